This design comes from an exercise in tuning for small area on the open sky130 flow, not from production work. Function was checked by simulation only, so behaviour that the tests miss may differ from the original. Order is by start time. A run may have started before the one above it ended, and the first run may already hold edits. Some runs may be left out. An edit can pass the tests and still lose a function that they never use. In runs 6 to 8 the design's own scripts or RTL, not TritonCTS, make the clock network. The flow treats the clock pin as an ideal source. Dropping or thinning the clock tree relies on that and would not hold on a real chip. Power and IR drop assume default switching activity.

==> design.v <==
module spt(
input clk_100m,
input rst_spt_n,
output reg spt_cpuif_head_err,
output reg spt_cpuif_tail_err,
output reg spt_cpuif_short_pkt,
output reg spt_cpuif_long_pkt,
output reg spt_cpuif_ok_pkt,
input vid_in,
input [15:0]data_in,
output SRAM_WE_A_N,
output [9:0]SRAM_ADDR_A,
output [16:0]SRAM_WDATA_A,
output [9:0]LAST_ADDR);
wire [15:0]payload_data_sum1;
reg vid_in_d0,vid_in_d1,vid_in_d2,vid_in_d3,vid_in_d4;
reg [9:0]data_cnt;
reg [16:0]payload_data_sum;
always@(posedge clk_100m)
if (!rst_spt_n)begin
vid_in_d0<=1'b0;
vid_in_d1<=1'b0;
vid_in_d2<=1'b0;
vid_in_d3<=1'b0;
vid_in_d4<=1'b0;
end
else begin
vid_in_d0<=vid_in;
vid_in_d1<=vid_in_d0;
vid_in_d2<=vid_in_d1;
vid_in_d3<=vid_in_d2;
vid_in_d4<=vid_in_d3;
end
wire vid_in_posedge=vid_in_d2&~vid_in_d3;
wire vid_in_negedge=~vid_in_d0&vid_in_d1;
wire payload_flag=vid_in_d2&vid_in_d3;
reg [15:0]data_1,data_2,data_3,data_reg;
always@(posedge clk_100m)
if(!rst_spt_n)begin
data_1<=16'h0000;
data_2<=16'h0000;
data_3<=16'h0000;
data_reg<=16'h0000;
end
else if(vid_in|vid_in_d0|vid_in_d1|vid_in_d2)begin
data_1<=data_in;
data_2<=data_1;
data_3<=data_2;
data_reg<=data_3;
end
reg[1:0]cs,nxst;
parameter [1:0]
INIT=2'b00,
HEAD=2'b01,
LOAD=2'b11,
TAIL=2'b10;
wire init_st=cs==INIT;
wire head_st=cs==HEAD;
wire load_st=cs==LOAD;
wire tail_st=cs==TAIL;
always @(posedge clk_100m)
if(!rst_spt_n)
cs<=INIT;
else
cs<=nxst;
always @(*)
case(cs)
INIT:
if(vid_in_posedge)
nxst=HEAD;
else
nxst=cs;
HEAD:
if(vid_in_d1)
nxst=LOAD;
else
nxst=INIT;
LOAD:
if(vid_in_d1)
nxst=LOAD;
else
nxst=TAIL;
TAIL:
nxst=INIT;
endcase
always@(posedge clk_100m)
if(!rst_spt_n)
data_cnt<=10'h000;
else if(head_st)
data_cnt<=10'h000;
else if(load_st)
data_cnt<=data_cnt+1;
always @(posedge clk_100m)
if(!rst_spt_n)
payload_data_sum<=17'h0_0000;
else if(head_st)
payload_data_sum<=17'h0_0000;
else if(payload_flag)
payload_data_sum<=data_reg+payload_data_sum1;
wire[15:0]tail_expect=(payload_data_sum1==16'hffff) ? payload_data_sum1:~payload_data_sum1;
assign payload_data_sum1=payload_data_sum[16]+payload_data_sum[15:0];
always@(posedge clk_100m)
if(!rst_spt_n)
spt_cpuif_head_err<=1'b0;
else if(tail_st)
spt_cpuif_head_err<=1'b0;
else if(head_st)
spt_cpuif_head_err<=data_reg!=16'h55d5;
always@(posedge clk_100m)
if(!rst_spt_n)
spt_cpuif_tail_err<=1'b0;
else if(head_st)
spt_cpuif_tail_err<=1'b0;
else if(tail_st)
spt_cpuif_tail_err<=data_reg!=tail_expect & data_cnt>=20 & data_cnt<=600;
always@(posedge clk_100m)
if(!rst_spt_n)
spt_cpuif_short_pkt<=1'b0;
else if(head_st)
spt_cpuif_short_pkt<=1'b0;
else if (tail_st)
spt_cpuif_short_pkt<=data_cnt<=20&data_cnt>3;
always@(posedge clk_100m)
if(!rst_spt_n)
spt_cpuif_long_pkt<=1'b0;
else if(head_st)
spt_cpuif_long_pkt<=1'b0;
else if(tail_st)
spt_cpuif_long_pkt<=data_cnt>601;
always@(posedge clk_100m)
if(!rst_spt_n)
spt_cpuif_ok_pkt<=1'b0;
else if(head_st)
spt_cpuif_ok_pkt<=1'b0;
else if(tail_st)
spt_cpuif_ok_pkt<=data_cnt>20 & data_cnt<=601 & data_reg==tail_expect &~spt_cpuif_head_err;
reg [9:0]last_addr;
reg spt_cs_a_n;
always@(posedge clk_100m)
if(!rst_spt_n)
spt_cs_a_n<=1'b1;
else if(!vid_in_d3&vid_in_d4)
spt_cs_a_n<=1'b1;
else if(vid_in_d3&!vid_in_d4)
spt_cs_a_n<=data_reg!=16'h55d5;
reg [9:0]spt_addr_a;
assign SRAM_WE_A_N=spt_cs_a_n;
assign SRAM_WDATA_A={vid_in_negedge,data_reg[7:0],data_reg[15:8]};
always@(posedge clk_100m)
if(!rst_spt_n)
spt_addr_a<=10'h000;
else if (head_st)
spt_addr_a<=spt_cpuif_ok_pkt? spt_addr_a : last_addr;
else if(vid_in_d2&vid_in_d3)
spt_addr_a<=spt_addr_a+1;
assign SRAM_ADDR_A=spt_addr_a;
always@(posedge clk_100m)
if(!rst_spt_n)
last_addr<=10'h000;
else if(spt_cpuif_ok_pkt)
last_addr<=spt_addr_a;
assign LAST_ADDR=last_addr;
endmodule
module pkt_stats(
input clk_100m,
input rst_core_n,
input spt_cpuif_head_err,
input spt_cpuif_tail_err,
input spt_cpuif_short_pkt,
input spt_cpuif_long_pkt,
input spt_cpuif_ok_pkt,
input CPU_RD,
input [15:0]CPU_ADDR,
output reg [31:0]CPU_RDATA
);
wire [15:0]cpuif_addr=CPU_ADDR;
wire reb_posedge=CPU_RD;
reg spt_cpuif_head_err_reg1,spt_cpuif_head_err_reg2;
always @(posedge clk_100m)
if(!rst_core_n)begin
spt_cpuif_head_err_reg1<=1'b0;
spt_cpuif_head_err_reg2<=1'b0;
end
else begin
spt_cpuif_head_err_reg1<=spt_cpuif_head_err;
spt_cpuif_head_err_reg2<=spt_cpuif_head_err_reg1;
end
wire spt_cpuif_head_err_posedge=spt_cpuif_head_err_reg1&~spt_cpuif_head_err_reg2;
reg spt_cpuif_tail_err_reg1,spt_cpuif_tail_err_reg2;
always @(posedge clk_100m)
if(!rst_core_n)begin
spt_cpuif_tail_err_reg1<=1'b0;
spt_cpuif_tail_err_reg2<=1'b0;
end
else begin
spt_cpuif_tail_err_reg1<=spt_cpuif_tail_err;
spt_cpuif_tail_err_reg2<=spt_cpuif_tail_err_reg1;
end
wire spt_cpuif_tail_err_posedge=spt_cpuif_tail_err_reg1&~spt_cpuif_tail_err_reg2;
reg spt_cpuif_short_pkt_reg1,spt_cpuif_short_pkt_reg2;
always @(posedge clk_100m)
if(!rst_core_n)begin
spt_cpuif_short_pkt_reg1<=1'b0;
spt_cpuif_short_pkt_reg2<=1'b0;
end
else begin
spt_cpuif_short_pkt_reg1<=spt_cpuif_short_pkt;
spt_cpuif_short_pkt_reg2<=spt_cpuif_short_pkt_reg1;
end
wire spt_cpuif_short_pkt_posedge=spt_cpuif_short_pkt_reg1&~spt_cpuif_short_pkt_reg2;
reg spt_cpuif_long_pkt_reg1,spt_cpuif_long_pkt_reg2;
always @(posedge clk_100m)
if(!rst_core_n)begin
spt_cpuif_long_pkt_reg1<=1'b0;
spt_cpuif_long_pkt_reg2<=1'b0;
end
else begin
spt_cpuif_long_pkt_reg1<=spt_cpuif_long_pkt;
spt_cpuif_long_pkt_reg2<=spt_cpuif_long_pkt_reg1;
end
wire spt_cpuif_long_pkt_posedge=spt_cpuif_long_pkt_reg1&~spt_cpuif_long_pkt_reg2;
reg spt_cpuif_ok_pkt_reg1,spt_cpuif_ok_pkt_reg2;
always @(posedge clk_100m)
if(!rst_core_n)begin
spt_cpuif_ok_pkt_reg1<=1'b0;
spt_cpuif_ok_pkt_reg2<=1'b0;
end
else begin
spt_cpuif_ok_pkt_reg1<=spt_cpuif_ok_pkt;
spt_cpuif_ok_pkt_reg2<=spt_cpuif_ok_pkt_reg1;
end
wire spt_cpuif_ok_pkt_posedge=spt_cpuif_ok_pkt_reg1&~spt_cpuif_ok_pkt_reg2;
reg [15:0]head_err_cnt;
always@(posedge clk_100m)
if(!rst_core_n)
head_err_cnt<=16'h0000;
else if(~reb_posedge&head_err_cnt==2**16-1)
head_err_cnt<=head_err_cnt;
else if(reb_posedge&~spt_cpuif_head_err_posedge)
head_err_cnt<=16'h0000;
else if(reb_posedge&spt_cpuif_head_err_posedge)
head_err_cnt<=16'h0001;
else if(spt_cpuif_head_err_posedge)
head_err_cnt<=head_err_cnt+1;
reg [15:0]tail_err_cnt;
always@(posedge clk_100m)
if(!rst_core_n)
tail_err_cnt<=16'h0000;
else if(~reb_posedge&tail_err_cnt==2**16-1)
tail_err_cnt<=tail_err_cnt;
else if(reb_posedge&~spt_cpuif_tail_err_posedge)
tail_err_cnt<=16'h0000;
else if(reb_posedge&spt_cpuif_tail_err_posedge)
tail_err_cnt<=16'h0001;
else if(spt_cpuif_tail_err_posedge)
tail_err_cnt<=tail_err_cnt+1;
reg [15:0]short_pkt_cnt;
always@(posedge clk_100m)
if(!rst_core_n)
short_pkt_cnt<=16'h0000;
else if( ~reb_posedge& short_pkt_cnt==2**16-1)
short_pkt_cnt<=short_pkt_cnt;
else if(reb_posedge&~spt_cpuif_short_pkt_posedge)
short_pkt_cnt<=16'h0000;
else if(reb_posedge&spt_cpuif_short_pkt_posedge)
short_pkt_cnt<=16'h0001;
else if(spt_cpuif_short_pkt_posedge)
short_pkt_cnt<=short_pkt_cnt+1;
reg [15:0]long_pkt_cnt;
always@(posedge clk_100m)
if(!rst_core_n)
long_pkt_cnt<=16'h0000;
else if(~reb_posedge& long_pkt_cnt==2**16-1)
long_pkt_cnt<=long_pkt_cnt;
else if(reb_posedge&~spt_cpuif_long_pkt_posedge)
long_pkt_cnt<=16'h0000;
else if(reb_posedge&spt_cpuif_long_pkt_posedge)
long_pkt_cnt<=16'h0001;
else if(spt_cpuif_long_pkt_posedge)
long_pkt_cnt<=long_pkt_cnt+1;
reg [15:0]ok_pkt_cnt;
always@(posedge clk_100m)
if(!rst_core_n)
ok_pkt_cnt<=16'h0000;
else if(~reb_posedge& ok_pkt_cnt==2**16-1)
ok_pkt_cnt<=ok_pkt_cnt;
else if(reb_posedge&~spt_cpuif_ok_pkt_posedge)
ok_pkt_cnt<=16'h0000;
else if(reb_posedge&spt_cpuif_ok_pkt_posedge)
ok_pkt_cnt<=16'h0001;
else if(spt_cpuif_ok_pkt_posedge)
ok_pkt_cnt<=ok_pkt_cnt+1;
reg[31:0]register_out;
always@(*)
case(cpuif_addr)
16'h4100:register_out={16'h0000,head_err_cnt};
16'h4104:register_out={16'h0000,tail_err_cnt};
16'h4108:register_out={16'h0000,short_pkt_cnt};
16'h410C:register_out={16'h0000,long_pkt_cnt};
16'h4110:register_out={16'h0000,ok_pkt_cnt};
default:register_out=32'h0000_0000;
endcase
always @(posedge clk_100m)
if(!rst_core_n)
CPU_RDATA<=32'h0000_0000;
else if(reb_posedge)
CPU_RDATA<=register_out;
endmodule
module pkt_checker(
input clk,
input rst_n,
input vid_in,
input [15:0]data_in,
input cpu_rd,
input [15:0]cpu_addr,
output [31:0]cpu_rdata,
output head_err,
output tail_err,
output short_pkt,
output long_pkt,
output ok_pkt,
output buf_we,
output [9:0]buf_waddr,
output [16:0]buf_wdata,
output [9:0]buf_commit
);
wire sram_we_a_n;
spt spt_0(
.clk_100m(clk),
.rst_spt_n(rst_n),
.spt_cpuif_head_err(head_err),
.spt_cpuif_tail_err(tail_err),
.spt_cpuif_short_pkt(short_pkt),
.spt_cpuif_long_pkt(long_pkt),
.spt_cpuif_ok_pkt(ok_pkt),
.vid_in(vid_in),
.data_in(data_in),
.SRAM_WE_A_N(sram_we_a_n),
.SRAM_ADDR_A(buf_waddr),
.SRAM_WDATA_A(buf_wdata),
.LAST_ADDR(buf_commit));
assign buf_we=~sram_we_a_n;
pkt_stats pkt_stats_0(
.clk_100m(clk),
.rst_core_n(rst_n),
.spt_cpuif_head_err(head_err),
.spt_cpuif_tail_err(tail_err),
.spt_cpuif_short_pkt(short_pkt),
.spt_cpuif_long_pkt(long_pkt),
.spt_cpuif_ok_pkt(ok_pkt),
.CPU_RD(cpu_rd),
.CPU_ADDR(cpu_addr),
.CPU_RDATA(cpu_rdata));
endmodule
==> run.sh <==
#!/bin/bash
# synth_recipe.tcl (not shown) runs the flow's synth.tcl, then flattens the netlist and writes it again
# the make line also repeats each setting of config.mk as NAME=value (left out here)
make -C /OpenROAD-flow-scripts/flow DESIGN_CONFIG=/design/flow/config.mk WORK_HOME=/design/flow/orfs CLKGATE_MAP_FILE= SYNTH_SCRIPT=/design/flow/synth_recipe.tcl finish
==> config.mk <==
export PLATFORM = sky130hd
export DESIGN_NAME = pkt_checker
export DESIGN_NICKNAME = pkt_checker
export VERILOG_FILES = /design/flow/design.v
export SDC_FILE = /design/flow/constraint.sdc
export NUM_CORES = 4
export LEC_CHECK = 0
export CAP_MARGIN = 20
export CORE_MARGIN = 2
export CORE_UTILIZATION = 40
export SLEW_MARGIN = 20
==> constraint.sdc <==
create_clock -name core_clock -period 4.5 [get_ports {clk}]
set_input_delay 0.9000 -clock core_clock [delete_from_list [all_inputs] [get_ports {clk}]]
set_output_delay 0.9000 -clock core_clock [all_outputs]
set_load 0.01 [all_outputs]
==> results.ini, run 1 <==
[clock_network]
cts_buffers = 27
clock_sinks = 230
htree_levels = 1
cts-resized-gates = 0
cts_setup_buffers = 0
cts_root_buf = clkbuf_16
clk_path_buf_depth = 3
clock_latency_ps = 540
clkSlewWorstSetupHoldPaths_ps = 50
cts-hold-fix-buffers = 0
cts_tree = yes

[sta]
fmax_mhz = 256
slew_headroom_pct = 40.8
hold_viol = 0
period_needed_ps = 3910
worst_slew_pin_slew_ps = 887
finClkSkew_ps = 14.3
fin_crit_sh_pct = 86.9
rsz0062_at_grt = no
drv_slew = 0
setup_violations = 0
setup_slack_ps = 588
hold-worst-slack_ps = 449
fin_tns_setup_ps = 0

[critical_path]
cp-startpoint = spt_0.payload_data_sum[0]
end_kind = flip-flop
rr_worst_depth = 14
worstSetupPathType = reg -> reg
cp_max_fo = 6
cp-endpoint = spt_0.payload_data_sum[15]
reg2reg_from = spt_0.payload_data_sum[0]
r2r_setup_slack_ps = 590
start_kind = flip-flop
required_ps = 4950
arrival_ps = 4370
r2r-end = spt_0.payload_data_sum[15]

[worst_hold_path]
hold_class = reg -> reg
hp-start = pkt_stats_0.spt_cpuif_long_pkt_reg1

[floorplanning]
core_area_um2 = 27800
die_area_um2 = 29600
ioPinCount = 111
die_h_um = 172
die_w_um = 172
num_rows = 61
start_util_pct = 40.6

[layout]
area_delta_synth_final_pct = 18.7
antenna_cells = 0
drive_above_1_share_pct = 4.93
largest_reg_flops = 17
top_register = spt_0.payload_data_sum
nets = 1487

[synthesis]
yosysSeqAreaShare_pct = 40.8
ys_top_cells_by_count = dfxtp_1, nand2_1, nor2_1, a21boi_0, xor2_1
synth_top_area_share_pct = 40.8
synth_edf_count = 0
syn_inst = 1353
ys_ff_latch = 230
syn_avg_cell_area_um2 = 8.34
synth.cell_area_um2 = 11300
yosys.area.top_type = dfxtp_1
synth_cell_types = 67
ys_top_cells_by_area = dfxtp_1, nand2_1, xor2_1
ys.flop_type = dfxtp_1
yosysMostFrequentCell = dfxtp_1
yosysWarnings = 2
async_reset_ff_share_pct = 0

[place]
portBuffers = 94
routabilityCongestion = 0.916
dpl.hpwl_mm = 19.7
pre_cts_ws_ps = 620

[global_route]
grt_util_all_layers_pct = 19.0
grt_overflow = 0
grt_pass1_vias = 8851
antenna_found_initial = 0
grt_max_degree = 95
grt_pass1_wl_mm = 45.7

[job]
cap_violations = 0

[power]
max-vdd-ir-drop_mv = 0.249
power.density_nw_per_um2 = 337
p_leak_nw = 4.69

[routing]
drc_errors = 0
viasPerCell = 5.34
firstDrtPassIters = 8
drt-total-wl_mm = 28.4
num_vias = 9709
wl_per_cell_um = 15.6
drtIter0Drc = 798
ant_nets = 0

[run_status]
status = timing/DRC/antenna clean

==> worst min-delay path by stage <==
stage                                                      to  slack [ps]  cells past startpoint
after floorplan           pkt_stats_0.spt_cpuif_long_pkt_reg2         420                      1
after global placement    pkt_stats_0.spt_cpuif_long_pkt_reg2         430                      1
after detailed placement  pkt_stats_0.spt_cpuif_long_pkt_reg2         440                      1
after CTS                 pkt_stats_0.spt_cpuif_long_pkt_reg2         450                      1
after global routing      pkt_stats_0.spt_cpuif_long_pkt_reg2         460                      1
final                     pkt_stats_0.spt_cpuif_long_pkt_reg2         450                      1
==> power breakdown <==
part	total (W)	leakage (nW)	internal [W]	switching, W
Combinational	0.000196	2.38	0.0000849	0.000111
Sequential	0.00209	1.86	0.00207	0.0000228
Clock	0.00222	0.449	0.00134	0.000879
Total	0.00451	4.69	0.00350	0.00101
==> routing by layer <==
metal | routed length [µm] | vias up | GRT usage [%]
met3 | 1390 | 51 | 2.40
met1 | 13200 | 4576 | 25.7
met5 | 0 | - | 0
met4 | 759 | 0 | 5.66
met2 | 13000 | 236 | 31.6
li1 | - | 4846 | -
==> worst max-delay path: stages (launching register included) <==
cell and delay, ps:
dfxtp_1 360, ha_1 310, ha_1 270, nand3_1 260
xor2_1 350, inv_1 80, ha_1 330, and3_1 200
a221o_1 340, o41a_1 390, a221oi_1 390, o21ai_0 180
xor2_1 150, nand2_1 60, a21oi_1 160
==> metrics by stage <==
stage          util [%]  cells  area (µm²)  power (W)
5_1_grt            48.2   1819       13400    0.00469
3_3_place_gp       44.9   1770       12500    0.00233
4_1_cts            48.2   1819       13400    0.00457
6_report           48.2   1819       13400    0.00451
3_5_place_dp       44.9   1770       12500    0.00234
2_1_floorplan         -   1368       11300    0.00226
==> layout make-up <==
cell class                      instances  area (µm²)
Fill cell                            2802       14400
Clock inverter                         15         173
Multi-Input combinational cell       1031        6270
Sequential cell                       230        4600
Timing Repair Buffer                  108        1040
Tap cell                              378         473
Clock buffer                           34         742
Inverter                               23        86.3
==> layout by cell type, fill, tap and decap left out, types with 21 or more instances in the layout <==
master             n
a21boi_0          69
a21oi_1           47
a31oi_1           21
and2_1            28
clkbuf_16         27
clkdlybuf4s50_1   93
dfxtp_1          230
ha_1              29
inv_1             23
nand2_1          217
nand3_1           43
nand4_1           28
nor2_1           124
nor2b_1           24
nor3_1            29
o21ai_0           52
xnor2_1           42
xor2_1            68
==> cells by family (layout without fill, tap and decap cells) <==
group,Yosys count,count (layout),share of synthesized area (%)
XOR/XNOR,112,112,8.94
adder cells (fa/ha/maj),30,30,3.39
other,1,16,0.0332
flip-flops,230,230,40.8
AND/OR/NAND/NOR,588,588,25.0
AO/OA/AOI/OAI,267,267,16.1
multiplexers,18,18,1.60
buffers and inverters,107,180,4.17
==> inputs of run 2 (changes only) <==
==> design.v (replaced) <==
module spt(
input clk_100m,
input rst_spt_n,
output reg spt_cpuif_head_err,
output reg spt_cpuif_tail_err,
output reg spt_cpuif_short_pkt,
output reg spt_cpuif_long_pkt,
output reg spt_cpuif_ok_pkt,
output head_rise,
output tail_rise,
input vid_in,
input [15:0]data_in,
output SRAM_WE_A_N,
output [9:0]SRAM_ADDR_A,
output [16:0]SRAM_WDATA_A,
output [9:0]LAST_ADDR);
reg vid_in_d0,vid_in_d1,vid_in_d2,vid_in_d3,vid_in_d4;
always@(posedge clk_100m)
if (!rst_spt_n)begin
vid_in_d0<=1'b0;
vid_in_d1<=1'b0;
vid_in_d2<=1'b0;
vid_in_d3<=1'b0;
vid_in_d4<=1'b0;
end
else begin
vid_in_d0<=vid_in;
vid_in_d1<=vid_in_d0;
vid_in_d2<=vid_in_d1;
vid_in_d3<=vid_in_d2;
vid_in_d4<=vid_in_d3;
end
wire vid_in_posedge=vid_in_d2&~vid_in_d3;
wire vid_in_negedge=~vid_in_d0&vid_in_d1;
wire payload_flag=vid_in_d2&vid_in_d3;
reg [15:0]data_1,data_2,data_3,data_reg;
always@(posedge clk_100m)begin
data_1<=data_in;
data_2<=data_1;
data_3<=data_2;
if(vid_in|vid_in_d0|vid_in_d1|vid_in_d2)
  data_reg<=data_3;
end
reg[1:0]cs,nxst;
parameter [1:0]
INIT=2'b00,
HEAD=2'b01,
LOAD=2'b11,
TAIL=2'b10;
wire init_st=cs==INIT;
wire head_st=cs==HEAD;
wire load_st=cs==LOAD;
wire tail_st=cs==TAIL;
always @(posedge clk_100m)
if(!rst_spt_n)
cs<=INIT;
else
cs<=nxst;
always @(*)
case(cs)
INIT: nxst=vid_in_posedge?HEAD:INIT;
HEAD: nxst=vid_in_d1?LOAD:INIT;
LOAD: nxst=vid_in_d1?LOAD:TAIL;
default: nxst=INIT;
endcase
reg [9:0]data_cnt;
always@(posedge clk_100m)
if(head_st)
data_cnt<=10'h000;
else if(load_st)
data_cnt<=data_cnt+1'b1;
reg [16:0]sum;
wire [15:0]sum_a=data_3&{16{vid_in_d2}};
wire [16:0]sum_b=head_st?17'h0:sum;
always@(posedge clk_100m)
sum<=sum_a+sum_b[15:0]+sum_b[16];
wire tail_ok=(&sum[15:1])&(sum[16]?~sum[0]:(sum[0]&(|data_reg)));
always@(posedge clk_100m)
if(!rst_spt_n)
spt_cpuif_head_err<=1'b0;
else if(tail_st)
spt_cpuif_head_err<=1'b0;
else if(head_st)
spt_cpuif_head_err<=data_reg!=16'h55d5;
always@(posedge clk_100m)
if(!rst_spt_n|head_st)begin
spt_cpuif_tail_err<=1'b0;
spt_cpuif_short_pkt<=1'b0;
spt_cpuif_long_pkt<=1'b0;
spt_cpuif_ok_pkt<=1'b0;
end
else if(tail_st)begin
spt_cpuif_tail_err<=~tail_ok & data_cnt>=20 & data_cnt<=600;
spt_cpuif_short_pkt<=data_cnt<=20&data_cnt>3;
spt_cpuif_long_pkt<=data_cnt>601;
spt_cpuif_ok_pkt<=data_cnt>20 & data_cnt<=601 & tail_ok &~spt_cpuif_head_err;
end
reg head_d1,head_d2,tail_d1,tail_d2;
always@(posedge clk_100m)begin
head_d1<=head_st&~spt_cpuif_head_err;
head_d2<=head_d1;
tail_d1<=tail_st;
tail_d2<=tail_d1;
end
assign head_rise=head_d2;
assign tail_rise=tail_d2;
reg [9:0]last_addr;
reg spt_cs_a_n;
always@(posedge clk_100m)
if(!rst_spt_n)
spt_cs_a_n<=1'b1;
else if(!vid_in_d3&vid_in_d4)
spt_cs_a_n<=1'b1;
else if(vid_in_d3&!vid_in_d4)
spt_cs_a_n<=data_reg!=16'h55d5;
reg [9:0]spt_addr_a;
assign SRAM_WE_A_N=spt_cs_a_n;
assign SRAM_WDATA_A={vid_in_negedge,data_reg[7:0],data_reg[15:8]};
always@(posedge clk_100m)
if (head_st)
spt_addr_a<=spt_cpuif_ok_pkt? spt_addr_a : last_addr;
else if(payload_flag)
spt_addr_a<=spt_addr_a+1'b1;
assign SRAM_ADDR_A=spt_addr_a;
always@(posedge clk_100m)
if(!rst_spt_n)
last_addr<=10'h000;
else if(spt_cpuif_ok_pkt)
last_addr<=spt_addr_a;
assign LAST_ADDR=last_addr;
endmodule
module pkt_stats(
input clk_100m,
input rst_core_n,
input spt_cpuif_head_err,
input spt_cpuif_tail_err,
input spt_cpuif_short_pkt,
input spt_cpuif_long_pkt,
input spt_cpuif_ok_pkt,
input head_rise,
input tail_rise,
input CPU_RD,
input [15:0]CPU_ADDR,
output reg [31:0]CPU_RDATA
);
wire [4:0]pe={spt_cpuif_ok_pkt&tail_rise,
              spt_cpuif_long_pkt&tail_rise,
              spt_cpuif_short_pkt&tail_rise,
              spt_cpuif_tail_err&tail_rise,
              spt_cpuif_head_err&head_rise};
reg [15:0]cnt[0:4];
integer i;
always@(posedge clk_100m)
for(i=0;i<5;i=i+1)
if(!rst_core_n)
cnt[i]<=16'h0000;
else if(CPU_RD)
cnt[i]<={15'h0000,pe[i]};
else if(pe[i]&~&cnt[i])
cnt[i]<=cnt[i]+1'b1;
reg[15:0]register_out;
always@(*)
case(CPU_ADDR)
16'h4100:register_out=cnt[0];
16'h4104:register_out=cnt[1];
16'h4108:register_out=cnt[2];
16'h410C:register_out=cnt[3];
16'h4110:register_out=cnt[4];
default:register_out=16'h0000;
endcase
always @(posedge clk_100m)
if(!rst_core_n)
CPU_RDATA<=32'h0000_0000;
else if(CPU_RD)
CPU_RDATA<={16'h0000,register_out};
endmodule
module pkt_checker(
input clk,
input rst_n,
input vid_in,
input [15:0]data_in,
input cpu_rd,
input [15:0]cpu_addr,
output [31:0]cpu_rdata,
output head_err,
output tail_err,
output short_pkt,
output long_pkt,
output ok_pkt,
output buf_we,
output [9:0]buf_waddr,
output [16:0]buf_wdata,
output [9:0]buf_commit
);
wire sram_we_a_n;
wire head_rise,tail_rise;
spt spt_0(
.clk_100m(clk),
.rst_spt_n(rst_n),
.spt_cpuif_head_err(head_err),
.spt_cpuif_tail_err(tail_err),
.spt_cpuif_short_pkt(short_pkt),
.spt_cpuif_long_pkt(long_pkt),
.spt_cpuif_ok_pkt(ok_pkt),
.head_rise(head_rise),
.tail_rise(tail_rise),
.vid_in(vid_in),
.data_in(data_in),
.SRAM_WE_A_N(sram_we_a_n),
.SRAM_ADDR_A(buf_waddr),
.SRAM_WDATA_A(buf_wdata),
.LAST_ADDR(buf_commit));
assign buf_we=~sram_we_a_n;
pkt_stats pkt_stats_0(
.clk_100m(clk),
.rst_core_n(rst_n),
.spt_cpuif_head_err(head_err),
.spt_cpuif_tail_err(tail_err),
.spt_cpuif_short_pkt(short_pkt),
.spt_cpuif_long_pkt(long_pkt),
.spt_cpuif_ok_pkt(ok_pkt),
.head_rise(head_rise),
.tail_rise(tail_rise),
.CPU_RD(cpu_rd),
.CPU_ADDR(cpu_addr),
.CPU_RDATA(cpu_rdata));
endmodule
==> run 2 against run 1 <==
Worst setup slack better by 580 ps. Core utilization increased by 0.55 points. Worst hold slack worse by 120 ps. Maximum frequency is 17% higher. Clock power is essentially flat. Critical path type unchanged.
==> results.ini, run 2 <==
[clock_network]
cts_buffers = 26  ; was 27
cts-hold-fix-buffers = 0  ; unchanged
clock_latency_ps = 530  ; was 540 ps
clock_sinks = 224  ; was 230
clk_path_buf_depth = 3  ; unchanged
htree_levels = 1  ; unchanged
cts_setup_buffers = 0  ; unchanged
cts_root_buf = clkbuf_16  ; unchanged
clkSlewWorstSetupHoldPaths_ps = 60  ; was 50 ps
cts_tree = yes  ; unchanged
cts-resized-gates = 0  ; unchanged

[critical_path]
arrival_ps = 3790  ; was 4370 ps
cp_cell_sequence = nand2b_1 > nand2_1 > fa_1 > inv_1 > fa_1 > a21o_1 > a221oi_1 > nor3_1 > o41ai_1 > xnor2_1  ; was ha_1 > ha_1 > nand3_1 > xor2_1 > inv_1 > ha_1 > and3_1 > a221o_1 > o41a_1 > a221oi_1 > o21ai_0 > xor2_1 > nand2_1 > a21oi_1
worstSetupPathType = reg -> reg  ; unchanged
start_kind = flip-flop  ; unchanged
slowest_stage = dfxtp_1  ; was o41a_1
cp_max_fo = 17  ; was 6
required_ps = 4960  ; was 4950 ps
crit_buf_inv = 1  ; unchanged
cpLargestDelayFamily = compound AO/OA/AOI/OAI gates  ; unchanged
end_kind = flip-flop  ; unchanged
crit_top_cell = fa_1  ; was ha_1
critPathMaxStageDelay_ps = 580  ; was 390 ps

[synthesis]
ys.flop_type = dfxtp_1  ; unchanged
synth_cell_types = 71  ; was 67
yosys.area.top_type = dfxtp_1  ; unchanged
ys_top_cells_by_count = dfxtp_1, nor2_1, nand2_1, mux2i_1, xnor2_1  ; was dfxtp_1, nand2_1, nor2_1, a21boi_0, xor2_1
syn_avg_cell_area_um2 = 9.37  ; was 8.34 µm²
async_reset_ff_share_pct = 0  ; unchanged
synth_edf_count = 26  ; was 0
yosysWarnings = 3  ; was 2
yosysSeqAreaShare_pct = 46.6  ; was 40.8%
ys_ff_latch = 224  ; was 230
synth.cell_area_um2 = 10200  ; was 11300 µm²
yosysMostFrequentCell = dfxtp_1  ; unchanged
synth_top_area_share_pct = 39.0  ; was 40.8%
syn_inst = 1085  ; was 1353
ys_top_cells_by_area = dfxtp_1, edfxtp_1, mux2i_1  ; was dfxtp_1, nand2_1, xor2_1

[floorplanning]
start_util_pct = 40.5  ; was 40.6%
num_rows = 58  ; was 61
die_w_um = 163  ; was 172 µm
die_area_um2 = 26700  ; was 29600 µm²
core_area_um2 = 25100  ; was 27800 µm²
ioPinCount = 111  ; unchanged
die_h_um = 163  ; was 172 µm

[global_route]
grt_pass1_vias = 7417  ; was 8851
grt_overflow = 0  ; unchanged
grt_util_all_layers_pct = 17.6  ; was 19.0%
antenna_found_initial = 0  ; unchanged
grt_pass1_wl_mm = 38.3  ; was 45.7 mm
grt_max_degree = 48  ; was 95

[worst_hold_path]
hold_class = reg -> reg  ; unchanged

[sta]
slew_headroom_pct = 32.4  ; was 40.8%
hold_viol = 0  ; unchanged
setup_slack_ps = 1170  ; was 588 ps
setup_violations = 0  ; unchanged
worst_slew_pin_slew_ps = 1010  ; was 887 ps
fin_tns_setup_ps = 0  ; unchanged
drv_slew = 0  ; unchanged
rsz0062_at_grt = no  ; unchanged
fin_crit_sh_pct = 74.0  ; was 86.9%
fmax_mhz = 300  ; was 256 MHz
period_needed_ps = 3330  ; was 3910 ps
finClkSkew_ps = 16.8  ; was 14.3 ps

[place]
pre_cts_ws_ps = 1170  ; was 620 ps
portBuffers = 94  ; unchanged
dpl.hpwl_mm = 16.6  ; was 19.7 mm
routabilityCongestion = 0.821  ; was 0.916

[layout]
antenna_cells = 0  ; unchanged
largestRegisters = pkt_stats_0.cnt (80), spt_0.sum (17)
layout_commonest_cell = dfxtp_1  ; unchanged
final_cell_mix = dfxtp_1, nor2_1, clkdlybuf4s50_1  ; was dfxtp_1, nand2_1, nor2_1
nets = 1226  ; was 1487
drive_above_1_share_pct = 5.41  ; was 4.93%
area_delta_synth_final_pct = 20.4  ; was 18.7%
largest_reg_flops = 80  ; was 17
top_register = pkt_stats_0.cnt  ; was spt_0.payload_data_sum

[power]
power.density_nw_per_um2 = 401  ; was 337 nW/µm²
p_leak_nw = 4.36  ; was 4.69 nW
max-vdd-ir-drop_mv = 0.344  ; was 0.249 mV

[routing]
wl_per_cell_um = 15.6  ; about the same
drc_errors = 0  ; unchanged
num_vias = 7895  ; was 9709
firstDrtPassIters = 5  ; was 8
drt-total-wl_mm = 23.6  ; was 28.4 mm
drtIter0Drc = 551  ; was 798
viasPerCell = 5.22  ; was 5.34
ant_nets = 0  ; unchanged

[run_status]
status = timing/DRC/antenna clean  ; unchanged

[job]
cap_violations = 0  ; unchanged

-- run 2: cell types whose count changed after synthesis, sizes merged, moves of 17 or more --
| cell | change |
|---|---|
| a21boi | -67 |
| nand2 | -136 |
| edfxtp | +26 |
| mux2i | +35 |
| nor2 | -27 |
| a222oi | -19 |
| a22oi | -17 |
| dfxtp | -32 |
| clkbuf | -18 |
| xor2 | -52 |
-- run 2: final cells by class --
class	count	area [µm²]
inverters	22	82.6
repair buffers	102	1010
fillers	2394	12900
multi-input cells	787	5080
well taps	330	413
clock inverters	9	139
clock buffers	38	777
flip-flops and latches	224	4740
-- run 2: worst paths after layout --
check / from / endpoint / slack (ps) / cells past startpoint
max: spt_0.cs[0] / spt_0.sum[12] / 1170 / 10
min: spt_0.data_2[11] / spt_0.data_3[11] / 320 / 0
max reg2reg: spt_0.cs[0] / spt_0.sum[12] / 1170 / 10
min reg2reg: spt_0.data_2[11] / spt_0.data_3[11] / 320 / 0
-- run 2: routing by layer --
layer / vias to the layer above / share of wire [%] / GRT usage (%)
li1: 4034 / - / -
met3: 36 / 3.8 / 2.54
met4: 0 / 2.7 / 5.06
met5: - / 0 / 0
met1: 3659 / 49 / 24.5
met2: 166 / 45 / 28.3
-- run 2: metrics by stage --
step / hold slack (ps) / util (%) / total power [W] / area (µm²) / instances
floorplan: 310 / - / 0.00259 / 10200 / 1100
global placement: 310 / 45.1 / 0.00274 / 11300 / 1465
detailed placement: 312 / 45.1 / 0.00274 / 11300 / 1465
CTS: 326 / 48.8 / 0.00496 / 12200 / 1512
global route: 329 / 48.8 / 0.00511 / 12200 / 1512
finish: 324 / 48.8 / 0.00491 / 12200 / 1512
-- run 2: where the power goes --
group	internal (W)	switching, W
Sequential	0.00214	0.0000663
Combinational	0.000237	0.000256
Clock	0.00137	0.000834
Total	0.00375	0.00116
-- run 2: logic make-up (layout without fill, tap and decap cells) --
group	count (synthesis)	in the layout	share of synthesized area [%]
compound gates	185	185	12.0
mux	53	53	5.22
flops	224	224	46.6
fa+ha+maj	27	27	3.47
xor+xnor	67	67	5.77
buf+inv	89	171	4.01
simple gates	439	439	22.9
other cells	1	16	0.0369
==> inputs of run 3 (changes only) <==
--- a/design.v
+++ b/design.v
@@ -149,29 +149,32 @@
               spt_cpuif_tail_err&tail_rise,
               spt_cpuif_head_err&head_rise};
+wire clr=CPU_RD|~rst_core_n;
 reg [15:0]cnt[0:4];
 integer i;
 always@(posedge clk_100m)
 for(i=0;i<5;i=i+1)
-if(!rst_core_n)
-cnt[i]<=16'h0000;
-else if(CPU_RD)
-cnt[i]<={15'h0000,pe[i]};
-else if(pe[i]&~&cnt[i])
-cnt[i]<=cnt[i]+1'b1;
-reg[15:0]register_out;
+cnt[i]<={{15{~clr}}&(cnt[i][15:1]^cnt_t[i][15:1]),
+         rst_core_n&(CPU_RD?pe[i]:cnt[i][0]^cnt_t[i][0])};
+reg [15:0]cnt_t[0:4];
+integer j,k;
 always@(*)
-case(CPU_ADDR)
-16'h4100:register_out=cnt[0];
-16'h4104:register_out=cnt[1];
-16'h4108:register_out=cnt[2];
-16'h410C:register_out=cnt[3];
-16'h4110:register_out=cnt[4];
-default:register_out=16'h0000;
-endcase
+for(j=0;j<5;j=j+1)begin
+cnt_t[j][0]=pe[j]&~&cnt[j];
+for(k=1;k<16;k=k+1)
+cnt_t[j][k]=cnt_t[j][k-1]&cnt[j][k-1];
+end
+wire base=CPU_ADDR[15:5]==11'h208 && CPU_ADDR[1:0]==2'b00;
+wire [4:0]sel;
+assign sel[0]=base&CPU_ADDR[4:2]==3'd0;
+assign sel[1]=base&CPU_ADDR[4:2]==3'd1;
+assign sel[2]=base&CPU_ADDR[4:2]==3'd2;
+assign sel[3]=base&CPU_ADDR[4:2]==3'd3;
+assign sel[4]=base&CPU_ADDR[4:2]==3'd4;
+wire [4:0]ld=sel&{5{CPU_RD&rst_core_n}};
+wire hold=~CPU_RD&rst_core_n;
 always @(posedge clk_100m)
-if(!rst_core_n)
-CPU_RDATA<=32'h0000_0000;
-else if(CPU_RD)
-CPU_RDATA<={16'h0000,register_out};
+CPU_RDATA<={16'h0000,
+  {16{ld[0]}}&cnt[0] | {16{ld[1]}}&cnt[1] | {16{ld[2]}}&cnt[2] |
+  {16{ld[3]}}&cnt[3] | {16{ld[4]}}&cnt[4] | {16{hold}}&CPU_RDATA[15:0]};
 endmodule
 module pkt_checker(
==> flow/run.sh (new file) <==
#!/bin/bash
# Synthesis: the standard script, but ABC maps for area (flow/abc_area.script
# in place of the speed script) and Yosys's half/full-adder extraction is off,
# so ABC maps the adders and counters too. Registers are unchanged.
# Layout: the standard ORFS flow, with ports buffered by buf_1 and a CTS
# that uses smaller clock buffers and no dummy loads.
set -euo pipefail
W=$PWD
rm -rf "$W/synth_scripts"
cp -r "$FLOW_HOME/scripts" "$W/synth_scripts"
cp "$W/flow/abc_area.script" "$W/synth_scripts/abc_speed.script"
bash standard.sh synth SCRIPTS_DIR="$W/synth_scripts" ADDER_MAP_FILE= > synth.log 2>&1
bash standard.sh finish \
  BUFFER_PORTS_ARGS="-buffer_cell sky130_fd_sc_hd__buf_1" \
  CTS_ARGS="-sink_clustering_enable -repair_clock_nets -dont_use_dummy_load -buf_list sky130_fd_sc_hd__clkbuf_8 -sink_clustering_size 12 -sink_clustering_max_diameter 60" \
  > layout.log 2>&1
==> flow/abc_area.script (new file) <==
&get -n
&st
&dch
&nf -R 1000 -E 100
&put
topo
dnsize -c
==> standard.sh (new file) <==
#!/bin/bash
# synth_recipe.tcl (not shown) runs the flow's synth.tcl, then flattens the netlist and writes it again
# the make line also repeats each setting of config.mk as NAME=value (left out here)
make -C /OpenROAD-flow-scripts/flow DESIGN_CONFIG=/design/flow/config.mk WORK_HOME=/design/flow/orfs CLKGATE_MAP_FILE= SYNTH_SCRIPT=/design/flow/synth_recipe.tcl "${@:-finish}"
removed: run.sh
==> run 3 against run 2 <==
Design area down 24%. Final cell count down 19%. First-iteration DRC count down 21%. Sequential power about the same. Global-route usage down 0.83 points. Clock power down 52%. Critical endpoint is now spt_0.sum[13]. Largest power group unchanged. Area after synthesis down 18%. Maximum frequency down 3.1%. Flip-flop and latch count unchanged. Combinational power down 31%.
==> results.ini, run 3 <==
[place]
portBuffers = 94  ; unchanged
placed_cell_area_um2 = 9050  ; was 11300 µm²
routabilityCongestion = 0.836  ; was 0.821
dpl.hpwl_mm = 13.5  ; was 16.6 mm

[synthesis]
synth_top_area_share_pct = 47.6  ; was 39.0%
syn_inst = 834  ; was 1085
synth_top_family_by_area = simple AND/OR/NAND/NOR gates  ; unchanged
synth_edf_count = 26  ; unchanged
synth_cell_types = 50  ; was 71
yosysSeqAreaShare_pct = 56.9  ; was 46.6%
syn_avg_cell_area_um2 = 9.99  ; was 9.37 µm²
yosysMostFrequentCell = dfxtp_1  ; unchanged
synth.cell_area_um2 = 8330  ; was 10200 µm²
synth_compound_area_share_pct = 13.7  ; was 12.0%
synthSimpleGateAreaFrac_pct = 23.8  ; was 22.9%
synthAdderAreaFrac_pct = 0.120  ; was 3.47%
ys_top_cells_by_area = dfxtp_1, edfxtp_1, nor2_1  ; was dfxtp_1, edfxtp_1, mux2i_1
ys_top_cells_by_count = dfxtp_1, nor2_1, nor3_1, nand2_1, a21oi_1  ; was dfxtp_1, nor2_1, nand2_1, mux2i_1, xnor2_1
ys_ff_latch = 224  ; unchanged
muxShareOfSynthArea_pct = 1.08  ; was 5.22%
ys.flop_type = dfxtp_1  ; unchanged
async_reset_ff_share_pct = 0  ; unchanged
yosysWarnings = 4  ; was 3
yosys.area.top_type = dfxtp_1  ; unchanged
synth_xor_area_share_pct = 2.31  ; was 5.77%

[floorplanning]
num_rows = 52  ; was 58
core_area_um2 = 20400  ; was 25100 µm²
die_area_um2 = 22000  ; was 26700 µm²
start_util_pct = 40.9  ; was 40.5%
die_h_um = 148  ; was 163 µm
die_w_um = 148  ; was 163 µm
ioPinCount = 111  ; unchanged

[clock_network]
clock_latency_ps = 540  ; was 530 ps
cts_buffers = 22  ; was 26
cts_setup_buffers = 0  ; unchanged
cts-resized-gates = 0  ; unchanged
cts-hold-fix-buffers = 0  ; unchanged
clkSlewWorstSetupHoldPaths_ps = 80  ; was 60 ps
cts_root_buf = clkbuf_8  ; was clkbuf_16
cts_tree = yes  ; unchanged
clk_path_buf_depth = 3  ; unchanged
clock_sinks = 224  ; unchanged
htree_levels = 1  ; unchanged

[sta]
hold_viol = 0  ; unchanged
rsz0062_at_grt = no  ; unchanged
setup_violations = 0  ; unchanged
drv_slew = 0  ; unchanged
period_needed_ps = 3440  ; was 3330 ps
worst_slew_pin_slew_ps = 954  ; was 1010 ps
fin_tns_setup_ps = 0  ; unchanged
fmax_mhz = 291  ; was 300 MHz
hold-worst-slack_ps = 324  ; about the same
finClkSkew_ps = 44.5  ; was 16.8 ps
slew_headroom_pct = 36.1  ; was 32.4%
fin_crit_sh_pct = 76.4  ; was 74.0%

[global_route]
grt_pass1_vias = 5981  ; was 7417
antenna_found_initial = 0  ; unchanged
grt_pass1_wl_mm = 30.4  ; was 38.3 mm
grt_util_all_layers_pct = 16.7  ; was 17.6%
grt_overflow = 0  ; unchanged
grt_max_degree = 38  ; was 48

[layout]
top_register = pkt_stats_0.cnt  ; unchanged
area_delta_synth_final_pct = 12.2  ; was 20.4%
drive_above_1_share_pct = 3.75  ; was 5.41%
layout_commonest_cell = dfxtp_1  ; unchanged
fill_cells = 1955  ; was 2394
largestRegisters = pkt_stats_0.cnt (80), spt_0.sum (17)  ; unchanged
post-route-util_pct = 45.9  ; was 48.8%
nets = 997  ; was 1226
largest_reg_flops = 80  ; unchanged
multi_input_comb_area_um2 = 3500  ; was 5080 µm²
final_cell_mix = dfxtp_1, nor2_1, buf_1  ; was dfxtp_1, nor2_1, clkdlybuf4s50_1
antenna_cells = 0  ; unchanged
stdcell_area_um2 = 9350  ; was 12200 µm²
regArea_um2 = 4740  ; unchanged

[critical_path]
arrival_ps = 3910  ; was 3790 ps
required_ps = 4970  ; was 4960 ps
cp_max_fo = 20  ; was 17
end_kind = flip-flop  ; unchanged
worstSetupPathType = reg -> reg  ; unchanged
start_kind = flip-flop  ; unchanged

[power]
max-vdd-ir-drop_mv = 0.299  ; was 0.344 mV
power.density_nw_per_um2 = 387  ; was 401 nW/µm²
p_leak_nw = 3.33  ; was 4.36 nW
finalPower_w = 0.00362  ; was 0.00491 W

[routing]
num_vias = 6598  ; was 7895
firstDrtPassIters = 7  ; was 5
ant_nets = 0  ; unchanged
drt-total-wl_mm = 18.7  ; was 23.6 mm
drtIter0Drc = 438  ; was 551
drc_errors = 0  ; unchanged
wl_per_cell_um = 15.2  ; was 15.6 µm
viasPerCell = 5.37  ; was 5.22

[run_status]
status = timing/DRC/antenna clean  ; unchanged

[worst_hold_path]
hold_class = reg -> reg  ; unchanged

[job]
cap_violations = 0  ; unchanged

-- run 3: cell types whose count changed in the layout (fill, tap and decap cells not counted), moves of 36 or more --
cell | previous run | this run
clkdlybuf4s50_1 | 93 | 0
xnor2_1 | 51 | 13
nand3_1 | 43 | 7
nor3_1 | 24 | 64
and2_1 | 41 | 0
buf_1 | 0 | 94
mux2i_1 | 53 | 9
-- run 3: where the power goes --
part	internal [W]	switching (W)	leakage, nW
sequential	0.00214	0.0000865	1.87
clock	0.000436	0.000625	0.158
combinational	0.000144	0.000194	1.30
-- run 3: critical path, stage by stage, from the launching register on --
cell	delay (ps)
dfxtp_1	450
nand2b_1	460
buf_4	320
nand4_1	170
and2_0	190
nand2_1	100
nor2_1	50
nor2_1	160
nor2_1	60
a211oi_1	360
o211ai_1	170
a21oi_1	240
o221a_1	270
clkinv_1	80
a21oi_1	150
xnor2_1	130
-- run 3: cell type report --
cell class | count | share of cell area, %
repair buffers | 105 | 4.66
well taps | 270 | 3.61
flip-flops and latches | 224 | 50.7
clock buffers | 22 | 3.24
inverters | 9 | 0.361
multi-input cells | 599 | 37.4
-- run 3: per-stage QoR --
stage / instances / setup slack [ps]
detailed placement: 1207 / 1120
global placement: 1207 / 1180
finish: 1229 / 1060
global route: 1229 / 682
CTS: 1229 / 1070
floorplan: 849 / 997
-- run 3: worst paths after layout --
path | from | to | slack, ps | cells past startpoint
setup / recovery | spt_0.cs[1] | spt_0.sum[13] | 1060 | 15
hold / removal | spt_0.data_2[4] | spt_0.data_3[4] | 320 | 0
setup reg to reg | spt_0.cs[1] | spt_0.sum[13] | 1060 | 15
hold reg to reg | spt_0.data_2[4] | spt_0.data_3[4] | 320 | 0
-- run 3: kinds of logic (layout without fill, tap and decap cells) --
family	count (synthesis)	count (layout)
buffers and inverters	26	136
adder cells (fa/ha/maj)	1	1
AND/OR/NAND/NOR	387	387
AO/OA/AOI/OAI	164	164
other	1	16
multiplexers	9	9
flip-flops	224	224
XOR/XNOR	22	22
-- run 3: metal layers --
metal	vias up	track usage (%)	wire length, µm
met5	-	0	0
met4	0	4.24	372
met3	25	2.52	829
met2	140	25.9	8060
met1	3069	24.6	9420
li1	3364	-	-
==> inputs of run 4 (changes only) <==
--- a/design.v
+++ b/design.v
@@ -68,6 +68,6 @@
 if(head_st)
 data_cnt<=10'h000;
-else if(load_st)
-data_cnt<=data_cnt+1'b1;
+else
+data_cnt<=data_cnt+load_st;
 reg [16:0]sum;
 wire [15:0]sum_a=data_3&{16{vid_in_d2}};
@@ -120,6 +120,6 @@
 if (head_st)
 spt_addr_a<=spt_cpuif_ok_pkt? spt_addr_a : last_addr;
-else if(payload_flag)
-spt_addr_a<=spt_addr_a+1'b1;
+else
+spt_addr_a<=spt_addr_a+payload_flag;
 assign SRAM_ADDR_A=spt_addr_a;
 always@(posedge clk_100m)
--- a/flow/run.sh
+++ b/flow/run.sh
@@ -11,6 +11,6 @@
 cp "$W/flow/abc_area.script" "$W/synth_scripts/abc_speed.script"
 bash standard.sh synth SCRIPTS_DIR="$W/synth_scripts" ADDER_MAP_FILE= > synth.log 2>&1
-bash standard.sh finish \
+bash standard.sh finish SKIP_REPAIR_TIE_FANOUT=1 \
   BUFFER_PORTS_ARGS="-buffer_cell sky130_fd_sc_hd__buf_1" \
-  CTS_ARGS="-sink_clustering_enable -repair_clock_nets -dont_use_dummy_load -buf_list sky130_fd_sc_hd__clkbuf_8 -sink_clustering_size 12 -sink_clustering_max_diameter 60" \
+  CTS_ARGS="-sink_clustering_enable -repair_clock_nets -dont_use_dummy_load -buf_list sky130_fd_sc_hd__clkbuf_8 -sink_clustering_size 16 -sink_clustering_max_diameter 70" \
   > layout.log 2>&1
==> run 4 against run 3 <==
Still clean on timing, DRC and antenna. Area after synthesis down 1.1%. Synthesized cell count grew 0.96%. Global-route usage shrank 0.68 points. Flip-flop and latch count did not move. Clock power fell by 9%. Sequential share of layout area about the same. Combinational power fell by 3%. Core utilization fell by 0.70 points. Worst hold slack lost 3.2 ps. Critical path type unchanged. Highest routed layer is now met5.
==> results.ini, run 4 <==
[synthesis]
ys_top_cells_by_area = dfxtp_1, edfxtp_1, nor2_1  ; unchanged
syn_inst = 842  ; was 834
synthSimpleGateAreaFrac_pct = 25.5  ; was 23.8%
synth_xor_area_share_pct = 2.34  ; was 2.31%
synth_top_family_by_area = simple AND/OR/NAND/NOR gates  ; unchanged
synth.cell_area_um2 = 8250  ; was 8330 µm²
synth_cell_types = 48  ; was 50
yosysWarnings = 4  ; unchanged
syn_avg_cell_area_um2 = 9.79  ; was 9.99 µm²
ys_top_cells_by_count = dfxtp_1, nor2_1, nor3_1, nand2_1, nand4_1  ; was dfxtp_1, nor2_1, nor3_1, nand2_1, a21oi_1
yosysMostFrequentCell = dfxtp_1  ; unchanged
synth_compound_area_share_pct = 12.7  ; was 13.7%
synth_top_area_share_pct = 50.5  ; was 47.6%
yosys.area.top_type = dfxtp_1  ; unchanged
synth_edf_count = 16  ; was 26
muxShareOfSynthArea_pct = 1.21  ; was 1.08%
synthAdderAreaFrac_pct = 0  ; was 0.120%
ys_ff_latch = 224  ; unchanged
yosysSeqAreaShare_pct = 56.3  ; was 56.9%
async_reset_ff_share_pct = 0  ; unchanged
ys.flop_type = dfxtp_1  ; unchanged

[sta]
period_needed_ps = 3330  ; was 3440 ps
fmax_mhz = 300  ; was 291 MHz
setup_violations = 0  ; unchanged
worst_slew_pin_slew_ps = 973  ; was 954 ps
fin_crit_sh_pct = 74.1  ; was 76.4%
drv_slew = 0  ; unchanged
rsz0062_at_grt = no  ; unchanged
fin_tns_setup_ps = 0  ; unchanged
hold-worst-slack_ps = 321  ; was 324 ps
finClkSkew_ps = 41.3  ; was 44.5 ps
hold_viol = 0  ; unchanged
slew_headroom_pct = 35.0  ; was 36.1%

[job]
cap_violations = 0  ; unchanged

[layout]
fill_cells = 1969  ; was 1955
area_delta_synth_final_pct = 11.0  ; was 12.2%
largest_reg_flops = 80  ; unchanged
nets = 986  ; was 997
multi_input_comb_area_um2 = 3460  ; was 3500 µm²
final_cell_mix = dfxtp_1, nor2_1, buf_1  ; unchanged
antenna_cells = 0  ; unchanged
top_register = pkt_stats_0.cnt  ; unchanged
layout_commonest_cell = dfxtp_1  ; unchanged
layout.cells.non_filler = 1218  ; was 1229
largestRegisters = pkt_stats_0.cnt (80), spt_0.sum (17)  ; unchanged
drive_above_1_share_pct = 3.38  ; was 3.75%
regArea_um2 = 4640  ; was 4740 µm²

[global_route]
grt_pass1_vias = 5857  ; was 5981
grt_util_all_layers_pct = 16.1  ; was 16.7%
grt_overflow = 0  ; unchanged
grt_max_degree = 44  ; was 38
antenna_found_initial = 1  ; was 0
grt_pass1_wl_mm = 29.0  ; was 30.4 mm

[power]
p_sw_share_pct = 25.2  ; was 25.0%
max-vdd-ir-drop_mv = 0.295  ; was 0.299 mV
p_int_w = 0.00263  ; was 0.00272 W
p_switching_w = 0.000885  ; was 0.000905 W
p_seq_share_pct = 63.3  ; was 61.4%
combPwrFrac_pct = 9.3  ; about the same
p_leak_nw = 3.25  ; was 3.33 nW
power.density_nw_per_um2 = 384  ; was 387 nW/µm²
p_clk_share_pct = 27.4  ; was 29.3%

[clock_network]
clkSlewWorstSetupHoldPaths_ps = 100  ; was 80 ps
clock_latency_ps = 510  ; was 540 ps
cts_buffers = 18  ; was 22
cts-hold-fix-buffers = 0  ; unchanged
clk_path_buf_depth = 3  ; unchanged
clock_sinks = 224  ; unchanged
htree_levels = 1  ; unchanged
cts-resized-gates = 0  ; unchanged
cts_setup_buffers = 0  ; unchanged
cts_root_buf = clkbuf_8  ; unchanged
cts_tree = yes  ; unchanged

[critical_path]
arrival_ps = 3740  ; was 3910 ps
required_ps = 4910  ; was 4970 ps
worstSetupPathType = reg -> reg  ; unchanged
end_kind = flip-flop  ; unchanged
start_kind = flip-flop  ; unchanged
cp_max_fo = 21  ; was 20

[floorplanning]
core_area_um2 = 20200  ; was 20400 µm²
die_area_um2 = 21800  ; was 22000 µm²
ioPinCount = 111  ; unchanged
die_w_um = 148  ; about the same
start_util_pct = 40.7  ; was 40.9%
die_h_um = 148  ; about the same
num_rows = 52  ; unchanged

[run_status]
status = timing/DRC/antenna clean  ; unchanged

[place]
portBuffers = 94  ; unchanged
routabilityCongestion = 0.829  ; was 0.836
dpl.hpwl_mm = 12.8  ; was 13.5 mm
dp.cells = 1200  ; was 1207

[routing]
drtIter0Drc = 500  ; was 438
firstDrtPassIters = 11  ; was 7
num_vias = 6522  ; was 6598
viasPerCell = 5.35  ; was 5.37
drt-total-wl_mm = 17.9  ; was 18.7 mm
ant_nets = 0  ; unchanged
wl_per_cell_um = 14.7  ; was 15.2 µm
drc_errors = 0  ; unchanged

[worst_hold_path]
hold_class = reg -> reg  ; unchanged

[run 4: cell types whose count changed in the layout (fill, tap and decap cells not counted), moves of 6 or more]
cell / delta
nor2_1: +18
conb_1: -15
nand2_1: +6
dfxtp_1: +10
nor3_1: +12
a21oi_1: -16
edfxtp_1: -10
[run 4: layer usage]
metal  vias up  routed length [µm]  global-route usage, %
met5         -                  13                      0
met3        31                 972                   3.24
li1       3340                   -                      -
met1      3005                8510                   22.1
met4         2                 421                   4.66
met2       144                8010                   25.7
[run 4: worst max-delay path: stages (launching register included)]
cell	delay [ps]
dfxtp_1	430
nand2b_1	150
buf_4	230
nand2_1	100
xor2_1	200
nand2_1	70
o21ai_0	130
nand2_1	80
o21ai_0	130
nand2_1	110
nand2_1	120
a41oi_1	160
nand2b_1	180
o211ai_1	250
nand2_1	120
nor3_1	150
nor2_1	90
nor3_1	170
or3_1	130
o21ai_0	90
xnor2_1	130
[run 4: logic make-up (layout without fill, tap and decap cells)]
kind of cell | after synthesis | in the layout
XOR/XNOR | 22 | 22
AO/OA/AOI/OAI | 144 | 144
multiplexers | 10 | 10
other | 1 | 1
AND/OR/NAND/NOR | 417 | 417
buffers and inverters | 24 | 130
flip-flops | 224 | 224
[run 4: layout make-up]
type	count	area share (%)
Multi-Input combinational cell	594	37.8
Inverter	7	0.287
Tap cell	270	3.69
Clock buffer	18	2.71
Timing Repair Buffer	105	4.76
Sequential cell	224	50.8
[run 4: power groups by stage]
stage          clock network, W  logic, W  registers, W
6_report               0.000962  0.000328       0.00223
5_1_grt                 0.00108  0.000369       0.00224
4_1_cts                 0.00102  0.000330       0.00222
3_5_place_dp                  0  0.000330       0.00227
3_3_place_gp                  0  0.000334       0.00227
2_1_floorplan                 0  0.000254       0.00225
[run 4: stage by stage]
step | instance area [µm²] | setup slack, ps | utilization, % | total power [W]
after floorplan | 8250 | 832 | - | 0.00250
after global placement | 8900 | 1220 | 44.0 | 0.00260
after detailed placement | 8900 | 1180 | 44.0 | 0.00260
after CTS | 9150 | 1160 | 45.2 | 0.00357
after global routing | 9150 | 607 | 45.2 | 0.00369
final | 9150 | 1170 | 45.2 | 0.00351
[run 4: worst paths after layout]
kind	start	to	slack, ps	cells after the start
min reg2reg	spt_0.tail_d1	spt_0.tail_d2	320	0
max	spt_0.cs[1]	spt_0.sum[15]	1170	20
max reg2reg	spt_0.cs[1]	spt_0.sum[15]	1170	20
min	spt_0.tail_d1	spt_0.tail_d2	320	0
==> inputs of run 5 (changes only) <==
--- a/design.v
+++ b/design.v
@@ -71,6 +71,7 @@
 data_cnt<=data_cnt+load_st;
 reg [16:0]sum;
-wire [15:0]sum_a=data_3&{16{vid_in_d2}};
-wire [16:0]sum_b=head_st?17'h0:sum;
+wire sum_restart=head_st|(load_st&~vid_in_d3);
+wire [15:0]sum_a=data_3;
+wire [16:0]sum_b=sum_restart?17'h0:sum;
 always@(posedge clk_100m)
 sum<=sum_a+sum_b[15:0]+sum_b[16];
--- a/config.mk
+++ b/config.mk
@@ -8,4 +8,4 @@
 export CAP_MARGIN = 20
 export CORE_MARGIN = 2
-export CORE_UTILIZATION = 40
+export CORE_UTILIZATION = 60
 export SLEW_MARGIN = 20
==> run 5 against run 4 <==
Critical path type unchanged. Maximum frequency is 8.6% lower. Area after synthesis is 0.58% lower. Still clean. Power is 5.6% higher. Core utilization is 22 points higher.
==> results.ini, run 5 <==
[clock_network]
clock_sinks = 224  ; unchanged
clock_latency_ps = 520  ; was 510 ps
cts-resized-gates = 0  ; unchanged
clk_path_buf_depth = 3  ; unchanged
cts-hold-fix-buffers = 0  ; unchanged
cts_tree = yes  ; unchanged
cts_root_buf = clkbuf_8  ; unchanged
cts_setup_buffers = 0  ; unchanged
htree_levels = 1  ; unchanged
cts_buffers = 17  ; was 18
clkSlewWorstSetupHoldPaths_ps = 100  ; about the same

[global_route]
grt_util_all_layers_pct = 24.2  ; was 16.1%
grt_max_degree = 49  ; was 44
grt_pass1_wl_mm = 28.8  ; was 29.0 mm
grt_pass1_vias = 5967  ; was 5857
antenna_found_initial = 0  ; was 1
grt_overflow = 0  ; unchanged

[routing]
ant_nets = 0  ; unchanged
drtIter0Drc = 837  ; was 500
drt-total-wl_mm = 18.1  ; was 17.9 mm
firstDrtPassIters = 8  ; was 11
viasPerCell = 6.01  ; was 5.35
wl_per_cell_um = 16.3  ; was 14.7 µm
drc_errors = 0  ; unchanged
num_vias = 6674  ; was 6522

[floorplanning]
die_w_um = 121  ; was 148 µm
die_area_um2 = 14600  ; was 21800 µm²
num_rows = 42  ; was 52
core_area_um2 = 13300  ; was 20200 µm²
start_util_pct = 61.7  ; was 40.7%
die_h_um = 121  ; was 148 µm
ioPinCount = 111  ; unchanged

[synthesis]
synth_edf_count = 16  ; unchanged
synth_top_area_share_pct = 50.8  ; was 50.5%
muxShareOfSynthArea_pct = 1.22  ; was 1.21%
ys.flop_type = dfxtp_1  ; unchanged
syn_avg_cell_area_um2 = 9.85  ; was 9.79 µm²
yosys.area.top_type = dfxtp_1  ; unchanged
synthAdderAreaFrac_pct = 0.122  ; was 0%
yosysMostFrequentCell = dfxtp_1  ; unchanged
synthSimpleGateAreaFrac_pct = 24.9  ; was 25.5%
yosysSeqAreaShare_pct = 56.7  ; was 56.3%
yosysWarnings = 4  ; unchanged
syn_inst = 832  ; was 842
synth_xor_area_share_pct = 2.46  ; was 2.34%
async_reset_ff_share_pct = 0  ; unchanged
ys_top_cells_by_count = dfxtp_1, nor2_1, nor3_1, a21oi_1, nand2_1  ; was dfxtp_1, nor2_1, nor3_1, nand2_1, nand4_1
synth_compound_area_share_pct = 12.7  ; about the same
ys_top_cells_by_area = dfxtp_1, edfxtp_1, nor2_1  ; unchanged
synth.cell_area_um2 = 8200  ; was 8250 µm²
synth_top_family_by_area = simple AND/OR/NAND/NOR gates  ; unchanged
synth_cell_types = 47  ; was 48
ys_ff_latch = 224  ; unchanged

[run_status]
status = timing/DRC/antenna clean  ; unchanged

[sta]
finClkSkew_ps = 57.5  ; was 41.3 ps
slew_headroom_pct = 28.8  ; was 35.0%
worst_slew_pin_slew_ps = 1060  ; was 973 ps
drv_slew = 0  ; unchanged
fin_crit_sh_pct = 81.0  ; was 74.1%
period_needed_ps = 3650  ; was 3330 ps
fmax_mhz = 274  ; was 300 MHz
rsz0062_at_grt = no  ; unchanged
hold-worst-slack_ps = 284  ; was 321 ps
hold_viol = 0  ; unchanged
fin_tns_setup_ps = 0  ; unchanged
setup_violations = 0  ; unchanged

[power]
p_seq_share_pct = 60.7  ; was 63.3%
p_clk_share_pct = 24.7  ; was 27.4%
p_sw_share_pct = 26.6  ; was 25.2%
p_switching_w = 0.000989  ; was 0.000885 W
combPwrFrac_pct = 14.6  ; was 9.3%
p_int_w = 0.00272  ; was 0.00263 W
p_leak_nw = 3.28  ; was 3.25 nW
max-vdd-ir-drop_mv = 0.374  ; was 0.295 mV
power.density_nw_per_um2 = 415  ; was 384 nW/µm²

[layout]
largest_reg_flops = 80  ; unchanged
layout.cells.non_filler = 1111  ; was 1218
nets = 973  ; was 986
layout_commonest_cell = dfxtp_1  ; unchanged
top_register = pkt_stats_0.cnt  ; unchanged
antenna_cells = 0  ; unchanged
drive_above_1_share_pct = 3.10  ; was 3.38%
largestRegisters = pkt_stats_0.cnt (80), spt_0.sum (17)  ; unchanged
final_cell_mix = dfxtp_1, nor2_1, buf_1  ; unchanged
area_delta_synth_final_pct = 9.25  ; was 11.0%

[job]
cap_violations = 0  ; unchanged

[critical_path]
worstSetupPathType = reg -> reg  ; unchanged
cp-endpoint = spt_0.sum[15]  ; unchanged
r2r_setup_slack_ps = 850  ; was 1170 ps
r2r-end = spt_0.sum[15]  ; unchanged
required_ps = 4900  ; was 4910 ps
cp_max_fo = 34  ; was 21
reg2reg_from = spt_0.cs[1]  ; unchanged
cp-startpoint = spt_0.cs[1]  ; unchanged
cp_cell_sequence = nand2_1 > nand2_1 > buf_4 > nand3_1 > nand2_1 > maj3_1 > a21oi_1 > or2_0 > o31ai_1 > and3_1 > o21ai_0 > or4_1 > o211ai_1 > nand4_1 > nand4_1 > xor2_1  ; was nand2b_1 > buf_4 > nand2_1 > xor2_1 > nand2_1 > o21ai_0 > nand2_1 > o21ai_0 > nand2_1 > nand2_1 > a41oi_1 > nand2b_1 > o211ai_1 > nand2_1 > nor3_1 > nor2_1 > nor3_1 > or3_1 > o21ai_0 > xnor2_1
arrival_ps = 4050  ; was 3740 ps
rr_worst_depth = 16  ; was 20
critPathMaxStageDelay_ps = 500  ; was 430 ps
end_kind = flip-flop  ; unchanged
start_kind = flip-flop  ; unchanged
slowest_stage = dfxtp_1  ; unchanged
crit_top_cell = nand2_1  ; unchanged

[worst_hold_path]
hold_class = reg -> reg  ; unchanged

[place]
dp.cells = 1094  ; was 1200
portBuffers = 94  ; unchanged
routabilityCongestion = 0.873  ; was 0.829
dpl.hpwl_mm = 13.2  ; was 12.8 mm

run 5: through the flow:
step / worst slack (ps) / util, % / cell area (µm²) / power [W]
2_1_floorplan: 810 / - / 8200 / 0.00270
3_3_place_gp: 1060 / 65.6 / 8720 / 0.00281
3_5_place_dp: 966 / 65.6 / 8720 / 0.00283
4_1_cts: 919 / 67.3 / 8950 / 0.00374
5_1_grt: 553 / 67.4 / 8960 / 0.00389
6_report: 853 / 67.4 / 8960 / 0.00371
run 5: metal layers:
layer	GRT usage, %	vias to the layer above	wire length, µm
li1	-	3274	-
met1	35.0	3122	8440
met2	37.7	254	8030
met3	4.51	24	1400
met4	5.67	0	267
met5	0	-	0
run 5: power groups by stage:
stage	Clock, W	Combinational, W	Sequential (W)
finish	0.000917	0.000542	0.00225
floorplan	0	0.000430	0.00227
global route	0.00102	0.000605	0.00227
global placement	0	0.000520	0.00229
detailed placement	0	0.000537	0.00229
CTS	0.000951	0.000540	0.00225
run 5: critical path: cells and delay by family (launching register included):
family	cells	cell delay (ps)
simple gates	9	1620
flops	1	500
xor+xnor	1	130
buf+inv	1	300
fa+ha+maj	1	210
compound gates	4	830
run 5: final cells by class:
type	count	area [µm²]
timing repair buffer	103	420
inverter	7	26.3
tap	176	220
fill	1098	4340
multi-input combinational	584	3410
sequential	224	4640
clock buffer	17	234
run 5: cell families after synthesis:
logic type	count (synthesis)
flip-flops	224
XOR/XNOR	23
buffers and inverters	24
AO/OA/AOI/OAI	151
adder cells (fa/ha/maj)	1
other	1
multiplexers	10
AND/OR/NAND/NOR	398
run 5: worst min-delay path by stage:
| stage | slack [ps] | startpoint | cells after the start | to |
|---|---|---|---|---|
| detailed placement | 310 | spt_0.data_2[7] | 0 | spt_0.data_3[7] |
| CTS | 290 | spt_0.data_2[8] | 0 | spt_0.data_3[8] |
| global route | 290 | spt_0.data_2[8] | 0 | spt_0.data_3[8] |
| floorplan | 310 | spt_0.data_1[0] | 0 | spt_0.data_2[0] |
| global placement | 310 | spt_0.data_2[11] | 0 | spt_0.data_3[11] |
| finish | 280 | spt_0.data_2[8] | 0 | spt_0.data_3[8] |
==> inputs of run 6 (changes only) <==
==> flow/run.sh (replaced) <==
#!/bin/bash
# Synthesis: the standard script, but ABC maps for area (flow/abc_area.script
# in place of the speed script) and Yosys's half/full-adder extraction is off,
# so ABC maps the adders and counters too. Registers are unchanged.
# Layout: the standard ORFS flow, with ports buffered by buf_1, one tie cell
# for the constant outputs, and the clock tree built by flow/manual_cts.tcl
# (ORFS's CTS step runs it and skips its own tree building).
set -euo pipefail
W=$PWD
rm -rf "$W/synth_scripts"
cp -r "$FLOW_HOME/scripts" "$W/synth_scripts"
cp "$W/flow/abc_area.script" "$W/synth_scripts/abc_speed.script"
bash standard.sh synth SCRIPTS_DIR="$W/synth_scripts" ADDER_MAP_FILE= > synth.log 2>&1
bash standard.sh finish SKIP_REPAIR_TIE_FANOUT=1 \
  BUFFER_PORTS_ARGS="-buffer_cell sky130_fd_sc_hd__buf_1" \
  PRE_CTS_TCL="$W/flow/manual_cts.tcl" \
  > layout.log 2>&1
==> flow/abc_area.script (replaced) <==
&get -n
&st
&dch -f
&nf -R 1000 -E 100 -F 8 -A 8
&put
topo
dnsize -c
==> flow/manual_cts.tcl (new file) <==
# Clock tree built by hand before ORFS's CTS step, which is then skipped:
# the flip-flops are split into balanced clusters by location (k-means with a
# size cap), each cluster gets a clkbuf_8 at its centre, and two root clkbuf_8,
# each at the centre of the leaves on one side, drive them. The clock port
# feeds only the two roots.
set leaf_cell sky130_fd_sc_hd__clkbuf_8
set root_cell sky130_fd_sc_hd__clkbuf_8
set max_fanout [expr {[info exists ::env(MANUAL_CTS_FANOUT)] ? $::env(MANUAL_CTS_FANOUT) : 18}]

set db [ord::get_db]
set block [ord::get_db_block]
set clk_net [[$block findBTerm clk] getNet]

set sinks {}
set xs {}
set ys {}
foreach it [$clk_net getITerms] {
  set inst [$it getInst]
  set bb [$inst getBBox]
  lappend sinks $it
  lappend xs [expr {([$bb xMin] + [$bb xMax]) / 2.0}]
  lappend ys [expr {([$bb yMin] + [$bb yMax]) / 2.0}]
}
set n [llength $sinks]
set k [expr {int(ceil(double($n) / $max_fanout))}]
set cap [expr {int(ceil(double($n) / $k))}]
puts "manual CTS: $n sinks, $k leaf buffers, at most $cap sinks each"

# initial centres: sinks sorted by x, then by y inside each of k slices
set order [lsort -real -indices $xs]
set cx {}
set cy {}
for {set c 0} {$c < $k} {incr c} {
  set i [lindex $order [expr {int(($c + 0.5) * $n / $k)}]]
  lappend cx [lindex $xs $i]
  lappend cy [lindex $ys $i]
}

for {set iter 0} {$iter < 40} {incr iter} {
  # capacity-limited assignment: all (sink, centre) pairs by distance
  set pairs {}
  for {set i 0} {$i < $n} {incr i} {
    set x [lindex $xs $i]
    set y [lindex $ys $i]
    for {set c 0} {$c < $k} {incr c} {
      set d [expr {abs($x - [lindex $cx $c]) + abs($y - [lindex $cy $c])}]
      lappend pairs [list $d $i $c]
    }
  }
  set pairs [lsort -real -index 0 $pairs]
  set assign [lrepeat $n -1]
  set count [lrepeat $k 0]
  set left $n
  foreach p $pairs {
    lassign $p d i c
    if {[lindex $assign $i] >= 0} continue
    if {[lindex $count $c] >= $cap} continue
    lset assign $i $c
    lset count $c [expr {[lindex $count $c] + 1}]
    incr left -1
    if {$left == 0} break
  }
  set sx [lrepeat $k 0.0]
  set sy [lrepeat $k 0.0]
  for {set i 0} {$i < $n} {incr i} {
    set c [lindex $assign $i]
    lset sx $c [expr {[lindex $sx $c] + [lindex $xs $i]}]
    lset sy $c [expr {[lindex $sy $c] + [lindex $ys $i]}]
  }
  for {set c 0} {$c < $k} {incr c} {
    if {[lindex $count $c] > 0} {
      lset cx $c [expr {[lindex $sx $c] / [lindex $count $c]}]
      lset cy $c [expr {[lindex $sy $c] / [lindex $count $c]}]
    }
  }
}

set leaf_master [$db findMaster $leaf_cell]
set root_master [$db findMaster $root_cell]
# two roots, each driving the leaves on one side (split by x)
set nroot 2
set lorder [lsort -real -indices $cx]
set roots {}
for {set r 0} {$r < $nroot} {incr r} {
  set root [odb::dbInst_create $block $root_master clkbuf_root_$r]
  set root_net [odb::dbNet_create $block clknet_root_$r]
  $root_net setSigType CLOCK
  [$root findITerm X] connect $root_net
  [$root findITerm A] connect $clk_net
  lappend roots [list $root $root_net 0.0 0.0 0]
}
for {set j 0} {$j < $k} {incr j} {
  set c [lindex $lorder $j]
  set r [expr {$j * $nroot / $k}]
  lassign [lindex $roots $r] root root_net rx ry rn
  set buf [odb::dbInst_create $block $leaf_master clkbuf_leaf_$c]
  set net [odb::dbNet_create $block clknet_leaf_$c]
  $net setSigType CLOCK
  [$buf findITerm X] connect $net
  [$buf findITerm A] connect $root_net
  $buf setLocation [expr {int([lindex $cx $c])}] [expr {int([lindex $cy $c])}]
  $buf setPlacementStatus PLACED
  lset roots $r [list $root $root_net [expr {$rx + [lindex $cx $c]}] [expr {$ry + [lindex $cy $c]}] [expr {$rn + 1}]]
}
for {set i 0} {$i < $n} {incr i} {
  set it [lindex $sinks $i]
  set net [$block findNet clknet_leaf_[lindex $assign $i]]
  $it disconnect
  $it connect $net
}
foreach rr $roots {
  lassign $rr root root_net rx ry rn
  $root setLocation [expr {int($rx / $rn)}] [expr {int($ry / $rn)}]
  $root setPlacementStatus PLACED
}
$clk_net setSigType CLOCK
global_connect

rename clock_tree_synthesis orfs_clock_tree_synthesis
proc clock_tree_synthesis {args} {
  puts "clock tree built by manual_cts.tcl; clock_tree_synthesis skipped"
}
==> run 6 against run 5 <==
Design area is 0.96% lower. Clock skew is 36 ps lower. Combinational power is 1% lower. Still clean. Critical path type unchanged. Worst setup slack worse by 67 ps. Critical endpoint unchanged. Via count is 1.1% lower.
==> results.ini, run 6 <==
[critical_path]
rr_worst_depth = 15  ; was 16
cp_max_fo = 33  ; was 34
required_ps = 4750  ; was 4900 ps
r2r_setup_slack_ps = 790  ; was 850 ps
start_kind = flip-flop  ; unchanged
critPathMaxStageDelay_ps = 430  ; was 500 ps
arrival_ps = 3970  ; was 4050 ps
r2r-end = spt_0.sum[15]  ; unchanged
end_kind = flip-flop  ; unchanged
reg2reg_from = spt_0.vid_in_d3  ; was spt_0.cs[1]
cp_cell_sequence = clkinv_1 > a21oi_2 > buf_4 > and3_1 > a31oi_1 > o21bai_1 > a21oi_1 > or2_0 > o31ai_1 > nand3_1 > and3_1 > a21oi_1 > a31oi_1 > o311ai_0 > xnor2_1  ; was nand2_1 > nand2_1 > buf_4 > nand3_1 > nand2_1 > maj3_1 > a21oi_1 > or2_0 > o31ai_1 > and3_1 > o21ai_0 > or4_1 > o211ai_1 > nand4_1 > nand4_1 > xor2_1
slowest_stage = o311ai_0  ; was dfxtp_1
worstSetupPathType = reg -> reg  ; unchanged

[synthesis]
syn_avg_cell_area_um2 = 9.96  ; was 9.85 µm²
ys.flop_type = dfxtp_1  ; unchanged
muxShareOfSynthArea_pct = 1.28  ; was 1.22%
yosys.area.top_type = dfxtp_1  ; unchanged
ys_ff_latch = 224  ; unchanged
yosysSeqAreaShare_pct = 57.2  ; was 56.7%
ys_top_cells_by_area = dfxtp_1, edfxtp_1, nor2_1  ; unchanged
synth_top_area_share_pct = 51.3  ; was 50.8%
synthSimpleGateAreaFrac_pct = 22.7  ; was 24.9%
synthAdderAreaFrac_pct = 0  ; was 0.122%
syn_inst = 816  ; was 832
yosysWarnings = 4  ; unchanged
yosysMostFrequentCell = dfxtp_1  ; unchanged
ys_top_cells_by_count = dfxtp_1, nor2_1, a21oi_1, nor3_1, and3_1  ; was dfxtp_1, nor2_1, nor3_1, a21oi_1, nand2_1
async_reset_ff_share_pct = 0  ; unchanged
synth_compound_area_share_pct = 13.8  ; was 12.7%
synth_cell_types = 48  ; was 47
synth_xor_area_share_pct = 3.13  ; was 2.46%
synth_top_family_by_area = simple AND/OR/NAND/NOR gates  ; unchanged
synth.cell_area_um2 = 8120  ; was 8200 µm²
synth_edf_count = 16  ; unchanged

[routing]
ant_nets = 0  ; unchanged
drc_errors = 0  ; unchanged
met2_length_mm = 8.66  ; was 8.03 mm
drt-total-wl_mm = 17.8  ; was 18.1 mm
viasPerCell = 6.03  ; was 6.01
met1_length_mm = 7.80  ; was 8.44 mm
num_vias = 6601  ; was 6674
highest_layer = met4  ; unchanged
drtIter0Drc = 721  ; was 837
wl_met3_um = 869  ; was 1.40 mm
wl_per_cell_um = 16.3  ; about the same
firstDrtPassIters = 7  ; was 8

[sta]
slew_headroom_pct = 35.4  ; was 28.8%
period_needed_ps = 3710  ; was 3650 ps
fin_tns_setup_ps = 0  ; unchanged
drv_slew = 0  ; unchanged
setup_slack_ps = 786  ; was 853 ps
setup_violations = 0  ; unchanged
worst_slew_pin_slew_ps = 965  ; was 1060 ps
rsz0062_at_grt = no  ; unchanged
fin_crit_sh_pct = 82.5  ; was 81.0%
hold-worst-slack_ps = 332  ; was 284 ps
finClkSkew_ps = 21.6  ; was 57.5 ps
hold_viol = 0  ; unchanged
fmax_mhz = 269  ; was 274 MHz

[layout]
antenna_cells = 0  ; unchanged
area_delta_synth_final_pct = 9.18  ; was 9.25%
top_register = pkt_stats_0.cnt  ; unchanged
largestRegisters = pkt_stats_0.cnt (80), spt_0.sum (17)  ; unchanged
nets = 956  ; was 973
layout_commonest_cell = dfxtp_1  ; unchanged
largest_reg_flops = 80  ; unchanged
regArea_um2 = 4640  ; unchanged
final_cell_mix = dfxtp_1, nor2_1, buf_1  ; unchanged
drive_above_1_share_pct = 3.16  ; was 3.10%
multi_input_comb_area_um2 = 3340  ; was 3410 µm²
fill_cells = 1104  ; was 1098

[place]
routabilityCongestion = 0.844  ; was 0.873
pre_cts_ws_ps = 845  ; was 966 ps
portBuffers = 94  ; unchanged
dpl.hpwl_mm = 12.9  ; was 13.2 mm

[global_route]
grt_pass1_vias = 6167  ; was 5967
grt_max_degree = 42  ; was 49
grt_overflow = 0  ; unchanged
grt_pass1_wl_mm = 28.8  ; about the same
antenna_found_initial = 0  ; unchanged
grt_util_all_layers_pct = 23.8  ; was 24.2%

[floorplanning]
ioPinCount = 111  ; unchanged
num_rows = 42  ; unchanged
core_area_um2 = 13200  ; was 13300 µm²
die_h_um = 120  ; was 121 µm
die_area_um2 = 14500  ; was 14600 µm²
start_util_pct = 61.3  ; was 61.7%
die_w_um = 120  ; was 121 µm

[clock_network]
clkSlewWorstSetupHoldPaths_ps = 110  ; was 100 ps
clock_latency_ps = 370  ; was 520 ps
cts-hold-fix-buffers = 0  ; unchanged
cts-resized-gates = 0  ; unchanged
cts_setup_buffers = 0  ; unchanged

[power]
max-vdd-ir-drop_mv = 0.375  ; was 0.374 mV
finalPower_w = 0.00366  ; was 0.00371 W
power.density_nw_per_um2 = 412  ; was 415 nW/µm²
p_leak_nw = 3.20  ; was 3.28 nW

[worst_hold_path]
hold_class = reg -> reg  ; unchanged
min_path_cells = 0  ; unchanged
hp-start = spt_0.data_2[7]  ; was spt_0.data_2[8]
holdPathEnd = spt_0.data_3[7]  ; was spt_0.data_3[8]

[job]
cap_violations = 0  ; unchanged

[run_status]
status = timing/DRC/antenna clean  ; unchanged

## run 6: cell type report
type / instances / share of cell area [%]
timing repair buffer: 104 / 4.82
sequential: 224 / 52.4
buffer: 15 / 2.33
multi-input combinational: 568 / 37.7
inverter: 7 / 0.296
tap: 176 / 2.48
## run 6: cells by family (layout without fill, tap and decap cells)
kind of cell / count (synthesis) / in the layout
DFF: 224 / 224
other: 1 / 1
muxes: 10 / 10
and+or+nand+nor: 357 / 357
AOI/OAI and AO/OA: 171 / 171
buffers and inverters: 24 / 126
xor gates and xnor gates: 29 / 29
## run 6: worst max path at each step
stage               cells past startpoint       startpoint  slack, ps             to
finish                                 15  spt_0.vid_in_d3        790  spt_0.sum[15]
global route                           16      spt_0.cs[0]        330  spt_0.sum[15]
CTS                                    15      spt_0.cs[0]        820  spt_0.sum[15]
detailed placement                     15      spt_0.cs[0]        840  spt_0.sum[15]
global placement                       15      spt_0.cs[0]        970  spt_0.sum[15]
floorplan                              16      spt_0.cs[0]          9  spt_0.sum[15]
## run 6: metal layers
metal | vias to the layer above | global-route usage [%]
met5 | - | 0
met2 | 213 | 42.4
met1 | 3102 | 31.3
li1 | 3257 | -
met4 | 0 | 6.18
met3 | 29 | 1.89
## run 6: critical path: cells and delay by family, from the launching register on
kind / cells / cell delay [ps]
AO/OA/AOI/OAI: 8 / 1800
AND/OR/NAND/NOR: 4 / 820
buffers and inverters: 2 / 480
flip-flops: 1 / 370
XOR/XNOR: 1 / 120
## run 6: metrics by stage
| step | std cells | area, µm² | utilization [%] |
|---|---|---|---|
| after floorplan | 816 | 8120 | - |
| after global placement | 1079 | 8660 | 65.4 |
| after detailed placement | 1079 | 8660 | 65.4 |
| after CTS | 1094 | 8870 | 67.0 |
| after global routing | 1094 | 8870 | 67.0 |
| final | 1094 | 8870 | 67.0 |
## run 6: power by group
group	total [W]	internal [W]	switching, W	leakage, nW
clock network	0.000867	0.000304	0.000563	0.108
registers	0.00225	0.00215	0.000106	1.86
logic	0.000536	0.000216	0.000320	1.23
total	0.00366	0.00267	0.000989	3.20
==> inputs of run 7 (changes only) <==
--- a/design.v
+++ b/design.v
@@ -74,6 +74,12 @@
 wire [15:0]sum_a=data_3;
 wire [16:0]sum_b=sum_restart?17'h0:sum;
-always@(posedge clk_100m)
-sum<=sum_a+sum_b[15:0]+sum_b[16];
+wire [16:0]sum_c;
+assign sum_c[0]=sum_b[16];
+genvar g;
+generate for(g=0;g<16;g=g+1)begin:add
+assign sum_c[g+1]=(sum_a[g]&sum_b[g])|(sum_c[g]&(sum_a[g]^sum_b[g]));
+end endgenerate
+always@(posedge clk_100m)
+sum<={sum_c[16],sum_a^sum_b[15:0]^sum_c[15:0]};
 wire tail_ok=(&sum[15:1])&(sum[16]?~sum[0]:(sum[0]&(|data_reg)));
 always@(posedge clk_100m)
==> run 7 against run 6 <==
First-iteration DRC count increased by 15%. Clock power increased by 1%. Register-to-register slack got worse by 1500 ps. The layout now fails its checks (negative setup slack). Die area decreased by 1.2%. Area after synthesis decreased by 1.2%. Via count increased by 6.1%. Critical path type unchanged. Maximum frequency decreased by 28%. Highest routed layer unchanged. Synthesized cell count decreased by 2.3%. Largest cell class unchanged.
==> results.ini, run 7 <==
[power]
p_sw_share_pct = 27.9  ; was 27.1%
p_switching_w = 0.00123  ; was 0.000989 W
combPwrFrac_pct = 28.1  ; was 14.7%
max-vdd-ir-drop_mv = 0.442  ; was 0.375 mV
p_leak_nw = 3.63  ; was 3.20 nW
power.density_nw_per_um2 = 462  ; was 412 nW/µm²
p_seq_share_pct = 51.9  ; was 61.6%
p_int_w = 0.00317  ; was 0.00267 W
p_clk_share_pct = 19.9  ; was 23.7%

[layout]
antenna_cells = 0  ; unchanged
nets = 1018  ; was 956
largestRegisters = pkt_stats_0.cnt (80), spt_0.sum (17)  ; unchanged
drive_above_1_share_pct = 12.6  ; was 3.16%
largest_reg_flops = 80  ; unchanged
fill_cells = 949  ; was 1104
area_delta_synth_final_pct = 18.4  ; was 9.18%
final_cell_mix = dfxtp_1, buf_1, nor2_1  ; was dfxtp_1, nor2_1, buf_1
layout.cells.non_filler = 1156  ; was 1094
layout_commonest_cell = dfxtp_1  ; unchanged
top_register = pkt_stats_0.cnt  ; unchanged

[routing]
drc_errors = 0  ; unchanged
drtIter0Drc = 827  ; was 721
num_vias = 7006  ; was 6601
ant_nets = 0  ; unchanged
firstDrtPassIters = 8  ; was 7
wl_per_cell_um = 18.2  ; was 16.3 µm
drt-total-wl_mm = 21.0  ; was 17.8 mm
viasPerCell = 6.06  ; was 6.03

[synthesis]
ys.flop_type = dfxtp_1  ; unchanged
ys_top_cells_by_count = dfxtp_1, nor2_1, nor3_1, a21oi_1, nand2_1  ; was dfxtp_1, nor2_1, a21oi_1, nor3_1, and3_1
ys_top_cells_by_area = dfxtp_1, edfxtp_1, nor2_1  ; unchanged
synth_top_area_share_pct = 51.9  ; was 51.3%
yosysWarnings = 4  ; unchanged
syn_avg_cell_area_um2 = 10.1  ; was 9.96 µm²
synth.cell_area_um2 = 8020  ; was 8120 µm²
yosysSeqAreaShare_pct = 57.9  ; was 57.2%
async_reset_ff_share_pct = 0  ; unchanged
syn_inst = 797  ; was 816
ys_ff_latch = 224  ; unchanged
synth_edf_count = 16  ; unchanged
yosysMostFrequentCell = dfxtp_1  ; unchanged
yosys.area.top_type = dfxtp_1  ; unchanged
synth_cell_types = 45  ; was 48

[critical_path]
slowest_stage = dfxtp_4  ; was o311ai_0
critPathMaxStageDelay_ps = 370  ; was 430 ps
rr_worst_depth = 34  ; was 15
r2r-end = spt_0.sum[15]  ; unchanged
worstSetupPathType = reg -> reg  ; unchanged
end_kind = flip-flop  ; unchanged
arrival_ps = 5430  ; was 3970 ps
r2r_setup_slack_ps = -670  ; was 790 ps
required_ps = 4760  ; was 4750 ps
crit_top_cell = nor2_1
reg2reg_from = spt_0.cs[0]  ; was spt_0.vid_in_d3
start_kind = flip-flop  ; unchanged
cp_max_fo = 4  ; was 33

[global_route]
grt_pass1_vias = 6667  ; was 6167
antenna_found_initial = 0  ; unchanged
grt_util_all_layers_pct = 29.1  ; was 23.8%
grt_max_degree = 53  ; was 42
grt_overflow = 0  ; unchanged
grt_pass1_wl_mm = 33.8  ; was 28.8 mm

[sta]
finClkSkew_ps = 39.0  ; was 21.6 ps
drv_slew = 0  ; unchanged
fin_tns_setup_ps = -2780  ; was 0 ps
worst_slew_pin_slew_ps = 804  ; was 965 ps
slew_headroom_pct = 45.7  ; was 35.4%
fmax_mhz = 193  ; was 269 MHz
period_needed_ps = 5170  ; was 3710 ps
rsz0062_at_grt = yes  ; was no
fin_crit_sh_pct = 115  ; was 82.5%
hold_viol = 0  ; unchanged
setup_slack_ps = -669  ; was 786 ps
setup_violations = 5  ; was 0

[worst_hold_path]
holdPathEnd = spt_0.data_3[2]  ; was spt_0.data_3[7]
hp-start = spt_0.data_2[2]  ; was spt_0.data_2[7]
hold_class = reg -> reg  ; unchanged
min_path_cells = 0  ; unchanged

[floorplanning]
die_area_um2 = 14300  ; was 14500 µm²
die_w_um = 120  ; about the same
ioPinCount = 111  ; unchanged
num_rows = 42  ; unchanged
start_util_pct = 61.1  ; was 61.3%
core_area_um2 = 13100  ; was 13200 µm²
die_h_um = 120  ; about the same

[place]
portBuffers = 94  ; unchanged
routabilityCongestion = 0.879  ; was 0.844
pre_cts_ws_ps = -301  ; was 845 ps
dp.cells = 1083  ; was 1079
dpl.hpwl_mm = 13.1  ; was 12.9 mm

[clock_network]
clock_latency_ps = 380  ; was 370 ps
clkSlewWorstSetupHoldPaths_ps = 110  ; about the same

[run_status]
status = failed layout checks  ; was timing/DRC/antenna clean
check.faults = negative setup slack

[job]
cap_violations = 0  ; unchanged

## run 7: cells by family after synthesis
group	synth area share [%]
AO/OA/AOI/OAI	13.1
XOR/XNOR	4.69
buffers and inverters	2.01
flip-flops	57.9
multiplexers	1.29
other	0.0467
AND/OR/NAND/NOR	21.0
## run 7: power by group through the flow
stage	clock network [W]	logic, W	registers [W]
after floorplan	0	0.000379	0.00228
after global placement	0	0.000570	0.00229
after detailed placement	0	0.000603	0.00230
after CTS	0.000645	0.00126	0.00230
after global routing	0.000957	0.00134	0.00229
final	0.000876	0.00124	0.00228
## run 7: through the flow
step           instance area (µm²)  power [W]  hold WS [ps]  util, %
2_1_floorplan                 8060    0.00266           310        -
3_3_place_gp                  8760    0.00286           310     66.7
3_5_place_dp                  8760    0.00290           312     66.7
4_1_cts                       9610    0.00420           312     73.1
5_1_grt                       9500    0.00459           337     72.3
6_report                      9500    0.00440           317     72.3
## run 7: layout make-up
class / count / area [µm²] / share of cell area, %
buffer: 15 / 206 / 2.17
tap: 176 / 220 / 2.32
multi-input combinational: 547 / 3310 / 34.9
timing repair buffer: 185 / 1080 / 11.4
sequential: 224 / 4650 / 48.9
inverter: 9 / 33.8 / 0.355
## run 7: worst max path at each step
stage                     start            end  slack [ps]
floorplan           spt_0.cs[0]  spt_0.sum[15]        -680
global placement    spt_0.cs[0]  spt_0.sum[15]        -120
detailed placement  spt_0.cs[0]  spt_0.sum[15]        -300
CTS                 spt_0.cs[0]  spt_0.sum[15]        -190
global route        spt_0.cs[0]  spt_0.sum[15]       -1080
finish              spt_0.cs[0]  spt_0.sum[15]        -670
## run 7: worst max-delay path: cells and delay by family (launching register included)
kind,cells,cell delay [ps]
AOI/OAI and AO/OA,16,3120
and+or+nand+nor,16,1340
DFF,1,370
xor gates and xnor gates,2,260
## run 7: per-layer routing
metal | wire length [µm] | up-vias | GRT usage, %
li1 | - | 3303 | -
met1 | 8900 | 3336 | 39.7
met2 | 9880 | 313 | 48.6
met3 | 1550 | 54 | 3.47
met4 | 702 | 0 | 8.97
met5 | 0 | - | 0
## run 7: repair_timing
action	4_1_cts	5_1_grt
endpoints found under the hold margin	0	0
pin swaps	2	5
setup endpoints to repair	3	10
hold buffers	0	0
cloned	0	0
gates resized for setup	24	10
buffers inserted	74	6
==> inputs of run 8 (changes only) <==
--- a/design.v
+++ b/design.v
@@ -74,12 +74,6 @@
 wire [15:0]sum_a=data_3;
 wire [16:0]sum_b=sum_restart?17'h0:sum;
-wire [16:0]sum_c;
-assign sum_c[0]=sum_b[16];
-genvar g;
-generate for(g=0;g<16;g=g+1)begin:add
-assign sum_c[g+1]=(sum_a[g]&sum_b[g])|(sum_c[g]&(sum_a[g]^sum_b[g]));
-end endgenerate
-always@(posedge clk_100m)
-sum<={sum_c[16],sum_a^sum_b[15:0]^sum_c[15:0]};
+always@(posedge clk_100m)
+sum<=sum_a+sum_b[15:0]+sum_b[16];
 wire tail_ok=(&sum[15:1])&(sum[16]?~sum[0]:(sum[0]&(|data_reg)));
 always@(posedge clk_100m)
--- a/flow/run.sh
+++ b/flow/run.sh
@@ -4,5 +4,5 @@
 # so ABC maps the adders and counters too. Registers are unchanged.
 # Layout: the standard ORFS flow, with ports buffered by buf_1, one tie cell
-# for the constant outputs, and the clock tree built by flow/manual_cts.tcl
+# for the constant outputs, timing-driven placement's repair not kept, and the clock tree built by flow/manual_cts.tcl
 # (ORFS's CTS step runs it and skips its own tree building).
 set -euo pipefail
@@ -12,5 +12,5 @@
 cp "$W/flow/abc_area.script" "$W/synth_scripts/abc_speed.script"
 bash standard.sh synth SCRIPTS_DIR="$W/synth_scripts" ADDER_MAP_FILE= > synth.log 2>&1
-bash standard.sh finish SKIP_REPAIR_TIE_FANOUT=1 \
+bash standard.sh finish SKIP_REPAIR_TIE_FANOUT=1 GPL_KEEP_OVERFLOW=0 \
   BUFFER_PORTS_ARGS="-buffer_cell sky130_fd_sc_hd__buf_1" \
   PRE_CTS_TCL="$W/flow/manual_cts.tcl" \
==> run 8 against run 7 <==
Now clean on timing, DRC and antenna. Maximum frequency rose by 30%. Final cell count is 5.7% lower. Area after synthesis grew 1.2%. Synthesized cell count grew 2.4%.
==> results.ini, run 8 <==
[layout]
largestRegisters = pkt_stats_0.cnt (80), spt_0.sum (17)  ; unchanged
top_register = pkt_stats_0.cnt  ; unchanged
largest_reg_flops = 80  ; unchanged
final_cell_mix = dfxtp_1, nor2_1, buf_1  ; was dfxtp_1, buf_1, nor2_1
layout_commonest_cell = dfxtp_1  ; unchanged
drive_above_1_share_pct = 3.17  ; was 12.6%
nets = 952  ; was 1018
area_delta_synth_final_pct = 9.26  ; was 18.4%
stdcell_area_um2 = 8880  ; was 9500 µm²
antenna_cells = 0  ; unchanged
layout.cells.non_filler = 1090  ; was 1156

[place]
dpl.hpwl_mm = 13.2  ; was 13.1 mm
routabilityCongestion = 0.893  ; was 0.879
dp.cells = 1073  ; was 1083
placed_cell_area_um2 = 8640  ; was 8760 µm²
portBuffers = 94  ; unchanged

[global_route]
grt_pass1_vias = 6196  ; was 6667
antenna_found_initial = 0  ; unchanged
grt_busiest_layer = met2  ; unchanged
grt_max_degree = 67  ; was 53
met3_usage_pct = 2.08  ; was 3.47%
grt_util_met1_pct = 32.5  ; was 39.7%
grt_overflow = 0  ; unchanged
grt_pass1_wl_mm = 29.3  ; was 33.8 mm
use_met2_pct = 42.5  ; was 48.6%
grt_util_all_layers_pct = 24.3  ; was 29.1%

[critical_path]
r2r_setup_slack_ps = 520  ; was -670 ps
end_kind = flip-flop  ; unchanged
required_ps = 4760  ; about the same
arrival_ps = 4240  ; was 5430 ps
start_kind = flip-flop  ; unchanged
cp_max_fo = 25  ; was 4
worstSetupPathType = reg -> reg  ; unchanged

[floorplanning]
die_h_um = 120  ; about the same
die_w_um = 120  ; about the same
die_area_um2 = 14500  ; was 14300 µm²
num_rows = 42  ; unchanged
ioPinCount = 111  ; unchanged
core_area_um2 = 13200  ; was 13100 µm²
start_util_pct = 61.3  ; was 61.1%

[synthesis]
ys_top_cells_by_area = dfxtp_1, edfxtp_1, nor2_1  ; unchanged
synth.cell_area_um2 = 8120  ; was 8020 µm²
ys_ff_latch = 224  ; unchanged
yosys.area.top_type = dfxtp_1  ; unchanged
yosysWarnings = 4  ; unchanged
yosysMostFrequentCell = dfxtp_1  ; unchanged
synth_top_area_share_pct = 51.3  ; was 51.9%
ys.flop_type = dfxtp_1  ; unchanged
synth_cell_types = 48  ; was 45
syn_avg_cell_area_um2 = 9.96  ; was 10.1 µm²
ys_top_cells_by_count = dfxtp_1, nor2_1, a21oi_1, nor3_1, and3_1  ; was dfxtp_1, nor2_1, nor3_1, a21oi_1, nand2_1
async_reset_ff_share_pct = 0  ; unchanged
syn_inst = 816  ; was 797
yosysSeqAreaShare_pct = 57.2  ; was 57.9%
synth_edf_count = 16  ; unchanged

[clock_network]
clkSlewWorstSetupHoldPaths_ps = 100  ; was 110 ps
clock_latency_ps = 390  ; was 380 ps

[sta]
hold_viol = 0  ; unchanged
period_needed_ps = 3980  ; was 5170 ps
rsz0062_at_grt = no  ; was yes
fin_crit_sh_pct = 88.5  ; was 115%
finClkSkew_ps = 41.6  ; was 39.0 ps
fin_tns_setup_ps = 0  ; was -2780 ps
slew_headroom_pct = 37.4  ; was 45.7%
worst_slew_pin_slew_ps = 936  ; was 804 ps
drv_slew = 0  ; unchanged
setup_violations = 0  ; was 5
fmax_mhz = 251  ; was 193 MHz

[job]
cap_violations = 0  ; unchanged

[routing]
firstDrtPassIters = 5  ; was 8
wl_per_cell_um = 16.5  ; was 18.2 µm
ant_nets = 0  ; unchanged
viasPerCell = 6.00  ; was 6.06
drtIter0Drc = 581  ; was 827
drc_errors = 0  ; unchanged
num_vias = 6543  ; was 7006
drt-total-wl_mm = 18.0  ; was 21.0 mm

[power]
power.density_nw_per_um2 = 410  ; was 462 nW/µm²
finalPower_w = 0.00364  ; was 0.00440 W
p_leak_nw = 3.19  ; was 3.63 nW
max-vdd-ir-drop_mv = 0.377  ; was 0.442 mV

[worst_hold_path]
hold_class = reg -> reg  ; unchanged

[run_status]
status = timing/DRC/antenna clean  ; was failed layout checks

run 8: logic make-up after synthesis:
group           share of synthesized area [%]
flops                                    57.2
buf+inv                                  1.89
xor+xnor                                 3.13
compound gates                           13.8
simple gates                             22.7
other cells                            0.0462
mux                                      1.28
run 8: per-stage QoR:
stage | hold WS, ps | setup slack (ps) | utilization [%]
after floorplan | 310 | 8.83 | -
after global placement | 310 | -656 | 64.7
after detailed placement | 313 | -55.9 | 65.2
after CTS | 313 | 209 | 66.8
after global routing | 340 | 102 | 67.0
final | 328 | 515 | 67.0
run 8: what timing repair did:
| item | CTS | global route |
|---|---|---|
| resized for setup | 1 | 2 |
| hold buffers | 0 | 0 |
| setup buffers | 0 | 2 |
| endpoints found under the setup margin | 1 | 4 |
run 8: path summary, 6_finish.rpt:
check,startpoint,end,depth (start not counted)
worst max-delay path,spt_0.cs[0],spt_0.sum[15],17
worst min register to register,spt_0.data_2[10],spt_0.data_3[10],0
worst min-delay path,spt_0.data_2[10],spt_0.data_3[10],0
worst max register to register,spt_0.cs[0],spt_0.sum[15],17
run 8: cell type report:
| class | count | area, µm² |
|---|---|---|
| Fill cell | 1106 | 4370 |
| Buffer | 15 | 206 |
| Sequential cell | 224 | 4640 |
| Multi-Input combinational cell | 568 | 3380 |
| Timing Repair Buffer | 100 | 397 |
| Inverter | 7 | 26.3 |
| Tap cell | 176 | 220 |
run 8: per-layer routing:
layer / up-vias / wire (µm)
met2: 185 / 8790
met4: 0 / 515
met3: 37 / 875
met5: - / 0
met1: 3089 / 7840
li1: 3232 / -
run 8: critical path: stages, from the launching register on:
cell,delay [ps]
dfxtp_1,430
nor2b_4,200
a21oi_4,270
buf_6,240
nand2_1,90
xnor2_1,170
and3_1,200
a31oi_1,70
o21bai_1,230
a21oi_1,120
or2_0,240
o31ai_1,340
nand3_1,140
and3_1,190
a21oi_1,180
a31oi_1,190
o311ai_0,440
xnor2_1,130
run 8: where the power goes:
part | leakage, nW | switching (W) | internal [W]
logic | 1.22 | 0.000316 | 0.000215
registers | 1.86 | 0.000110 | 0.00215
clock network | 0.108 | 0.000551 | 0.000303
total | 3.19 | 0.000977 | 0.00267

==> separate check: timing with driven ports <==
The results above use ideal ports. As a check the final layouts listed here were re-extracted and re-timed, cells and wires unchanged.
Step 1 (the two cells are an assumption about what drives the block):
set clk [get_ports {clk}]
set_driving_cell -lib_cell sky130_fd_sc_hd__clkbuf_16 $clk
set_driving_cell -lib_cell sky130_fd_sc_hd__buf_2 [delete_from_list [all_inputs] $clk]
Step 2 also shifts input and output timing later by t, the mid clock arrival at the registers, as if the neighbouring blocks saw the same clock.
Three values: ideal, step 1, step 2; two values: the first two.
| run | t (ns) | setup slack, ns | hold WS [ns] |
|---|---|---|---|
| run 1 | 0.581 | 0.588 / 0.588 / 0.588 | 0.449 / 0.449 / 0.449 |
| run 2 | 0.565 | 1.169 / 1.169 / 1.169 | 0.324 / 0.324 / 0.324 |
| run 3 | 0.550 | 1.061 / 1.061 / 1.061 | 0.324 / 0.324 / 0.324 |
| run 4 | 0.534 | 1.166 / 1.166 / 1.166 | 0.321 / 0.321 / 0.321 |
| run 5 | 0.526 | 0.853 / 0.853 / 0.853 | 0.284 / 0.284 / 0.284 |
| run 6 | 0.407 | 0.786 / 0.786 / 0.786 | 0.332 / 0.332 / 0.332 |
| run 7 | 0.409 | -0.669 / -0.669 / -0.669 | 0.317 / 0.317 / 0.317 |
| run 8 | 0.413 | 0.515 / 0.515 / 0.515 | 0.328 / 0.328 / 0.328 |
